This design comes from an exercise in tuning for small area, a short achievable clock period and few clock cycles per item on the open sky130 flow, not from production work. In this exercise RTL edits were held to simulation tests only and were not proved equivalent to the original. The runs stand in the order in which they began. Some may have run side by side, so a run need not build on the results above it, and the first need not be the original design. Some runs may be left out. An edit can pass the tests and still lose a function that they never use.

<file path="flow/run.sh">
#!/bin/bash
# synth_recipe.tcl (not shown) runs the flow's synth.tcl, then flattens the netlist and writes it again
# the make line also repeats each setting of config.mk as NAME=value (left out here)
make -C /OpenROAD-flow-scripts/flow DESIGN_CONFIG=/design/flow/config.mk WORK_HOME=/design/flow/orfs CLKGATE_MAP_FILE= SYNTH_SCRIPT=/design/flow/synth_recipe.tcl finish
</file>
<file path="flow/config.mk">
export PLATFORM = sky130hd
export DESIGN_NAME = configurable_fir
export DESIGN_NICKNAME = configurable_fir
export VERILOG_FILES = /design/flow/design.v
export SDC_FILE = /design/flow/constraint.sdc
export NUM_CORES = 4
export LEC_CHECK = 0
export CAP_MARGIN = 20
export CORE_MARGIN = 2
export CORE_UTILIZATION = 40
export SLEW_MARGIN = 20
</file>
<file path="flow/constraint.sdc">
create_clock -name core_clock -period 8.0 [get_ports {clk}]
set_input_delay 1.6000 -clock core_clock [delete_from_list [all_inputs] [get_ports {clk}]]
set_output_delay 1.6000 -clock core_clock [all_outputs]
set_load 0.01 [all_outputs]
</file>
<file path="flow/design.v">
module configurable_fir
#(
  parameter int G_NUM_STAGES_LOG2 = 2,
  parameter int G_STAGE_DEPTH_LOG2 = 2,
  parameter int G_DATA_WIDTH = 16,
  parameter int G_TAP_WIDTH = 16,
  parameter int G_OUTPUT_UNSCALED = 0,
  localparam int N_LOG2 = G_NUM_STAGES_LOG2,
  localparam int M_LOG2 = G_STAGE_DEPTH_LOG2
)
(
  input  logic clk,
  input  logic reset,
  input  logic enable,
  input  logic bypass,
  input  logic [G_TAP_WIDTH-1:0]  tap_din,
  input  logic                    tap_din_valid,
  output logic                    tap_din_ready,
  output logic                    tap_din_done,
  input  logic [G_DATA_WIDTH-1:0] din,
  input  logic                    din_valid,
  output logic                    din_ready,
  output logic [G_DATA_WIDTH+(M_LOG2+N_LOG2+G_TAP_WIDTH)*G_OUTPUT_UNSCALED-1:0] dout,
  output logic                    dout_valid,
  input  logic                    dout_ready
);
  localparam int N = 2**G_NUM_STAGES_LOG2;
  localparam int M = 2**G_STAGE_DEPTH_LOG2;
  typedef enum
  {
    SM_INIT,
    SM_PROGRAM_TAPS,
    SM_GET_INPUT,
    SM_CALC,
    SM_ADD2,
    SM_RESIZE2,
    SM_OUTPUT
  } state_t;
  state_t state;
  logic [G_DATA_WIDTH-1:0] brm_din;
  logic                     brm_din_rd_din_valid_gate;
  logic [M_LOG2-1:0]        brm_din_wr_din_addr;
  logic [G_DATA_WIDTH-1:0]  brm_din_wr_din_value  [0:N-1];
  logic                     brm_din_wr_din_valid;
  logic [M_LOG2-1:0]        brm_din_rd_din_addr;
  logic                     brm_din_rd_din_valid;
  logic [G_DATA_WIDTH-1:0]  brm_din_rd_dout_value [0:N-1];
  logic                     brm_din_rd_dout_valid [0:N-1];
  logic [N_LOG2-1:0]        brm_taps_wr_din_bank_counter;
  logic [M_LOG2-1:0]        brm_taps_wr_din_addr;
  logic [G_TAP_WIDTH-1:0]   brm_taps_wr_din_value;
  logic                     brm_taps_wr_din_valid  [0:N-1];
  logic [M_LOG2-1:0]        brm_taps_rd_din_addr;
  logic                     brm_taps_rd_din_valid  [0:N-1];
  logic [G_DATA_WIDTH-1:0]  brm_taps_rd_dout_value [0:N-1];
  logic                     brm_taps_rd_dout_valid [0:N-1];
  logic unsigned [N_LOG2+M_LOG2-1:0] program_counter;
  logic [G_DATA_WIDTH-1:0] registered_bram_data [0:N-2];
  logic signed [M_LOG2+G_DATA_WIDTH+G_TAP_WIDTH-1:0]  accumulate        [0:N-1];
  logic signed [M_LOG2+G_DATA_WIDTH+G_TAP_WIDTH-1:0]  accumulate_rs     [0:N-1];
  logic signed [G_DATA_WIDTH-1:0]                     accumulate_short  [0:N-1];
  logic unsigned [M_LOG2-1:0]                         accumulate_counter;
  logic signed [M_LOG2+N_LOG2+G_DATA_WIDTH+G_TAP_WIDTH-1:0] accumulate_2;
  logic signed [M_LOG2+N_LOG2+G_DATA_WIDTH+G_TAP_WIDTH-1:0] accumulate_2_rs;
  logic signed [G_DATA_WIDTH-1:0]                           accumulate_2_short;
  logic mult_dout_valid;
  logic signed [G_DATA_WIDTH+G_TAP_WIDTH-1:0] mult [0:N-1];
  always @ (posedge clk) begin
    if (reset == 1 || enable == 0) begin
      brm_din_rd_din_valid        <= 0;
      brm_din_rd_din_valid_gate   <= 0;
      tap_din_ready               <= 0;
      tap_din_done                <= 0;
      din_ready                   <= 0;
      dout_valid                  <= 0;
      state                       <= SM_INIT;
    end
    else begin
      case (state)
        SM_INIT : begin
          for (int i = 0 ; i < N-1 ; i++) begin
            registered_bram_data[i] <= 0;
          end
          brm_din_rd_din_valid_gate   <= 1;
          program_counter <= 0;
          tap_din_ready   <= 1;
          brm_din_wr_din_addr <= 0;
          brm_din_rd_din_addr <= 0;
          state           <= SM_PROGRAM_TAPS;
        end
        SM_PROGRAM_TAPS : begin
          if (tap_din_valid == 1 && tap_din_ready == 1) begin
            if (program_counter == M*N-1) begin
              din_ready                 <= 1;
              tap_din_ready             <= 0;
              brm_din_rd_din_valid_gate <= 0;
              brm_din_wr_din_addr       <= 0;
              tap_din_done              <= 1;
              state                     <= SM_GET_INPUT;
            end
            else begin
              program_counter <= program_counter + 1;
              brm_din_wr_din_addr <= brm_din_wr_din_addr + 1;
            end
          end
        end
        SM_GET_INPUT : begin
          if (din_valid == 1 && din_ready == 1) begin
            din_ready <= 0;
            brm_din_wr_din_addr <= M+1-1;
            brm_din_rd_din_addr <= M-1;
            brm_din_rd_din_valid  <= 1;
            accumulate_counter    <= 0;
            brm_taps_rd_din_addr <= 0;
            for (int i = 0 ; i < N ; i++) begin
              accumulate[i] <= 0;
            end
            state     <= SM_CALC;
          end
        end
        SM_CALC : begin
          if (brm_din_rd_din_valid == 1) begin
            if (brm_din_rd_din_addr == 0) begin
              brm_din_rd_din_valid <= 0;
            end
            else begin
              brm_din_rd_din_addr <= brm_din_rd_din_addr - 1;
            end
          end
          if (brm_din_rd_dout_valid[0] == 1 && brm_din_wr_din_valid == 0) begin
            for (int i = 0 ; i < N-1 ; i++) begin
              registered_bram_data[i] <= brm_din_rd_dout_value[i];
            end
          end
          if (brm_din_rd_dout_valid[0] == 1) begin
            brm_din_wr_din_addr <= brm_din_wr_din_addr - 1;
          end
          if (mult_dout_valid == 1) begin
            if (accumulate_counter == M-1) begin
              accumulate_counter  <= 0;
              accumulate_2        <= 0;
              state               <= SM_ADD2;
            end
            else begin
              accumulate_counter <= accumulate_counter + 1;
            end
            for (int i = 0 ; i < N ; i++) begin
              accumulate[i] <= accumulate[i] + mult[i];
            end
          end
        end
        SM_ADD2 : begin
          if (accumulate_counter == N-1) begin
            state               <= SM_RESIZE2;
          end
          else begin
            accumulate_counter  <= accumulate_counter + 1;
          end
          accumulate_2          <= accumulate_2 + accumulate[accumulate_counter];
        end
        SM_RESIZE2 : begin
          accumulate_2_rs = accumulate_2 >>> (G_TAP_WIDTH-1);
          if (accumulate_2_rs > (2**(G_DATA_WIDTH-1))-1) begin
            accumulate_2_short <= 2**(G_DATA_WIDTH-1)-1;
          end
          else if (accumulate_2_rs < -(2**(G_DATA_WIDTH-1))) begin
            accumulate_2_short <= -2**(G_DATA_WIDTH-1);
          end
          else begin
            accumulate_2_short <= accumulate_2_rs;
          end
          state       <= SM_OUTPUT;
        end
        SM_OUTPUT : begin
          if (dout_valid == 1 && dout_ready == 1) begin
            din_ready   <= 1;
            dout_valid  <= 0;
            state       <= SM_GET_INPUT;
          end
          else begin
            if (G_OUTPUT_UNSCALED == 1) begin
              dout      <= accumulate_2;
            end
            else begin
              dout      <= accumulate_2_short;
            end
            dout_valid  <= 1;
          end
        end
        default : begin
        end
      endcase
    end
  end
  assign brm_taps_wr_din_bank_counter = program_counter[N_LOG2+M_LOG2-1 -: N_LOG2];
  assign brm_taps_wr_din_addr = program_counter[M_LOG2-1 -: M_LOG2];
  assign brm_taps_wr_din_value = tap_din;
  always_comb begin
    case (state)
      SM_PROGRAM_TAPS : begin
        brm_din_wr_din_valid = 1;
        for (int i = 0 ; i < N ; i++) begin
          brm_din_wr_din_value[i] = 0;
        end
      end
      SM_GET_INPUT : begin
        brm_din_wr_din_valid        = din_valid;
        for (int i = 0 ; i < N ; i++) begin
          if (i == 0) begin
            brm_din_wr_din_value[i] = din;
          end
          else begin
            brm_din_wr_din_value[i] = registered_bram_data[i-1];
          end
        end
      end
      SM_CALC : begin
        if (brm_din_wr_din_addr == 0) begin
          brm_din_wr_din_valid      = 0;
        end
        else begin
          brm_din_wr_din_valid      = brm_din_rd_dout_valid[0];
        end
        for (int i = 0 ; i < N ; i++) begin
          brm_din_wr_din_value[i]   = brm_din_rd_dout_value[i];
        end
      end
      default : begin
        brm_din_wr_din_valid = 0;
        for (int i = 0 ; i < N ; i++) begin
          brm_din_wr_din_value[i]   = 0;
        end
      end
    endcase
  end
  generate
    for (genvar i = 0 ; i < N ; i++) begin
      assign brm_taps_wr_din_valid[i] = (brm_taps_wr_din_bank_counter == i) ? tap_din_valid : 0;
      config_fir_bram
      #(
        .G_ADDR_WIDTH   (M_LOG2),
        .G_DATA_WIDTH   (G_DATA_WIDTH)
      )
      u_din_bram
      (
        .clk            (clk),
        .wr_din_addr    (brm_din_wr_din_addr      ),
        .wr_din_value   (brm_din_wr_din_value[i]  ),
        .wr_din_valid   (brm_din_wr_din_valid     ),
        .rd_din_addr    (brm_din_rd_din_addr      ),
        .rd_din_valid   (brm_din_rd_din_valid     ),
        .rd_dout_value  (brm_din_rd_dout_value[i] ),
        .rd_dout_valid  (brm_din_rd_dout_valid[i] )
      );
      config_fir_bram
      #(
        .G_ADDR_WIDTH   (M_LOG2),
        .G_DATA_WIDTH   (G_TAP_WIDTH)
      )
      u_taps_bram
      (
        .clk            (clk),
        .wr_din_addr    (brm_taps_wr_din_addr       ),
        .wr_din_value   (brm_taps_wr_din_value      ),
        .wr_din_valid   (brm_taps_wr_din_valid[i]   ),
        .rd_din_addr    (brm_din_rd_din_addr        ),
        .rd_din_valid   (brm_din_rd_din_valid       ),
        .rd_dout_value  (brm_taps_rd_dout_value[i]  ),
        .rd_dout_valid  (brm_taps_rd_dout_valid[i]  )
      );
    end
  endgenerate
  always @ (posedge clk) begin
    for (int i = 0 ; i < N ; i++) begin
      mult[i]   <= signed'(brm_din_rd_dout_value[i])*signed'(brm_taps_rd_dout_value[i]);
    end
    mult_dout_valid  <= brm_din_rd_dout_valid[0];
  end
endmodule
module config_fir_bram
#(
  parameter int G_ADDR_WIDTH = 4,
  parameter int G_DATA_WIDTH = 4
)
(
  input logic                     clk,
  input logic [G_ADDR_WIDTH-1:0]  wr_din_addr,
  input logic [G_DATA_WIDTH-1:0]  wr_din_value,
  input logic                     wr_din_valid,
  input logic [G_ADDR_WIDTH-1:0]  rd_din_addr,
  input logic                     rd_din_valid,
  output logic [G_DATA_WIDTH-1:0] rd_dout_value,
  output logic                    rd_dout_valid
);
  logic [G_DATA_WIDTH-1:0] bram_memory [0:2**G_ADDR_WIDTH-1];
  always @ (posedge clk) begin
    if (wr_din_valid == 1) begin
      bram_memory[wr_din_addr] <= wr_din_value;
    end
  end
  always @ (posedge clk) begin
    rd_dout_value <= bram_memory[rd_din_addr];
  end
  always @ (posedge clk) begin
    rd_dout_valid <= rd_din_valid;
  end
endmodule
</file>
==> summary.md, run 1 <==
| Metric | Value |
|---|---|
| # setup viols final | `0` |
| Synth area leaders | `edfxtp_1, fa_1, ha_1` |
| H-tree Lvls | `3` |
| Worst endpoint required time | `8590 ps` |
| I/O Buffers | `57` |
| I/O Pins | `59` |
| Commonest non-fill, non-tap cell in the layout | `inv_1` |
| Starting Density | `0.402` |
| Clk Latency, worst-skew pair | `790 ps` |
| Mux cell area share after synthesis | `0.0420` |
| Num CTS Buffers | `112` |
| Syn avg cell area | `11.4 sq um` |
| Yosys Warn Count | `16` |
| Initial antenna violation count | `15` |
| Largest family of logic cells by synthesized area | `adder cells` |
| DRC | `0` |
| Post-layout nets | `8807` |
| Number of routed nets with antenna violations | `0` |
| Largest stage delay, worst path | `950 ps` |
| Routability Congestion | `0.882` |
| Die extent in y | `457 um` |
| Largest net degree at the start of global routing | `123` |
| First-pass GRT wire length | `325 mm` |
| Sequential fraction of the synthesis area | `0.348` |
| Synth unique cells | `80` |
| Post-place setup slack | `789 ps` |
| Placed cell area | `0.0858 sq mm` |
| Hpwl dp | `157 mm` |
| Crit path DAT | `7850 ps` |
| Core Area | `0.204 sq mm` |
| Max Root-Sink Buffers | `3` |
| Gr usage total | `0.201` |
| Xor/xnor cell area share of the yosys netlist | `0.0271` |
| Setup ws final | `737 ps` |
| Grt ovf | `0` |
| Crit share post-route | `0.908` |
| CP cell instances | `nand2_1 > inv_1 > fa_1 > fa_1 > fa_1 > fa_1 > fa_1 > inv_1 > fa_1 > inv_1 > ha_1 > inv_1 > nor3_1 > a221o_1 > nor3_1 > a21boi_0 > o311ai_0 > a31o_2 > a21oi_1 > xnor2_1` |
| Worst-Margin Slew | `1080 ps` |
| Top Layer Used | `met5` |
| Synth area leader | `edfxtp_1` |
| # fillers | `18900` |
| Final TNS setup | `0 ps` |
| CP most frequent cell | `fa_1` |
| Outcome | `timing/DRC/antenna clean` |
| Endpoint class of the critical path | `flop` |
| Relative slew slack | `0.276` |
| Layout cells sized above 1 | `0.0594` |
| Post_cts resized | `0` |
| Slew Limit Fails | `0` |
| Total Wirelength | `207 mm` |
| Met2 wire len | `95.7 mm` |
| Fin Clk Skew | `81.3 ps` |
| Startpoint types | `flop` |
| Met3 WL | `12.1 mm` |
| Compound-gate portion of the synthesized area | `0.0695` |
| Chip Width | `457 um` |
| Worst flop-to-flop path startpoint | `genblk1[0].u_taps_bram.rd_dout_value[1]` |
| Area added between synthesis and finish | `9.41%` |
| Max-cap violations | `0` |
| TritonCTS clock tree | `built` |
| Synth Area in Simple Gates | `0.112` |
| Unrepaired setup endpoints after global routing | `no` |
| Fin. Hold Viols | `0` |
| Vias in the first global route | `55300` |
| Setup Buffers After CTS | `0` |
| Clock sinks | `1040` |
| Top cell type's share of synthesized area | `0.283` |
| DR WL/cell | `20.7 um` |
| Drt initial violations | `3786` |
| DR vias/cell | `5.20` |
| Hold buffers post-CTS | `0` |
| Wl on met1 | `92.7 mm` |
| Number of synthesized flops with an enable pin | `774` |
| Yosys reg bits | `1040` |
| DIE AREA | `0.209 sq mm` |
| FMAX | `0.138 GHz` |
| Clock root buffer | `clkbuf_16` |
| Syn Inst Count | `7197` |
| Critical Path Fanout Max | `16` |
| Worst setup startpoint | `genblk1[0].u_taps_bram.rd_dout_value[1]` |
| Slowest stage cell, crit path | `fa_1` |
| Kind of critical path | `reg -> reg` |
| Mapped cell area | `0.0820 sq mm` |
| Most common flop cell mapped by yosys | `edfxtp_1` |
| Final instance area | `0.0897 sq mm` |
| Ys async rst share | `0` |
| # rows | `166` |
| Hold Path Class | `reg -> reg` |
| Hold Crit Start | `brm_din_rd_din_valid` |
| Post-layout minimum cycle time | `7260 ps` |
| Worst-path clk slew | `70 ps` |
| Most frequent cells in the layout | `inv_1, fa_1, edfxtp_1` |
| DR vias | `52000` |
| Drt first pass iters | `9` |
| Adder-cell share of the synthesized area | `0.334` |
layer usage:
layer	track usage	up-vias
met5	0	-
met4	0.0626	4
met3	0.0301	301
met2	0.325	1428
met1	0.280	26600
li1	-	23600
kinds of logic after synthesis:
kind of cell,after synthesis
compound gates,832
xor+xnor,254
fa+ha+maj,1561
buf+inv,1463
flops,1040
mux,184
simple gates,1863
final timing paths:
kind / slack (ps) / end / depth (start not counted)
max: 740 / mult[0][31] / 20
min: 380 / genblk1[0].u_din_bram.rd_dout_valid / 0
max reg2reg: 740 / mult[0][31] / 20
min reg2reg: 380 / genblk1[0].u_din_bram.rd_dout_valid / 0
synthesized netlist by cell type, drive strengths merged, types with 15 or more instances:
library cell / n
or3: 31
a222oi: 34
o21bai: 35
and3: 25
a21o: 175
a21oi: 213
xnor2: 170
inv: 1239
mux2i: 56
edfxtp: 774
o211ai: 19
buf: 23
a21boi: 17
nand2b: 56
nor2b: 30
clkbuf: 201
nand3: 53
dfxtp: 266
ha: 508
fa: 1053
o31ai: 18
and2: 569
nand4: 15
xor2: 84
o21a: 49
mux4: 128
nand2: 596
o21ai: 130
a31oi: 18
nor2: 351
nor3: 92
a211oi: 34
area by class of cell:
cell class                 instances  area (sq um)  share of cell area
antenna                            1          2.50           0.0000279
clock buffer                     152          3200              0.0356
clock inverter                    60           753             0.00839
inverter                        1239          4650              0.0518
multi-input combinational       4694         48100               0.536
sequential                      1040         28600               0.318
tap                             2688          3360              0.0375
timing repair buffer             120          1080              0.0120
flip-flops by register name (all words and copies together) (netlist names), 2 cells and up:
| register | cells |
|---|---|
| mult | 128 |
| dout | 16 |
| accumulate_2_short | 16 |
| brm_din_rd_din_addr | 2 |
| program_counter | 4 |
| brm_din_wr_din_addr | 2 |
| accumulate_counter | 2 |
| state | 3 |
| registered_bram_data | 48 |
| accumulate | 136 |
| genblk1.u_din_bram.rd_dout_value | 64 |
| genblk1.u_taps_bram.bram_memory | 256 |
| genblk1.u_taps_bram.rd_dout_value | 64 |
| genblk1.u_din_bram.bram_memory | 256 |
| accumulate_2 | 36 |
per-stage QoR:
step           hold slack (ps)  instances  utilization
6_report                   376       9994        0.440
5_1_grt                    384       9993        0.440
4_1_cts                    374       9993        0.440
3_5_place_dp               359       9781        0.420
3_3_place_gp               352       9781        0.420
2_1_floorplan              343       7197            -
worst max-delay path, delay by kind of cell, from the launching register on:
kind                       cells  cell delay (ps)
xor gates and xnor gates       1               80
and+or+nand+nor                3              460
adders and majority gates      7             3860
buffers and inverters          4              370
AOI/OAI and AO/OA              5             1480
DFF                            1              820
Testbench counts, summed over its fixed seeds: cycles 28,672, items 2,048.
Power of run 1 is not shown: default switching activity piles up to over one toggle a cycle in this logic, so the estimate is an artifact.
## Run 2: large edit since run 1, in outline
flow/design.v: 307 -> 13177 lines; modules unchanged: 0
  configurable_fir: edited, 279 -> 13177 lines, shown in part
  removed: config_fir_bram
==> module configurable_fir, changes in run 2, first 57 of 13448 lines <==
@@ -1,279 +1,13177 @@
-module configurable_fir
-#(
-  parameter int G_NUM_STAGES_LOG2 = 2,
-  parameter int G_STAGE_DEPTH_LOG2 = 2,
-  parameter int G_DATA_WIDTH = 16,
-  parameter int G_TAP_WIDTH = 16,
-  parameter int G_OUTPUT_UNSCALED = 0,
-  localparam int N_LOG2 = G_NUM_STAGES_LOG2,
-  localparam int M_LOG2 = G_STAGE_DEPTH_LOG2
-)
-(
-  input  logic clk,
-  input  logic reset,
-  input  logic enable,
-  input  logic bypass,
-  input  logic [G_TAP_WIDTH-1:0]  tap_din,
-  input  logic                    tap_din_valid,
-  output logic                    tap_din_ready,
-  output logic                    tap_din_done,
-  input  logic [G_DATA_WIDTH-1:0] din,
-  input  logic                    din_valid,
-  output logic                    din_ready,
-  output logic [G_DATA_WIDTH+(M_LOG2+N_LOG2+G_TAP_WIDTH)*G_OUTPUT_UNSCALED-1:0] dout,
-  output logic                    dout_valid,
-  input  logic                    dout_ready
+module configurable_fir (
+  input  logic        clk,
+  input  logic        reset,
+  input  logic        enable,
+  input  logic        bypass,
+  input  logic [15:0] tap_din,
+  input  logic        tap_din_valid,
+  output logic        tap_din_ready,
+  output logic        tap_din_done,
+  input  logic [15:0] din,
+  input  logic        din_valid,
+  output logic        din_ready,
+  output logic [15:0] dout,
+  output logic        dout_valid,
+  input  logic        dout_ready
 );
-  localparam int N = 2**G_NUM_STAGES_LOG2;
-  localparam int M = 2**G_STAGE_DEPTH_LOG2;
-  typedef enum
-  {
-    SM_INIT,
-    SM_PROGRAM_TAPS,
-    SM_GET_INPUT,
-    SM_CALC,
-    SM_ADD2,
-    SM_RESIZE2,
-    SM_OUTPUT
-  } state_t;
-  state_t state;
-  logic [G_DATA_WIDTH-1:0] brm_din;
-  logic                     brm_din_rd_din_valid_gate;
--- a/flow/config.mk
+++ b/flow/config.mk
@@ -7,2 +7,3 @@
 export LEC_CHECK = 0
+export ABC_AREA = 1
 export CAP_MARGIN = 20
==> run 2 against run 1 <==
Net effect: still clean on timing, DRC and antenna; critical path depth down 5; wire length rose to 3.6 times the previous value; via count up 99%; die area up 30%; first-iteration DRC count rose to 6.1 times the previous value; worst hold slack better by 70 ps; critical endpoint is now P[84].
==> summary.md, run 2 <==
| Metric | Value |
|---|---|
| Outcome | `timing/DRC/antenna clean (unchanged)` |
| Worst endpoint required time | `8710 ps (was 8590 ps)` |
| H-tree Lvls | `3 (unchanged)` |
| Placed cell area | `0.113 sq mm (was 0.0858 sq mm)` |
| DR vias/cell | `7.33 (was 5.20)` |
| Routability Congestion | `1.16 (was 0.882)` |
| Endpoint class of the critical path | `flop (unchanged)` |
| Worst-path clk slew | `70 ps (about the same)` |
| DR vias | `104000 (was 52000)` |
| DR WL/cell | `52.9 um (was 20.7 um)` |
| Top-count cell post-synth | `fa_1 (was inv_1)` |
| Die extent in y | `521 um (was 457 um)` |
| Drt first pass iters | `12 (was 9)` |
| Hold WS | `447 ps (was 376 ps)` |
| Grt ovf | `0 (unchanged)` |
| Fin Clk Skew | `87.2 ps (was 81.3 ps)` |
| Synth area leaders | `fa_1, edfxtp_1, o22ai_1 (was edfxtp_1, fa_1, ha_1)` |
| Non-filler cells, final | `14100 (was 9994)` |
| First-pass GRT wire length | `966 mm (was 325 mm)` |
| Yosys reg bits | `874 (was 1040)` |
| FMAX | `0.138 GHz (about the same)` |
| Hold Path Class | `reg -> reg (unchanged)` |
| I/O Pins | `59 (unchanged)` |
| Max-cap violations | `0 (unchanged)` |
| Vias in the first global route | `97400 (was 55300)` |
| Hpwl dp | `606 mm (was 157 mm)` |
| I/O Buffers | `57 (unchanged)` |
| Placed insts | `13900 (was 9781)` |
| Clk Latency, worst-skew pair | `970 ps (was 790 ps)` |
| DIE AREA | `0.272 sq mm (was 0.209 sq mm)` |
| DRC | `0 (unchanged)` |
| TritonCTS clock tree | `built (unchanged)` |
| Gr usage total | `0.542 (was 0.201)` |
| Post_cts resized | `0 (unchanged)` |
| Post-layout nets | `12700 (was 8807)` |
| Yosys Warn Count | `7 (was 16)` |
| Worst-Margin Slew | `1360 ps (was 1080 ps)` |
| Hold buffers post-CTS | `0 (unchanged)` |
| Unrepaired setup endpoints after global routing | `no (unchanged)` |
| Startpoint types | `flop (unchanged)` |
| Chip Width | `521 um (was 457 um)` |
| Starting Density | `0.403 (was 0.402)` |
| Most common flop cell mapped by yosys | `edfxtp_1 (unchanged)` |
| Initial antenna violation count | `68 (was 15)` |
| Fin. Hold Viols | `0 (unchanged)` |
| Largest net degree at the start of global routing | `114 (was 123)` |
| Number of synthesized flops with an enable pin | `864 (was 774)` |
| Total Wirelength | `748 mm (was 207 mm)` |
| Commonest non-fill, non-tap cell in the layout | `fa_1 (was inv_1)` |
| Setup Buffers After CTS | `0 (unchanged)` |
| Top cell type's share of synthesized area | `0.394 (was 0.283)` |
| # rows | `189 (was 166)` |
| Clock sinks | `874 (was 1040)` |
| Max Root-Sink Buffers | `4 (was 3)` |
| Final instance area | `0.116 sq mm (was 0.0897 sq mm)` |
| Crit share post-route | `0.905 (was 0.908)` |
| Layout cells sized above 1 | `0.0659 (was 0.0594)` |
| Sequential fraction of the synthesis area | `0.244 (was 0.348)` |
| Post-layout minimum cycle time | `7240 ps (was 7260 ps)` |
| Number of routed nets with antenna violations | `0 (unchanged)` |
| Most frequent cells in the layout | `fa_1, a21oi_1, o22ai_1 (was inv_1, fa_1, edfxtp_1)` |
| Syn Inst Count | `10600 (was 7197)` |
| List of most frequent post-synthesis cells | `fa_1, a21oi_1, o22ai_1 (was inv_1, fa_1, edfxtp_1)` |
| Kind of critical path | `reg -> reg (unchanged)` |
| Synth unique cells | `38 (was 80)` |
| Crit path DAT | `7950 ps (was 7850 ps)` |
| Clock root buffer | `clkbuf_16 (unchanged)` |
| Synth area leader | `fa_1 (was edfxtp_1)` |
| Drt initial violations | `23100 (was 3786)` |
| Mapped cell area | `0.107 sq mm (was 0.0820 sq mm)` |
| Biggest regs | `H (256), T (256), P (200) (was genblk1.u_din_bram.bram_memory (256), genblk1.u_taps_bram.bram_memory (256), accumulate (136))` |
| # fillers | `25700 (was 18900)` |
| Core Area | `0.266 sq mm (was 0.204 sq mm)` |
| Relative slew slack | `0.0895 (was 0.276)` |
| Area added between synthesis and finish | `8.90% (was 9.41%)` |
| Ys async rst share | `0 (unchanged)` |
| Num CTS Buffers | `120 (was 112)` |
| # setup viols final | `0 (unchanged)` |
| Syn avg cell area | `10.0 sq um (was 11.4 sq um)` |
| Slew Limit Fails | `0 (unchanged)` |
| Critical Path Fanout Max | `10 (was 16)` |
## run 2: cell types whose count changed after synthesis, sizes merged, moves of 189 or more
cell | before | now
a21oi | 213 | 1875
and2 | 569 | 2
clkbuf | 201 | 720
dfxtp | 266 | 10
fa | 1053 | 2107
ha | 508 | 111
inv | 1239 | 1625
o221ai | 2 | 191
o22ai | 4 | 1830
## run 2: layout make-up
cell class                 count  area [sq um]  area share
antenna                       26          65.1    0.000559
sequential                   874         26100       0.224
multi-input combinational   7342         71800       0.616
tap                         3533          4420      0.0379
clock buffer                 134          3080      0.0264
inverter                    1638          6160      0.0529
clock inverter                83           802     0.00688
timing repair buffer         505          4050      0.0347
## run 2: per-layer routing
| layer | routed length (um) | up-vias | global-route usage |
|---|---|---|---|
| met5 | 245 | - | 0.00298 |
| met3 | 126000 | 2818 | 0.265 |
| met1 | 260000 | 52400 | 0.675 |
| met2 | 274000 | 11300 | 0.690 |
| li1 | - | 37000 | - |
| met4 | 88100 | 32 | 0.467 |
## run 2: cells by family (layout without fill, tap and decap cells)
| logic type | Yosys count | count (layout) | share of synthesized area |
|---|---|---|---|
| xor+xnor | 29 | 29 | 0.00237 |
| compound gates | 4109 | 4109 | 0.224 |
| other cells | 0 | 26 | 0 |
| fa+ha+maj | 2218 | 2218 | 0.407 |
| flops | 874 | 874 | 0.244 |
| simple gates | 986 | 986 | 0.0364 |
| buf+inv | 2433 | 2360 | 0.0856 |
## run 2: worst max-delay path, stage by stage, from the launching register on
cell	delay, ps
edfxtp_1	880
clkinv_1	700
o22ai_1	340
a21oi_1	170
fa_1	560
fa_1	550
inv_1	300
fa_1	920
inv_1	150
fa_1	450
fa_1	560
inv_1	70
fa_1	500
inv_1	70
fa_1	720
inv_1	60
## run 2: stage by stage
step	worst slack [ps]	util	TNS, ps
floorplan	-901	-	-100560
global placement	1160	0.424	0
detailed placement	1190	0.424	0
CTS	1150	0.438	0
global route	880	0.438	0
finish	757	0.439	0
## run 2: path summary, 6_finish.rpt
kind	start	to	slack [ps]	depth (start not counted)
setup / recovery	PS[4][13]	P[84]	760	15
hold / removal	T[7][15]	T[6][15]	450	0
setup reg to reg	PS[4][13]	P[84]	760	15
hold reg to reg	T[7][15]	T[6][15]	450	0
Testbench counts for the RTL of run 2, summed over its fixed seeds: cycles 2,072, items 2,048.
Power of run 2 is not shown: the default activity estimate is doubtful for this run.
==> run 3, diff against run 2 <==
--- a/flow/config.mk
+++ b/flow/config.mk
@@ -7,3 +7,2 @@
 export LEC_CHECK = 0
-export ABC_AREA = 1
 export CAP_MARGIN = 20
==> run 3 against run 2 <==
Net effect: count of clock-buffer cells in the layout grew 9; core utilization is 0.71 points lower; fmax rose by 4.5%; sequential share of layout area decreased by 2.4 points; die area is 13% higher; register-to-register slack gained 310 ps; cell count shrank 1.4%; wire length down 7.6%; flip-flop and latch count unchanged.
==> summary.md, run 3 <==
| Metric | Value |
|---|---|
| Drt first pass iters | `10 (was 12)` |
| Fin util | `0.432 (was 0.439)` |
| Clk Latency, worst-skew pair | `950 ps (was 970 ps)` |
| DR WL/cell | `49.6 um (was 52.9 um)` |
| R2R Setup Slk | `1070 ps (was 760 ps)` |
| Hold Crit Start | `h_v (was T[7][15])` |
| Slowest stage cell, crit path | `fa_1 (unchanged)` |
| Kind of critical path | `reg -> reg (unchanged)` |
| Die extent in y | `555 um (was 521 um)` |
| Reg2reg end | `P[84] (unchanged)` |
| Met2 Resource Use GR | `0.600 (was 0.690)` |
| Hold WS | `454 ps (was 447 ps)` |
| Total Wirelength | `691 mm (was 748 mm)` |
| Gr usage total | `0.442 (was 0.542)` |
| Yosys Warn Count | `7 (unchanged)` |
| Synth area leaders | `fa_1, edfxtp_1, mux2_2 (was fa_1, edfxtp_1, o22ai_1)` |
| FF+latch area | `0.0261 sq mm (unchanged)` |
| Number of routed nets with antenna violations | `0 (unchanged)` |
| Starting Density | `0.401 (was 0.403)` |
| Max-cap violations | `0 (unchanged)` |
| Crit path DAT | `7620 ps (was 7950 ps)` |
| I/O Pins | `59 (unchanged)` |
| Grt met1 use | `0.551 (was 0.675)` |
| Startpoint types | `flop (unchanged)` |
| Final TNS setup | `0 ps (unchanged)` |
| CP most frequent cell | `fa_1 (unchanged)` |
| Most common flop cell mapped by yosys | `edfxtp_1 (unchanged)` |
| Max Root-Sink Buffers | `4 (unchanged)` |
| Outcome | `timing/DRC/antenna clean (unchanged)` |
| Num CTS Buffers | `124 (was 120)` |
| Layout cells sized above 1 | `0.270 (was 0.0659)` |
| Worst-Margin Slew | `1330 ps (was 1360 ps)` |
| Synth area leader | `fa_1 (unchanged)` |
| Area added between synthesis and finish | `7.50% (was 8.90%)` |
| Worst endpoint required time | `8690 ps (was 8710 ps)` |
| Hold Path Class | `reg -> reg (unchanged)` |
| # setup viols final | `0 (unchanged)` |
| Worst-path clk slew | `70 ps (about the same)` |
| Commonest non-fill, non-tap cell in the layout | `fa_1 (unchanged)` |
| Endpoint class of the critical path | `flop (unchanged)` |
| Drt initial violations | `18700 (was 23100)` |
| Core Area | `0.303 sq mm (was 0.266 sq mm)` |
| Top-count cell post-synth | `fa_1 (unchanged)` |
| First-pass GRT wire length | `915 mm (was 966 mm)` |
| List of most frequent post-synthesis cells | `fa_1, mux2_2, a22oi_1 (was fa_1, a21oi_1, o22ai_1)` |
| Slew Limit Fails | `0 (unchanged)` |
| Final instance area | `0.131 sq mm (was 0.116 sq mm)` |
| Post-layout nets | `12100 (was 12700)` |
| Hold buffers post-CTS | `0 (unchanged)` |
| Most frequent cells in the layout | `fa_1, mux2_2, a22oi_1 (was fa_1, a21oi_1, o22ai_1)` |
| Yosys reg bits | `874 (unchanged)` |
| FMAX | `0.144 GHz (was 0.138 GHz)` |
| DIE AREA | `0.308 sq mm (was 0.272 sq mm)` |
| Vias in the first global route | `96800 (was 97400)` |
| Largest net degree at the start of global routing | `118 (was 114)` |
| DR vias/cell | `7.07 (was 7.33)` |
| DR vias | `98500 (was 104000)` |
| Clock sinks | `874 (unchanged)` |
| Placed cell area | `0.127 sq mm (was 0.113 sq mm)` |
| Top cell type's share of synthesized area | `0.347 (was 0.394)` |
| I/O Buffers | `57 (unchanged)` |
| Post_cts resized | `0 (unchanged)` |
| Routability Congestion | `1.14 (was 1.16)` |
| # rows | `202 (was 189)` |
| Sequential fraction of the synthesis area | `0.215 (was 0.244)` |
| H-tree Lvls | `3 (unchanged)` |
| Area of the multi-input gates | `0.0872 sq mm (was 0.0718 sq mm)` |
| Syn Inst Count | `10400 (was 10600)` |
| Reg2Reg Depth | `13 (was 15)` |
| TritonCTS clock tree | `built (unchanged)` |
| Ys async rst share | `0 (unchanged)` |
| # fillers | `28000 (was 25700)` |
| DRC | `0 (unchanged)` |
| Clock root buffer | `clkbuf_16 (unchanged)` |
| Mapped cell area | `0.121 sq mm (was 0.107 sq mm)` |
| CP cell instances | `nor2b_1 > a22oi_1 > fa_1 > fa_1 > fa_1 > fa_1 > fa_1 > fa_1 > inv_1 > fa_1 > inv_1 > fa_1 > inv_1 (was clkinv_1 > o22ai_1 > a21oi_1 > fa_1 > fa_1 > inv_1 > fa_1 > inv_1 > fa_1 > fa_1 > inv_1 > fa_1 > inv_1 > fa_1 > inv_1)` |
| Hpwl dp | `541 mm (was 606 mm)` |
| Synth unique cells | `59 (was 38)` |
| Met3 Use GR | `0.215 (was 0.265)` |
| Number of synthesized flops with an enable pin | `864 (unchanged)` |
| Crit share post-route | `0.866 (was 0.905)` |
| Unrepaired setup endpoints after global routing | `no (unchanged)` |
| Biggest regs | `H (256), T (256), P (200) (unchanged)` |
| Relative slew slack | `0.112 (was 0.0895)` |
| Critical Path Fanout Max | `19 (was 10)` |
| Grt ovf | `0 (unchanged)` |
| Fin Clk Skew | `75.2 ps (was 87.2 ps)` |
| Largest stage delay, worst path | `990 ps (was 920 ps)` |
| Post-layout minimum cycle time | `6930 ps (was 7240 ps)` |
| Fin. Hold Viols | `0 (unchanged)` |
| Setup Buffers After CTS | `0 (unchanged)` |
| Hold path endpoint | `h_v (was T[6][15])` |
| Chip Width | `555 um (was 521 um)` |
| Busiest grt layer | `met2 (unchanged)` |
| Worst flop-to-flop path startpoint | `H[7][5] (was PS[4][13])` |
| Initial antenna violation count | `50 (was 68)` |
| Hold path depth | `1 (was 0)` |
| Syn avg cell area | `11.7 sq um (was 10.0 sq um)` |
[run 3: logic make-up (layout without fill, tap and decap cells)]
family	after synthesis	after routing	share of synthesized area
compound gates	2311	2311	0.145
other cells	0	7	0
simple gates	908	908	0.0349
flops	874	874	0.215
buf+inv	2163	1707	0.0669
fa+ha+maj	2218	2218	0.359
xor+xnor	32	32	0.00231
mux	1906	1906	0.177
[run 3: stage by stage]
stage	setup WS, ps	std cells
6_report	1070	13900
5_1_grt	1090	13900
4_1_cts	1260	13900
3_5_place_dp	1270	13700
3_3_place_gp	1300	13700
2_1_floorplan	531	10400
[run 3: worst max-delay path: cells and delay by family, from the launching register on]
family	cells	cell delay [ps]
buffers and inverters	3	160
flip-flops	1	770
AO/OA/AOI/OAI	1	250
adder cells (fa/ha/maj)	8	4730
AND/OR/NAND/NOR	1	750
[run 3: layer usage]
layer / up-vias / part of all wire
met5: - / 0.0013
met4: 56 / 0.086
met3: 2034 / 0.16
met2: 9248 / 0.39
met1: 51400 / 0.36
li1: 35800 / -
[run 3: worst max-delay path by stage]
| stage | start | end | slack (ps) | cells after the start |
|---|---|---|---|---|
| floorplan | dout_ready | H[0][0] | 530 | 5 |
| global route | H[7][5] | P[84] | 1090 | 13 |
| CTS | H[7][5] | P[84] | 1260 | 13 |
| global placement | H[15][12] | P[132] | 1300 | 12 |
| detailed placement | H[7][5] | P[84] | 1270 | 13 |
| finish | H[7][5] | P[84] | 1070 | 13 |
[run 3: area by class of cell]
| type | count | share of cell area |
|---|---|---|
| Clock inverter | 85 | 0.00612 |
| Timing Repair Buffer | 636 | 0.0387 |
| Tap cell | 3978 | 0.0381 |
| Sequential cell | 874 | 0.200 |
| Multi-Input combinational cell | 7375 | 0.668 |
| Antenna cell | 7 | 0.000134 |
| Clock buffer | 143 | 0.0245 |
| Inverter | 843 | 0.0242 |
Power of run 3 is not shown: the default activity estimate is doubtful for this run.
## Run 4: large edit since run 3, in outline
flow/design.v: 13177 -> 10989 lines; modules unchanged: 0
  configurable_fir: edited, 13177 -> 10975 lines, shown in part
  fir_seln: new, 3 lines
  fir_selp: new, 3 lines
  fir_fa: new, 4 lines
  fir_ha: new, 4 lines
==> module configurable_fir, changes in run 4, first 49 of 15517 lines <==
@@ -20,3 +20,4 @@
   logic [16:0] PS [0:7];
-  logic [4:0]  tap_cnt;
+  logic [20:0] C;
+  logic [3:0]  tap_cnt;
   logic        tap_acc;
@@ -27,8 +28,10 @@
     if (rst) begin
-      tap_cnt       <= 5'd0;
+      tap_cnt       <= 4'd0;
       tap_din_ready <= 1'b1;
       tap_din_done  <= 1'b0;
+      C             <= 21'd1048607;
     end else if (tap_acc) begin
-      tap_cnt <= tap_cnt + 5'd1;
-      if (tap_cnt == 5'd15) begin
+      tap_cnt <= tap_cnt + 4'd1;
+      C       <= C + {{5{tap_din[15]}}, tap_din};
+      if (tap_cnt == 4'd15) begin
         tap_din_ready <= 1'b0;
@@ -49,7 +52,47 @@
   logic [15:0] H [0:15];
-  logic        stall, s_acc, h_shift, h_v, p_v;
-  assign stall     = dout_valid & ~dout_ready;
-  assign din_ready = tap_din_done & ~stall;
-  assign s_acc     = din_valid & din_ready & ~rst;
-  assign h_shift   = s_acc | ~tap_din_done;
+  logic        s_acc, h_shift;
+  logic        hn, l1, l2;
+  logic [1:0]  age;
+  logic [2:0]  cnt;
+  logic [15:0] E [1:3];    
+  logic        leave, dlv, ins, hn_left;
+  logic [2:0]  cnt_l, cnt_n;
+  logic        hn_n, l1_n, done_n, rdy_n;
+  logic [1:0]  age_n;
+  assign leave   = dout_valid & dout_ready;
+  assign cnt_l   = cnt - {2'b0, leave};
+  assign dlv     = hn & age[1] & (cnt_l != 3'd4);
+  assign ins     = l2 | dlv;
+  assign cnt_n   = cnt_l + {2'b0, ins};
+  assign hn_left = hn & ~dlv;
+  assign s_acc   = din_valid & din_ready & ~rst;
+  assign h_shift = s_acc | ~tap_din_done;
+  assign hn_n    = s_acc | hn_left;
+  assign l1_n    = s_acc & hn_left;
+  assign age_n   = h_shift ? 2'd0 : (age[1] ? age : age + 2'd1);
+  assign done_n  = tap_din_done | (tap_acc & (tap_cnt == 4'd15));
+  function automatic logic rdy_f(input logic a, input logic l, input logic hn_, input logic l1_,
==> module fir_seln as of run 4 <==
module fir_seln (input logic sa, input logic ta, input logic sb, input logic tb, input logic sc, input logic tc, output logic y);
  assign y = ~((sa & ta) | (sb & tb) | (sc & tc));
endmodule
==> module fir_selp as of run 4 <==
module fir_selp (input logic sa, input logic ta, input logic sb, input logic tb, input logic sc, input logic tc, output logic y);
  assign y = (sa & ta) | (sb & tb) | (sc & tc);
endmodule
==> module fir_fa as of run 4 <==
module fir_fa (input logic a, input logic b, input logic c, output logic s, output logic co);
  assign s  = a ^ b ^ c;
  assign co = (a & b) | (a & c) | (b & c);
endmodule
==> module fir_ha as of run 4 <==
module fir_ha (input logic a, input logic b, output logic s, output logic co);
  assign s  = a ^ b;
  assign co = a & b;
endmodule
--- a/flow/config.mk
+++ b/flow/config.mk
@@ -10,2 +10,8 @@
 export CORE_UTILIZATION = 40
+export CTS_CLUSTER_DIAMETER = 100
+export CTS_CLUSTER_SIZE = 30
+export MIN_ROUTING_LAYER = met2
+export SETUP_SLACK_MARGIN = 4.0
 export SLEW_MARGIN = 20
+export SYNTH_HIERARCHICAL = 1
+export SYNTH_MINIMUM_KEEP_SIZE = 0
==> run 4 against run 3 <==
Net effect: the flow now stops in global routing; synthesized cell count is 32% lower; area after synthesis down 12%.
==> summary.md, run 4 <==
| Metric | Value |
|---|---|
| Outcome | `stopped before the end (was timing/DRC/antenna clean)` |
| Failing step | `global routing` |
| First Err | `[ERROR GRT-0116] Global routing finished with congestion. Check the congestion regions in the DRC Viewer.` |
| Syn avg cell area | `15.2 sq um (was 11.7 sq um)` |
| # rows | `189 (was 202)` |
| Clock sinks | `1326 (was 874)` |
| I/O Pins | `59 (unchanged)` |
| Mapped cell area | `0.107 sq mm (was 0.121 sq mm)` |
| Max Root-Sink Buffers | `4 (unchanged)` |
| Syn Inst Count | `7035 (was 10400)` |
| Synth area leaders | `fa_1, a222oi_1, edfxtp_1 (was fa_1, edfxtp_1, mux2_2)` |
| Routability Congestion | `1.35 (was 1.14)` |
| Clock root buffer | `clkbuf_16 (unchanged)` |
| Yosys Warn Count | `21 (was 7)` |
| List of most frequent post-synthesis cells | `a222oi_1, fa_1, edfxtp_1 (was fa_1, mux2_2, a22oi_1)` |
| Most common flop cell mapped by yosys | `edfxtp_1 (unchanged)` |
| Chip Width | `521 um (was 555 um)` |
| Starting Density | `0.403 (was 0.401)` |
| Ys async rst share | `0 (unchanged)` |
| Yosys reg bits | `1326 (was 874)` |
| Sequential fraction of the synthesis area | `0.315 (was 0.215)` |
| Hpwl dp | `530 mm (was 541 mm)` |
| I/O Buffers | `57 (unchanged)` |
| Synth area leader | `fa_1 (unchanged)` |
| Largest net degree at the start of global routing | `100` |
| Synth unique cells | `65 (was 59)` |
| H-tree Lvls | `3 (unchanged)` |
| Num CTS Buffers | `91 (was 124)` |
| Top-count cell post-synth | `a222oi_1 (was fa_1)` |
| Die extent in y | `521 um (was 555 um)` |
| Hold buffers post-CTS | `0 (unchanged)` |
| Top cell type's share of synthesized area | `0.400 (was 0.347)` |
| Number of synthesized flops with an enable pin | `712 (was 864)` |
## run 4: cell count changes after synthesis, moves of 132 or more
cell	previous run	this run
buf_1	239	0
a22o_1	306	3
clkbuf_1	1079	19
mux2_2	1904	0
edfxtp_1	864	712
a222oi_1	0	2176
nand2b_1	135	3
and2_1	21	154
inv_1	843	236
dfxtp_1	10	614
a22oi_1	1870	0
nand2_1	546	73
## run 4: worst min path at each step
stage	end	cells after the start	slack, ps	start
floorplan	P2[0]	0	310	P1[0]
global placement	P2[5]	0	310	P1[5]
detailed placement	P2[102]	0	320	P1[473]
CTS	P2[7]	0	330	P1[9]
## run 4: logic make-up after synthesis
group | share of synthesized area
buffers and inverters | 0.0102
other | 0.0000351
AND/OR/NAND/NOR | 0.0351
XOR/XNOR | 0.00489
multiplexers | 0.000374
AO/OA/AOI/OAI | 0.222
adder cells (fa/ha/maj) | 0.413
flip-flops | 0.315
## run 4: repair_timing
action	in CTS
pin swaps	102
setup endpoints to repair	542
hold endpoints to repair	0
cloned	6
buffers inserted	391
resized for setup	422
## run 4: through the flow
stage / cell area, sq um / utilization / worst slack [ps] / hold slack, ps / instances
after floorplan: 107000 / - / 1550 / 310 / 7047
after global placement: 115000 / 0.432 / 2760 / 315 / 10900
after detailed placement: 115000 / 0.432 / 2700 / 316 / 10900
after CTS: 124000 / 0.466 / 3880 / 331 / 11500
## run 4: modules after synthesis, one instance, submodules excluded
module            flip-flops and latches  cell area, sq um  copies in the design
configurable_fir                    1326             41700                     1
fir_fa                                 0              20.0                  2138
fir_selp                               0              13.8                   128
fir_ha                                 0              12.5                    18
fir_seln                               0              10.0                  2048
Testbench counts for the RTL of run 4, summed over its fixed seeds: cycles 2,080, items 2,048.
--- run 5: outline of the changes from run 4 ---
flow/design.v: 10989 -> 10989 lines; modules unchanged: 4
  configurable_fir: edited, 10975 -> 10975 lines, shown in part
==> module configurable_fir as of run 5, first 62 of 10975 lines <==
module configurable_fir (
  input  logic        clk,
  input  logic        reset,
  input  logic        enable,
  input  logic        bypass,
  input  logic [15:0] tap_din,
  input  logic        tap_din_valid,
  output logic        tap_din_ready,
  output logic        tap_din_done,
  input  logic [15:0] din,
  input  logic        din_valid,
  output logic        din_ready,
  output logic [15:0] dout,
  output logic        dout_valid,
  input  logic        dout_ready
);
  logic rst;
  assign rst = reset | ~enable;
  logic [15:0] T  [0:15];
  logic [16:0] PS [0:7];
  logic [20:0] C;
  logic [3:0]  tap_cnt;
  logic        tap_acc;
  logic [16:0] ps_new;
  assign tap_acc = tap_din_valid & tap_din_ready & ~rst;
  assign ps_new  = {T[15][15], T[15]} + {tap_din[15], tap_din};
  always_ff @(posedge clk) begin
    if (rst) begin
      tap_cnt       <= 4'd0;
      tap_din_ready <= 1'b1;
      tap_din_done  <= 1'b0;
      C             <= 21'd1048607;
    end else if (tap_acc) begin
      tap_cnt <= tap_cnt + 4'd1;
      C       <= C + {{5{tap_din[15]}}, tap_din};
      if (tap_cnt == 4'd15) begin
        tap_din_ready <= 1'b0;
        tap_din_done  <= 1'b1;
      end
    end
  end
  always_ff @(posedge clk) begin
    if (tap_acc) begin
      for (int k = 0; k < 15; k++) T[k] <= T[k+1];
      T[15] <= tap_din;
    end
    if (tap_acc & tap_cnt[0]) begin
      for (int k = 0; k < 7; k++) PS[k] <= PS[k+1];
      PS[7] <= ps_new;
    end
  end
  logic [15:0] H [0:15];
  logic        s_acc, h_shift;
  logic        hn, l1, l2;
  logic [1:0]  age;
  logic [2:0]  cnt;
  logic [15:0] E [1:3];    
  logic        leave, dlv, ins, hn_left;
  logic [2:0]  cnt_l, cnt_n;
  logic        hn_n, l1_n, done_n, rdy_n;
  logic [1:0]  age_n;
  assign leave   = dout_valid & dout_ready;
--- a/flow/config.mk
+++ b/flow/config.mk
@@ -12,3 +12,2 @@
 export CTS_CLUSTER_SIZE = 30
-export MIN_ROUTING_LAYER = met2
 export SETUP_SLACK_MARGIN = 4.0
==> run 5 against run 4 <==
Net effect: now clean on timing, DRC and antenna; synthesized cell count increased by 49%; area after synthesis increased by 20%.
==> summary.md, run 5 <==
| Metric | Value |
|---|---|
| Kind of critical path | `reg -> reg` |
| Startpoint types | `flop` |
| Mapped cell area | `0.129 sq mm (was 0.107 sq mm)` |
| Initial antenna violation count | `28` |
| Die extent in y | `571 um (was 521 um)` |
| Largest stage delay, worst path | `550 ps` |
| Worst-path clk slew | `100 ps` |
| Critical path depth in cells | `15` |
| Fin Clk Skew | `104 ps` |
| WP buf/inv | `4` |
| I/O Pins | `59 (unchanged)` |
| Max-cap violations | `0` |
| Yosys Warn Count | `14 (was 21)` |
| I/O Buffers | `57 (unchanged)` |
| Crit path DAT | `4990 ps` |
| Grt ovf | `0` |
| Fin. Hold Viols | `0` |
| Top cell type's share of synthesized area | `0.333 (was 0.400)` |
| Largest net degree at the start of global routing | `99` |
| CP cell instances | `fa_1 > inv_2 > ha_4 > a21o_1 > or4_4 > o211a_4 > a41o_4 > a2111oi_4 > o21ai_2 > nor4_4 > buf_6 > buf_12 > o21ai_4 > clkbuf_16 > o221a_1` |
| Worst-Margin Slew | `1200 ps` |
| Worst setup startpoint | `P2[41]` |
| Unrepaired setup endpoints after global routing | `yes` |
| Hold Crit Start | `P1[471]` |
| Hold path endpoint | `P2[99]` |
| DR vias/cell | `7.11` |
| Crit share post-route | `0.536` |
| Drt first pass iters | `13` |
| Met2 Resource Use GR | `0.577` |
| Endpoint class of the critical path | `flop` |
| Max Root-Sink Buffers | `4 (unchanged)` |
| DIE AREA | `0.326 sq mm` |
| Clock sinks | `1326 (unchanged)` |
| DR WL/cell | `47.6 um` |
| H-tree Lvls | `3 (unchanged)` |
| Hold path depth | `0` |
| Sequential fraction of the synthesis area | `0.262 (was 0.315)` |
| Slowest stage cell, crit path | `fa_1` |
| Busiest grt layer | `met2` |
| Reg2Reg Depth | `15` |
| Outcome | `timing/DRC/antenna clean (was stopped before the end)` |
| Reg2reg end | `dout[12]` |
| Drt initial violations | `19600` |
| Syn avg cell area | `12.3 sq um (was 15.2 sq um)` |
| Hold Path Class | `reg -> reg` |
| Commonest non-fill, non-tap cell in the layout | `fa_1` |
| Largest register FFs | `474` |
| Ys async rst share | `0 (unchanged)` |
| Relative slew slack | `0.198` |
| Final TNS setup | `0 ps` |
| Top reg by flops | `P1` |
| Top-count cell post-synth | `fa_1 (was a222oi_1)` |
| Area added between synthesis and finish | `11.8%` |
| List of most frequent post-synthesis cells | `fa_1, a22oi_1, mux2_2 (was a222oi_1, fa_1, edfxtp_1)` |
| Clk Latency, worst-skew pair | `980 ps` |
| FF+latch area | `0.0337 sq mm` |
| Chip Width | `571 um (was 521 um)` |
| First-pass GRT wire length | `930 mm` |
| Hpwl dp | `512 mm (was 530 mm)` |
| Starting Density | `0.402 (was 0.403)` |
| Worst endpoint required time | `8700 ps` |
| Met3 Use GR | `0.189` |
| Most frequent cells in the layout | `fa_1, a22oi_1, mux2_2` |
| # fillers | `29200` |
| Yosys reg bits | `1326 (unchanged)` |
| # setup viols final | `0` |
| Number of routed nets with antenna violations | `0` |
| Number of synthesized flops with an enable pin | `712 (unchanged)` |
| DRC | `0` |
| Worst path top cell family by delay | `compound AO/OA/AOI/OAI gates` |
| Routability Congestion | `1.10 (was 1.35)` |
| Gr usage total | `0.421` |
| Post-layout nets | `12600` |
| Synth area leader | `fa_1 (unchanged)` |
| # rows | `208 (was 189)` |
| Most common flop cell mapped by yosys | `edfxtp_1 (unchanged)` |
| Core Area | `0.321 sq mm` |
| Post-layout minimum cycle time | `4290 ps` |
| Synth unique cells | `68 (was 65)` |
| Clock root buffer | `clkbuf_16 (unchanged)` |
| FMAX | `0.233 GHz` |
| Worst flop-to-flop path startpoint | `P2[41]` |
| Grt met1 use | `0.532` |
| Num CTS Buffers | `93 (was 91)` |
| Syn Inst Count | `10500 (was 7035)` |
| Layout cells sized above 1 | `0.321` |
| Critical Path Fanout Max | `7` |
| Vias in the first global route | `102000` |
| DR vias | `104000` |
| Area of the multi-input gates | `0.0909 sq mm` |
| TritonCTS clock tree | `built` |
| Slew Limit Fails | `0` |
| Total Wirelength | `698 mm` |
| R2R Setup Slk | `3710 ps` |
| Synth area leaders | `fa_1, mux2_2, edfxtp_1 (was fa_1, a222oi_1, edfxtp_1)` |
| Biggest regs | `P1 (474), H (256), T (256)` |
run 5: kinds of logic after synthesis:
family	count (synthesis)	share of synthesized area
buf+inv	1445	0.0424
compound gates	2471	0.145
simple gates	1025	0.0371
other cells	1	0.0000291
fa+ha+maj	2248	0.343
xor+xnor	61	0.00415
flops	1326	0.262
mux	1905	0.167
run 5: per-module statistics from Yosys (local to each module, per instance):
module            times used  area (sq um)  flops+latches
fir_fa                  2138          20.0              0
configurable_fir           1         85700           1326
fir_ha                    18          12.5              0
run 5: per-stage QoR:
stage               hold slack [ps]  setup slack, ps  cell area, sq um  std cells   util
floorplan                       310             1520            129000      10500      -
detailed placement              313             2640            132000      13800  0.412
CTS                             336             3720            141000      14500  0.441
finish                          333             3710            144000      14700  0.449
global route                    342             3670            144000      14700  0.449
global placement                313             2690            132000      13800  0.412
run 5: layout make-up:
class / instances / area share
sequential: 1326 / 0.234
clock buffer: 97 / 0.0167
inverter: 104 / 0.00271
multi-input combinational: 7724 / 0.632
antenna: 8 / 0.000139
clock inverter: 68 / 0.00813
tap: 4305 / 0.0374
timing repair buffer: 1041 / 0.0691
run 5: metal layers:
layer | part of all wire | up-vias
met5 | 0.00064 | -
met4 | 0.089 | 26
met3 | 0.16 | 2300
met2 | 0.39 | 10100
met1 | 0.35 | 54200
li1 | - | 37600
run 5: what timing repair did:
action	CTS	global route
endpoints found under the setup margin	519	256
hold buffers	0	0
gates cloned	3	0
resized for setup	173	97
pin swaps	23	28
buffers inserted	500	194
run 5: worst max-delay path by stage:
stage / end / slack (ps)
final: dout[12] / 3710
after detailed placement: dout[7] / 2640
after floorplan: H[0][0] / 1520
after global placement: E[1][14] / 2690
after global routing: dout[7] / 3670
after CTS: dout[7] / 3720
Testbench counts for the RTL of run 5, summed over its fixed seeds: cycles 2,080, items 2,048.
Power of run 5 is not shown: the default activity estimate is doubtful for this run.
==> run 6, diff against run 5 <==
--- a/flow/config.mk
+++ b/flow/config.mk
@@ -10,4 +10,2 @@
 export CORE_UTILIZATION = 40
-export CTS_CLUSTER_DIAMETER = 100
-export CTS_CLUSTER_SIZE = 30
 export SETUP_SLACK_MARGIN = 4.0
==> run 6 against run 5 <==
Net effect: critical path type unchanged; sequential share of layout area is 0.24 points lower; still clean on timing, DRC and antenna; first-iteration DRC count shrank 2.6%; non-clock buffer count fell by 59.
==> summary.md, run 6 <==
| Metric | Value |
|---|---|
| Synth area leader | `fa_1 (unchanged)` |
| Drt initial violations | `19100 (was 19600)` |
| Clock root buffer | `clkbuf_16 (unchanged)` |
| Max Root-Sink Buffers | `4 (unchanged)` |
| Clock sinks | `1326 (unchanged)` |
| CP cell instances | `fa_1 > inv_2 > ha_4 > a21o_1 > or4_4 > o211a_4 > a41o_4 > a2111oi_4 > o21ai_2 > nor4_4 > buf_6 > buf_4 > o21ai_4 > buf_12 > o221a_2 (was fa_1 > inv_2 > ha_4 > a21o_1 > or4_4 > o211a_4 > a41o_4 > a2111oi_4 > o21ai_2 > nor4_4 > buf_6 > buf_12 > o21ai_4 > clkbuf_16 > o221a_1)` |
| FMAX | `0.231 GHz (was 0.233 GHz)` |
| First-pass GRT wire length | `932 mm (was 930 mm)` |
| Critical Path Fanout Max | `15 (was 7)` |
| WP buf/inv | `4 (unchanged)` |
| Post-layout minimum cycle time | `4330 ps (was 4290 ps)` |
| Largest register FFs | `474 (unchanged)` |
| Area added between synthesis and finish | `12.9% (was 11.8%)` |
| Fin. Hold Viols | `0 (unchanged)` |
| Gr usage total | `0.421 (about the same)` |
| Placed insts | `13800 (unchanged)` |
| DR WL/cell | `47.4 um (was 47.6 um)` |
| Hpwl dp | `512 mm (unchanged)` |
| Final instance area | `0.145 sq mm (was 0.144 sq mm)` |
| Total Wirelength | `700 mm (was 698 mm)` |
| Top-count cell post-synth | `fa_1 (unchanged)` |
| Most frequent cells in the layout | `fa_1, a22oi_1, mux2_2 (unchanged)` |
| Clk Latency, worst-skew pair | `960 ps (was 980 ps)` |
| Ys async rst share | `0 (unchanged)` |
| Starting Density | `0.402 (unchanged)` |
| Commonest non-fill, non-tap cell in the layout | `fa_1 (unchanged)` |
| Yosys Warn Count | `14 (unchanged)` |
| Die extent in y | `571 um (unchanged)` |
| DIE AREA | `0.326 sq mm (unchanged)` |
| Mapped cell area | `0.129 sq mm (unchanged)` |
| Worst path top cell family by delay | `compound AO/OA/AOI/OAI gates (unchanged)` |
| H-tree Lvls | `4 (was 3)` |
| Hold WS | `283 ps (was 333 ps)` |
| # setup viols final | `0 (unchanged)` |
| Most common flop cell mapped by yosys | `edfxtp_1 (unchanged)` |
| Sequential fraction of the synthesis area | `0.262 (unchanged)` |
| Vias in the first global route | `102000 (about the same)` |
| DR vias/cell | `7.12 (was 7.11)` |
| Worst-path clk slew | `60 ps (was 100 ps)` |
| Syn Inst Count | `10500 (unchanged)` |
| Largest net degree at the start of global routing | `99 (unchanged)` |
| Worst endpoint required time | `8640 ps (was 8700 ps)` |
| Core Area | `0.321 sq mm (unchanged)` |
| Non-filler cells, final | `14800 (was 14700)` |
| Routability Congestion | `1.10 (unchanged)` |
| Number of routed nets with antenna violations | `0 (unchanged)` |
| Syn avg cell area | `12.3 sq um (unchanged)` |
| DRC | `0 (unchanged)` |
| Top reg by flops | `P1 (unchanged)` |
| Yosys reg bits | `1326 (unchanged)` |
| DR vias | `105000 (was 104000)` |
| Crit path DAT | `4970 ps (was 4990 ps)` |
| Kind of critical path | `reg -> reg (unchanged)` |
| Fin Clk Skew | `104 ps (about the same)` |
| Endpoint class of the critical path | `flop (unchanged)` |
| Num CTS Buffers | `171 (was 93)` |
| I/O Pins | `59 (unchanged)` |
| # fillers | `29000 (was 29200)` |
| Slowest stage cell, crit path | `fa_1 (unchanged)` |
| Number of synthesized flops with an enable pin | `712 (unchanged)` |
| Placed cell area | `0.132 sq mm (unchanged)` |
| Biggest regs | `P1 (474), H (256), T (256) (unchanged)` |
| Drt first pass iters | `10 (was 13)` |
| Chip Width | `571 um (unchanged)` |
| Hold Path Class | `reg -> reg (unchanged)` |
| I/O Buffers | `57 (unchanged)` |
| Top cell type's share of synthesized area | `0.333 (unchanged)` |
| Layout cells sized above 1 | `0.323 (was 0.321)` |
| Initial antenna violation count | `35 (was 28)` |
| Final TNS setup | `0 ps (unchanged)` |
| List of most frequent post-synthesis cells | `fa_1, a22oi_1, mux2_2 (unchanged)` |
| Worst-Margin Slew | `1230 ps (was 1200 ps)` |
| TritonCTS clock tree | `built (unchanged)` |
| Startpoint types | `flop (unchanged)` |
| Post-layout nets | `12600 (about the same)` |
| Max-cap violations | `0 (unchanged)` |
| Largest stage delay, worst path | `550 ps (about the same)` |
| Grt ovf | `0 (unchanged)` |
| Relative slew slack | `0.181 (was 0.198)` |
| # rows | `208 (unchanged)` |
| Outcome | `timing/DRC/antenna clean (unchanged)` |
| Crit share post-route | `0.541 (was 0.536)` |
| Slew Limit Fails | `0 (unchanged)` |
| Unrepaired setup endpoints after global routing | `yes (unchanged)` |
| Synth unique cells | `68 (unchanged)` |
| Synth area leaders | `fa_1, mux2_2, edfxtp_1 (unchanged)` |
[run 6: logic make-up (layout without fill, tap and decap cells)]
group	count (synthesis)	count (layout)	synth area share
buffers and inverters	1445	1391	0.0424
muxes	1905	1905	0.167
DFF	1326	1326	0.262
adders and majority gates	2248	2248	0.343
xor gates and xnor gates	61	61	0.00415
other	1	41	0.0000291
AOI/OAI and AO/OA	2471	2471	0.145
and+or+nand+nor	1025	1026	0.0371
[run 6: cell type report]
type	count	area [sq um]	area share
clock buffers	220	4690	0.0323
flip-flops and latches	1326	33700	0.232
repair buffers	982	9230	0.0635
multi-input cells	7724	90900	0.626
inverters	104	390	0.00269
diodes	28	70.1	0.000482
clock inverters	85	988	0.00680
well taps	4305	5390	0.0371
[run 6: Yosys stat by module (local to each module, per instance)]
module            times used  cells  area [sq um]  flops+latches
configurable_fir           1   8326         85700           1326
fir_fa                  2138      1          20.0              0
fir_ha                    18      1          12.5              0
[run 6: metrics by stage]
stage	utilization	setup WS (ps)
2_1_floorplan	-	1520
3_3_place_gp	0.412	2690
3_5_place_dp	0.412	2640
4_1_cts	0.447	3720
5_1_grt	0.453	3620
6_report	0.453	3670
[run 6: final timing paths]
path,startpoint,end,slack [ps],cells past startpoint
worst max-delay path,P2[39],dout[0],3670,15
worst min-delay path,P1[8],P2[6],280,0
worst max register to register,P2[39],dout[0],3670,15
worst min register to register,P1[8],P2[6],280,0
[run 6: repair_timing]
item | in CTS | in global routing
hold buffers | 0 | 0
pin swaps | 23 | 18
endpoints found under the hold margin | 0 | 0
gates cloned | 2 | 0
gates resized for setup | 159 | 105
buffers inserted | 486 | 152
endpoints found under the setup margin | 519 | 261
[run 6: layer usage]
layer / global-route usage / part of all wire
met1: 0.527 / 0.35
met2: 0.579 / 0.39
met3: 0.195 / 0.16
met5: 0.00485 / 0.0010
met4: 0.277 / 0.091
Power of run 6 is not shown: the default activity estimate is doubtful for this run.
==> run 7, diff against run 6 <==
--- a/flow/config.mk
+++ b/flow/config.mk
@@ -7,2 +7,3 @@
 export LEC_CHECK = 0
+export ABC_AREA = 1
 export CAP_MARGIN = 20
==> run 7 against run 6 <==
Net effect: clock skew decreased by 35 ps; critical path depth decreased by 6; non-clock buffer count is 170 lower; first-iteration DRC count is 11% higher; fmax grew 3.2%; synthesized cell count increased by 2.9%; flip-flop and latch count unchanged; global-route usage increased by 12 points.
==> summary.md, run 7 <==
| Metric | Value |
|---|---|
| DR vias | `109000 (was 105000)` |
| Outcome | `timing/DRC/antenna clean (unchanged)` |
| Endpoint class of the critical path | `flop (unchanged)` |
| Slew Limit Fails | `0 (unchanged)` |
| I/O Buffers | `57 (unchanged)` |
| Ys async rst share | `0 (unchanged)` |
| R2R Setup Slk | `3800 ps (was 3670 ps)` |
| Routability Congestion | `1.15 (was 1.10)` |
| Critical Path Fanout Max | `5 (was 15)` |
| Clock root buffer | `clkbuf_16 (unchanged)` |
| Drt initial violations | `21100 (was 19100)` |
| Hold buffers post-CTS | `0 (unchanged)` |
| Syn Inst Count | `10800 (was 10500)` |
| # rows | `196 (was 208)` |
| Num CTS Buffers | `166 (was 171)` |
| DR vias/cell | `7.31 (was 7.12)` |
| Yosys reg bits | `1326 (unchanged)` |
| Max-cap violations | `0 (unchanged)` |
| Synth area leaders | `fa_1, edfxtp_1, o22ai_1 (was fa_1, mux2_2, edfxtp_1)` |
| DR WL/cell | `53.1 um (was 47.4 um)` |
| Total Wirelength | `791 mm (was 700 mm)` |
| Layout cells sized above 1 | `0.169 (was 0.323)` |
| Mapped cell area | `0.114 sq mm (was 0.129 sq mm)` |
| Worst endpoint required time | `8810 ps (was 8640 ps)` |
| Top-count cell post-synth | `fa_1 (unchanged)` |
| Top cell type's share of synthesized area | `0.376 (was 0.333)` |
| Drt first pass iters | `13 (was 10)` |
| # fillers | `26600 (was 29000)` |
| Post-layout nets | `13300 (was 12600)` |
| Hold Path Class | `reg -> reg (unchanged)` |
| Die extent in y | `538 um (was 571 um)` |
| Starting Density | `0.401 (was 0.402)` |
| Biggest regs | `P1 (474), H (256), T (256) (unchanged)` |
| Crit share post-route | `0.524 (was 0.541)` |
| Number of routed nets with antenna violations | `0 (unchanged)` |
| List of most frequent post-synthesis cells | `fa_1, a21oi_1, o22ai_1 (was fa_1, a22oi_1, mux2_2)` |
| Synth unique cells | `48 (was 68)` |
| I/O Pins | `59 (unchanged)` |
| Kind of critical path | `reg -> reg (unchanged)` |
| Number of synthesized flops with an enable pin | `712 (unchanged)` |
| Worst path top cell family by delay | `adder cells (was compound AO/OA/AOI/OAI gates)` |
| Hpwl dp | `612 mm (was 512 mm)` |
| Largest stage delay, worst path | `970 ps (was 550 ps)` |
| Core Area | `0.284 sq mm (was 0.321 sq mm)` |
| Most common flop cell mapped by yosys | `edfxtp_1 (unchanged)` |
| Synth area leader | `fa_1 (unchanged)` |
| Crit path DAT | `5000 ps (was 4970 ps)` |
| DRC | `0 (unchanged)` |
| Syn avg cell area | `10.6 sq um (was 12.3 sq um)` |
| # setup viols final | `0 (unchanged)` |
| Slowest stage cell, crit path | `fa_2 (was fa_1)` |
| Most frequent cells in the layout | `a21oi_1, o22ai_1, fa_1 (was fa_1, a22oi_1, mux2_2)` |
| DIE AREA | `0.289 sq mm (was 0.326 sq mm)` |
| Worst-Margin Slew | `1300 ps (was 1230 ps)` |
| Largest register FFs | `474 (unchanged)` |
| Clock sinks | `1326 (unchanged)` |
| Fin. Hold Viols | `0 (unchanged)` |
| Area added between synthesis and finish | `15.2% (was 12.9%)` |
| Chip Width | `538 um (was 571 um)` |
| Largest net degree at the start of global routing | `108 (was 99)` |
| Worst-path clk slew | `80 ps (was 60 ps)` |
| Max Root-Sink Buffers | `4 (unchanged)` |
| H-tree Lvls | `4 (unchanged)` |
| WP buf/inv | `3 (was 4)` |
| Initial antenna violation count | `55 (was 35)` |
| Unrepaired setup endpoints after global routing | `yes (unchanged)` |
| Startpoint types | `flop (unchanged)` |
| Post-layout minimum cycle time | `4200 ps (was 4330 ps)` |
| Vias in the first global route | `103000 (was 102000)` |
| First-pass GRT wire length | `1020 mm (was 932 mm)` |
| Non-filler cells, final | `14900 (was 14800)` |
| Fin Clk Skew | `68.9 ps (was 104 ps)` |
| TritonCTS clock tree | `built (unchanged)` |
| Placed insts | `14000 (was 13800)` |
| FMAX | `0.238 GHz (was 0.231 GHz)` |
| Commonest non-fill, non-tap cell in the layout | `a21oi_1 (was fa_1)` |
| Clk Latency, worst-skew pair | `960 ps (about the same)` |
| Yosys Warn Count | `14 (unchanged)` |
| Gr usage total | `0.539 (was 0.421)` |
| Grt ovf | `0 (unchanged)` |
| Relative slew slack | `0.131 (was 0.181)` |
| Top reg by flops | `P1 (unchanged)` |
| Sequential fraction of the synthesis area | `0.295 (was 0.262)` |
| CP cell instances | `clkinvlp_4 > buf_4 > buf_4 > o22ai_1 > a21oi_1 > fa_2 > fa_2 > fa_1 > fa_1 (was fa_1 > inv_2 > ha_4 > a21o_1 > or4_4 > o211a_4 > a41o_4 > a2111oi_4 > o21ai_2 > nor4_4 > buf_6 > buf_4 > o21ai_4 > buf_12 > o221a_2)` |
## run 7: changes by cell type in the layout (fill, tap and decap cells not counted), sizes merged, moves of 137 or more
cell and change:
nand2b -147, clkinvlp +162, a22oi -2049, buf -170
o22ai +2025, mux2 -1904, nor2 +199, nor2b -137
a21oi +2035, inv +676
## run 7: per-module statistics from Yosys (local to each module, per instance)
module / times used / flip-flops and latches
fir_fa: 2138 / 0
fir_ha: 18 / 0
configurable_fir: 1 / 1326
## run 7: layout make-up
type | instances | area, sq um | share of cell area
clock inverter | 86 | 866 | 0.00659
multi-input combinational | 7709 | 76000 | 0.579
clock buffer | 215 | 4660 | 0.0355
inverter | 960 | 4260 | 0.0324
antenna | 29 | 72.6 | 0.000552
sequential | 1326 | 33700 | 0.256
tap | 3762 | 4710 | 0.0358
timing repair buffer | 812 | 7100 | 0.0541
## run 7: layer usage
layer,up-vias,share of wire,global-route usage
met2,11200,0.38,0.707
met1,55700,0.35,0.653
met4,56,0.11,0.417
li1,38900,-,-
met5,-,0.0020,0.0260
met3,2995,0.17,0.288
## run 7: logic make-up (layout without fill, tap and decap cells)
kind of cell | count (synthesis) | in the layout | synth area share
xor+xnor | 47 | 47 | 0.00361
compound gates | 4383 | 4383 | 0.219
buf+inv | 1763 | 2073 | 0.0583
flops | 1326 | 1326 | 0.295
fa+ha+maj | 2248 | 2248 | 0.388
simple gates | 1016 | 1018 | 0.0362
other cells | 1 | 42 | 0.0000329
## run 7: worst paths after layout
path                  from     end  cells after the start
setup / recovery  PS[2][0]  P1[29]                      9
hold / removal       P1[2]   P2[2]                      0
setup reg to reg  PS[2][0]  P1[29]                      9
hold reg to reg      P1[2]   P2[2]                      0
## run 7: repair_timing
action | in CTS | in global routing
resized for setup | 563 | 336
setup endpoints to repair | 891 | 500
endpoints found under the hold margin | 0 | 0
gates cloned | 2 | 0
setup buffers | 345 | 179
pin swaps | 24 | 54
## run 7: worst register-to-register path: stages, from the launching register on
cell and delay (ps):
edfxtp_1 450, clkinvlp_4 230, buf_4 200, buf_4 130
o22ai_1 160, a21oi_1 90, fa_2 970, fa_2 750
fa_1 610, fa_1 490
## run 7: through the flow
stage / setup slack, ps / instance area [sq um] / hold WS, ps / util / TNS (ps)
final: 3800 / 131000 / 328 / 0.462 / 0
after global routing: 3890 / 131000 / 337 / 0.462 / 0
after CTS: 3980 / 129000 / 330 / 0.452 / 0
after detailed placement: 1950 / 118000 / 315 / 0.416 / 0
after global placement: 1910 / 118000 / 312 / 0.416 / 0
after floorplan: -925 / 114000 / 310 / - / -192000
Power of run 7 is not shown: the default activity estimate is doubtful for this run.

-- afterwards: timing with drivers on the ports --
In the flow no input, the clock included, has a driving cell. The finished layouts below were timed again as built, in two steps.
Step 1 assumes that a clkbuf_16 drives the clock port and a buf_2 every other input.
Step 2 also shifts input and output timing later by t, the mid clock arrival at the registers, as if the neighbouring blocks saw the same clock.
Three values: no drivers, after step 1, after step 2; two values: the first two.
| run | t, ns | setup slack, ns | hold slack, ns | latest minus earliest clock arrival (ns) | pins driven straight from the clock port |
|---|---|---|---|---|---|
| run 1 | 0.835 | 0.737 / 0.737 / 0.737 | 0.376 / 0.376 / 0.376 | 0.087 / 0.088 | 1 |
| run 2 | 1.040 | 0.757 / 0.757 / 0.757 | 0.447 / 0.447 / 0.447 | 0.091 / 0.090 | 1 |
| run 3 | 1.038 | 1.071 / 1.071 / 1.071 | 0.454 / 0.454 / 0.454 | 0.075 / 0.075 | 1 |
| run 5 | 1.029 | 3.708 / 3.708 / 2.922 | 0.333 / 0.333 / 0.333 | 0.104 / 0.104 | 1 |
| run 6 | 1.036 | 3.670 / 3.670 / 2.915 | 0.283 / 0.283 / 0.283 | 0.104 / 0.105 | 1 |
| run 7 | 1.030 | 3.804 / 3.804 / 3.141 | 0.328 / 0.328 / 0.328 | 0.069 / 0.069 | 1 |
After both steps every run listed still meets setup and hold. For run 5, which loses most, drivers alone change the setup slack by 0.000 ns; drivers and shift together by -0.786 ns.
